This design comes from an exercise in tuning for small area and a short achievable clock period on the open sky130 flow, not from production work. At most, simulation tests tie the RTL to the original design; equivalence was not proved. Runs are listed by start time; runs that overlapped did not see each other's results, and the first one shown may already differ from the original design. Not every run is shown, and edits may drop behaviour that the tests do not exercise. The RTL of runs 2 to 8 was laid out without a check of its function. Power is estimated from default activity; no workload was simulated.

==> flow/design.v <==
`timescale 1 ns / 1 ps
`default_nettype none
module sync_fifo
    #(
    parameter DATA_WIDTH = 8,
    parameter ADDR_WIDTH = 8
    )(
    clk,
    rst_n,
    wr_en,
    wr_full,
    wr_data,
    rd_en,
    rd_empty,
    rd_data
    );    
    input wire clk;
    input wire rst_n;
    input wire wr_en;
    output wire wr_full;
    input wire [DATA_WIDTH-1:0] wr_data;
    input wire rd_en;
    output wire rd_empty;
    output reg [DATA_WIDTH-1:0] rd_data;
    reg [DATA_WIDTH-1:0] dbg_wr_data_illegal;
    reg [DATA_WIDTH-1:0] fifo_mem [(1 << ADDR_WIDTH)-1:0];
    reg [ADDR_WIDTH-1:0] wr_ptr;
    reg [ADDR_WIDTH-1:0] rd_ptr;
    reg [ADDR_WIDTH:0] qCount;
    wire enqueue;
    wire dequeue;
    assign wr_full  = (~rst_n) ? 1'b0 : (qCount == (1 << ADDR_WIDTH));
    assign rd_empty = (~rst_n) ? 1'b1 : (qCount == {ADDR_WIDTH{1'b0}});
    assign enqueue = wr_en && (~wr_full);
    assign dequeue = rd_en && (~rd_empty);
    always @(posedge clk) begin
        if (rst_n) begin
            if (enqueue) begin
                fifo_mem[wr_ptr] <= wr_data;
            end
            if (!enqueue && !dequeue) begin
                dbg_wr_data_illegal <= wr_data;
            end
        end
    end
    always @(posedge clk or negedge rst_n) begin
        if (!rst_n) begin
            wr_ptr <= {ADDR_WIDTH{1'b0}};
            rd_ptr <= {ADDR_WIDTH{1'b0}};
            qCount <= {ADDR_WIDTH{1'b0}};
            rd_data <= {DATA_WIDTH{1'b0}};
        end
        else begin
            case ({enqueue,dequeue})
                2'b11: begin  
                    rd_data <= fifo_mem[rd_ptr];
                end
                2'b10: begin  
                    rd_data <= rd_data;
                end
                2'b01: begin  
                    rd_data <= fifo_mem[rd_ptr];
                end
                default: begin  
                    rd_data <= rd_data;
                end
            endcase
            qCount <= qCount + (enqueue - dequeue);
            wr_ptr <= wr_ptr + enqueue;
            rd_ptr <= rd_ptr + dequeue;
        end
    end
endmodule
`resetall
==> flow/run.sh <==
#!/bin/bash
# synth_recipe.tcl (not shown) runs the flow's synth.tcl, then flattens the netlist and writes it again
# the make line also repeats each setting of config.mk as NAME=value (left out here)
make -C /OpenROAD-flow-scripts/flow DESIGN_CONFIG=/design/flow/config.mk WORK_HOME=/design/flow/orfs CLKGATE_MAP_FILE= SYNTH_SCRIPT=/design/flow/synth_recipe.tcl finish
==> flow/config.mk <==
export PLATFORM = sky130hd
export DESIGN_NAME = sync_fifo
export DESIGN_NICKNAME = sync_fifo
export VERILOG_FILES = /design/flow/design.v
export SDC_FILE = /design/flow/constraint.sdc
export NUM_CORES = 8
export LEC_CHECK = 0
export CAP_MARGIN = 20
export CORE_MARGIN = 2
export CORE_UTILIZATION = 40
export SETUP_SLACK_MARGIN = 1.2
export SLEW_MARGIN = 20
==> flow/constraint.sdc <==
create_clock -name core_clock -period 3.6 [get_ports {clk}]
set_input_delay 0.7200 -clock core_clock [delete_from_list [all_inputs] [get_ports {clk}]]
set_output_delay 0.7200 -clock core_clock [all_outputs]
set_load 0.01 [all_outputs]
==> results.py, run 1 <==
metrics = {
    "sta": {
        "maxSlewHeadroom": 0.363,
        "fin_hold_ws_ns": 0.175,
        "hold_viol_final": 0,
        "worst_pin_slew_ns": 0.956,
        "fin_crit_sh": 0.892,
        "fin_crit_ns": 3.21,
        "rsz0062_at_grt": "true",
        "fin_ws_ns": 0.387,
        "skew_ns": 0.0634,
        "max_freq_mhz": 311,
        "drv_slew": 0,
        "finalSetupViolCount": 0,
    },
    "min_path": {
        "hold_class": "in -> async",
    },
    "floorplan": {
        "core_mm2": 0.202,
        "die_h_um": 456,
        "io_pins": 22,
        "initial_core_util": 0.403,
        "dieArea_mm2": 0.207,
        "num_rows": 165,
        "die_w_um": 456,
    },
    "yosys": {
        "synth.distinct_cells": 68,
        "synth_most_common_cell": "edfxtp_1",
        "yosys-top-cells-count": "edfxtp_1, mux4_2, nor2_1, mux2i_1, nand2_1",
        "syn_area_per_cell_um2": 20.4,
        "syn_inst": 3998,
        "yosys-top-cells-area": "edfxtp_1, mux4_2, mux2i_1",
        "ys_seq_elements": 2081,
        "synth_flop_cell": "edfxtp_1",
        "ys_warn_count": 1,
        "ys_seq_area_frac": 0.764,
        "synth_edf_count": 2048,
        "synth_top_area_frac": 0.754,
        "synth-async-reset-ratio": 0.0159,
        "syn_area_mm2": 0.0815,
        "syn_nets": 4024,
        "yosysTopAreaCell": "edfxtp_1",
    },
    "clock_network": {
        "clock_sinks": 2081,
        "cts_tree": "built",
        "clk_latency_ns": 0.88,
        "clk_path_buf_depth": 3,
        "cts-htree-levels": 4,
        "holdBufCountCts": 0,
        "clkTransAtPathRegs_ns": 0.06,
        "cts_buffers": 207,
        "root_buffer": "clkbuf_16",
    },
    "placement": {
        "hpwl_mm": 144,
        "io_buffers": 21,
        "gp_congestion": 0.852,
        "dp.cells": 7043,
        "place_ws_ns": -0.0421,
    },
    "finish": {
        "area_growth_pct": 23.0,
        "layout.nets": 4794,
        "fill_cells": 16100,
        "finalNonFillerCells": 7619,
        "drive_gt1_frac": 0.359,
        "fin_util": 0.496,
    },
    "global_routing": {
        "antenna_found_initial": 5,
        "grt_pass1_wl_mm": 329,
        "grt_pass1_vias": 43500,
        "track_usage": 0.220,
        "grt_max_degree": 109,
        "grt-ovfl-total": 0,
    },
    "power_and_ir_drop": {
        "ir_drop_mv": 0.471,
        "finalPower_mw": 75.2,
        "p_per_area_mw_per_mm2": 749,
        "p_leak_nw": 33.3,
    },
    "detailed_routing": {
        "ant_nets": 0,
        "drtIter0Drc": 6149,
        "post-route-drc-count": 0,
        "drt-total-wl_mm": 236,
        "drt-pass1-iter-count": 5,
        "vias": 44400,
        "wl_per_cell_um": 30.9,
        "viasPerCell": 5.83,
    },
    "worst_setup_path": {
        "path_max_fanout": 7,
        "startpoint_type": "register",
        "criticalPathCategory": "reg -> reg",
        "startpoint": "rd_ptr[0]$_DFF_PN0_",
        "end_kind": "register",
        "r2r_start": "rd_ptr[0]$_DFF_PN0_",
        "required_ns": 4.36,
        "arrival_ns": 3.97,
    },
    "outcome": {
        "status": "finished clean",
    },
    "job": {
        "maxCapViolations": 0,
    },
}
==> cells in the final DEF, fill, tap and decap left out, drive strengths merged, types with 7 or more instances in the layout <==
cell,instances
a31oi,14
nand2,126
a22oi,39
inv,24
dfrtp,33
a21oi,48
mux2i,241
o22ai,24
edfxtp,2048
mux2,10
nor2,307
a22o,15
nand2b,7
o221ai,9
nand3,42
and2,9
clkbuf,283
and3,11
or4,8
a211oi,28
a221o,28
a221oi,59
bufbuf,7
mux4,416
nor2b,14
o311ai,7
ha,13
bufinv,16
clkinv,95
o21ai,46
nor3,32
buf,770
dlymetal6s2s,7
a2111oi,13
xnor2,14
==> sequential cells by signal (all words and copies together) (netlist names) <==
name	cells
rd_data	8
qCount	9
fifo_mem	2048
rd_ptr	8
wr_ptr	8
==> metrics by stage <==
| stage | instance area (um^2) | TNS [ns] |
|---|---|---|
| after global routing | 100000 | 0 |
| after global placement | 88900 | -0.317 |
| after detailed placement | 88900 | -0.0421 |
| after floorplan | 81600 | 0 |
| after CTS | 97600 | 0 |
| final | 100000 | 0 |
==> worst max-delay path: stages (launching register included) <==
cell and delay [ns]:
dfrtp_4 0.50, buf_12 0.15, buf_12 0.14, buf_12 0.14
buf_16 0.14, buf_16 0.14, buf_12 0.13, buf_6 0.11
mux4_2 0.45, mux4_2 0.59, o21ai_2 0.20, o21ai_1 0.09
a32o_1 0.29
==> routing by layer <==
metal | share of wire | GRT usage
met4 | 0.033 | 0.0797
met2 | 0.48 | 0.349
met1 | 0.40 | 0.308
met5 | 0 | 0
met3 | 0.090 | 0.0380
==> final timing paths <==
kind                       depth (start not counted)                          to  slack (ns)
max                                               12      rd_data[4]$_DFFE_PN0P_        0.39
min in group core_clock                            1  fifo_mem[169][7]$_DFFE_PP_        0.28
min reg2reg                                        1         wr_ptr[3]$_DFF_PN0_        0.54
max in group asynchronous                          3         rd_ptr[0]$_DFF_PN0_        2.98
min                                                3         qCount[1]$_DFF_PN0_        0.18
max reg2reg                                       12      rd_data[4]$_DFFE_PN0P_        0.39
==> power by group <==
group / leakage [nW] / total (mW) / internal, mW / switching (mW)
Combinational: 11.2 / 26.5 / 11.7 / 14.9
Clock: 3.25 / 21.2 / 11.8 / 9.39
Sequential: 18.8 / 27.4 / 26.9 / 0.478
==> layout make-up <==
class                   count  area, um^2  area share
clock buffers             262        5390      0.0537
well taps                2672        3340      0.0333
clock inverters           120        1300      0.0129
diodes                      6        15.0    0.000150
repair buffers            807        8810      0.0878
multi-input cells        1653       19000       0.190
inverters                  18        75.1    0.000748
flip-flops and latches   2081       62400       0.622
==> kinds of logic (layout without fill, tap and decap cells) <==
family / after synthesis / count (layout) / share of synthesized area
AND/OR/NAND/NOR: 571 / 572 / 0.0296
flip-flops: 2081 / 2081 / 0.764
AO/OA/AOI/OAI: 380 / 380 / 0.0351
buffers and inverters: 265 / 1207 / 0.0207
other: 0 / 6 / 0
adder cells (fa/ha/maj): 14 / 14 / 0.00224
XOR/XNOR: 20 / 20 / 0.00215
multiplexers: 667 / 667 / 0.146
==> what timing repair did <==
item	in CTS	in global routing
setup buffers	76	83
pin swaps	40	53
resized for setup	200	425
setup endpoints to repair	2071	2077
cloned	14	15
==> run 2: changes to the inputs <==
==> flow/design.v (replaced) <==
`timescale 1 ns / 1 ps
`default_nettype none
module sync_fifo
    #(
    parameter DATA_WIDTH = 8,
    parameter ADDR_WIDTH = 8
    )(
    clk,
    rst_n,
    wr_en,
    wr_full,
    wr_data,
    rd_en,
    rd_empty,
    rd_data
    );
    input wire clk;
    input wire rst_n;
    input wire wr_en;
    output wire wr_full;
    input wire [DATA_WIDTH-1:0] wr_data;
    input wire rd_en;
    output wire rd_empty;
    output reg [DATA_WIDTH-1:0] rd_data;
    localparam DEPTH = 1 << ADDR_WIDTH;
    reg [DATA_WIDTH-1:0] mem [0:DEPTH-1];
    reg [DATA_WIDTH-1:0] head;       
    reg [ADDR_WIDTH-1:0] wr_ptr;
    reg [ADDR_WIDTH-1:0] nxt;        
    reg [ADDR_WIDTH:0]   cnt;        
    reg full_r;                      
    reg empty_r;                     
    reg one_r;                       
    wire enq = wr_en & ~full_r;
    wire deq = rd_en & ~empty_r;
    assign wr_full  = full_r;
    assign rd_empty = empty_r;
    wire cnt_is2   = (cnt == 2);
    wire cnt_is255 = (cnt == DEPTH - 1);
    always @(posedge clk) begin
        if (enq)
            mem[wr_ptr] <= wr_data;
    end
    always @(posedge clk) begin
        if (empty_r | (deq & one_r))
            head <= wr_data;
        else if (deq)
            head <= mem[nxt];
        rd_data <= head;
    end
    always @(posedge clk or negedge rst_n) begin
        if (!rst_n) begin
            wr_ptr  <= {ADDR_WIDTH{1'b0}};
            nxt     <= {{(ADDR_WIDTH-1){1'b0}}, 1'b1};
            cnt     <= {(ADDR_WIDTH+1){1'b0}};
            full_r  <= 1'b0;
            empty_r <= 1'b1;
            one_r   <= 1'b0;
        end else begin
            wr_ptr <= wr_ptr + enq;
            nxt    <= nxt + deq;
            case ({enq, deq})
                2'b10: begin
                    cnt     <= cnt + 1'b1;
                    full_r  <= cnt_is255;
                    empty_r <= 1'b0;
                    one_r   <= empty_r;
                end
                2'b01: begin
                    cnt     <= cnt - 1'b1;
                    full_r  <= 1'b0;
                    empty_r <= one_r;
                    one_r   <= cnt_is2;
                end
                default: ;
            endcase
        end
    end
endmodule
`resetall
==> run 2 against run 1 <==
Effect of this change:
- still clean on timing, DRC and antenna
- area after synthesis is 0.69% higher
- worst hold slack better by 0.20 ns
- critical path depth is the same
==> results.py, run 2 <==
metrics = {
    "sta": {
        "fin_hold_ws_ns": 0.372,
        "drv_slew": 0,
        "finalSetupViolCount": 0,
        "rsz0062_at_grt": "true",
        "tns_ns": 0,
        "fin_crit_ns": 3.45,
        "fin_ws_ns": 0.153,
        "fin_crit_sh": 0.958,
        "hold_viol_final": 0,
        "maxSlewHeadroom": 0.238,
        "skew_ns": 0.0335,
        "max_freq_mhz": 290,
        "worst_pin_slew_ns": 1.14,
    },
    "floorplan": {
        "die_h_um": 457,
        "die_w_um": 457,
        "io_pins": 22,
        "core_mm2": 0.204,
        "dieArea_mm2": 0.209,
        "num_rows": 166,
        "initial_core_util": 0.402,
    },
    "global_routing": {
        "antenna_found_initial": 3,
        "track_usage": 0.215,
        "grt_pass1_vias": 42800,
        "grt_max_degree": 209,
        "grt_use_met2": 0.345,
        "grt-ovfl-total": 0,
        "grtUsageMet1": 0.300,
        "met3_usage": 0.0375,
        "grt_pass1_wl_mm": 322,
        "grt-busiest-layer": "met2",
    },
    "finish": {
        "layout.nets": 4580,
        "design_area_mm2": 0.0975,
        "top_register": "mem",
        "final_cell_mix": "edfxtp_1, buf_4, mux4_2, mux2i_1, clkbuf_16",
        "drive_gt1_frac": 0.328,
        "area_growth_pct": 18.7,
        "largest_reg_flops": 2048,
        "mostFrequentLayoutCell": "edfxtp_1",
        "top_regs": "mem x2048, cnt x9",
        "fill_cells": 16800,
        "finalNonFillerCells": 7426,
        "fin_util": 0.477,
    },
    "yosys": {
        "yosys-top-cells-count": "edfxtp_1, mux4_2, nor2_1, mux2i_1, nand2_1",
        "synth_top_area_frac": 0.752,
        "syn_nets": 4065,
        "synth-async-reset-ratio": 0.0134,
        "syn_inst": 4048,
        "yosys-top-cells-area": "edfxtp_1, mux4_2, mux2i_1",
        "ys_seq_elements": 2092,
        "ys_warn_count": 1,
        "syn_area_per_cell_um2": 20.3,
        "synth_flop_cell": "edfxtp_1",
        "syn_area_mm2": 0.0821,
        "synth_edf_count": 2056,
        "synth_most_common_cell": "edfxtp_1",
        "ys_seq_area_frac": 0.762,
        "synth.distinct_cells": 66,
        "yosysTopAreaCell": "edfxtp_1",
    },
    "worst_setup_path": {
        "end_kind": "register",
        "reg2reg_slack_ns": 0.15,
        "startpoint_type": "register",
        "crit_chain": "buf_12 > buf_12 > buf_4 > buf_12 > mux4_2 > a221oi_4 > buf_4 > o22ai_4 > o41ai_4 > a31oi_4 > buf_6 > a211o_1",
        "slowest_stage": "dfstp_4",
        "path_max_fanout": 7,
        "arrival_ns": 4.04,
        "crit_path_frequent_cell": "buf_12",
        "required_ns": 4.19,
        "max_stage_delay_ns": 0.64,
        "criticalPathCategory": "reg -> reg",
    },
    "outcome": {
        "status": "finished clean",
    },
    "clock_network": {
        "cts_tree": "built",
        "root_buffer": "clkbuf_16",
        "cts-htree-levels": 4,
        "clkTransAtPathRegs_ns": 0.06,
        "cts_buffers": 204,
        "clk_latency_ns": 0.85,
        "clock_sinks": 2092,
        "clk_path_buf_depth": 3,
    },
    "power_and_ir_drop": {
        "finalPower_mw": 74.8,
        "p_leak_nw": 31.4,
        "ir_drop_mv": 0.729,
        "p_per_area_mw_per_mm2": 767,
    },
    "detailed_routing": {
        "ant_nets": 0,
        "wl_per_cell_um": 30.4,
        "drtIter0Drc": 4913,
        "drt-total-wl_mm": 226,
        "vias": 42900,
        "post-route-drc-count": 0,
        "viasPerCell": 5.78,
        "drt-pass1-iter-count": 5,
    },
    "placement": {
        "hpwl_mm": 138,
        "io_buffers": 21,
        "dp.cells": 6956,
        "post_dp_cell_area_mm2": 0.0891,
        "gp_congestion": 0.843,
        "place_ws_ns": -0.645,
    },
    "job": {
        "maxCapViolations": 0,
    },
    "min_path": {
        "hold_class": "reg -> reg",
    },
}
==> run 2: cell count changes in the layout (fill, tap and decap cells not counted), moves of 15 or more <==
cell / before / now
a21oi_1: 38 / 72
buf_6: 203 / 17
mux2i_1: 226 / 246
nor2_1: 263 / 192
nor2_2: 28 / 43
nor2_4: 16 / 78
o21ai_0: 16 / 37
==> run 2: power breakdown <==
part	internal [mW]	leakage (nW)	total, mW	switching, mW
sequential	27.3	18.9	27.9	0.628
combinational	11.2	9.30	25.8	14.6
clock	11.9	3.21	21.1	9.18
==> run 2: final cells by class <==
| type | count | area (um^2) | share of cell area |
|---|---|---|---|
| multi-input cells | 1691 | 19300 | 0.198 |
| clock inverters | 117 | 1100 | 0.0113 |
| inverters | 8 | 37.5 | 0.000385 |
| well taps | 2688 | 3360 | 0.0345 |
| clock buffers | 261 | 5460 | 0.0560 |
| flip-flops and latches | 2092 | 62600 | 0.642 |
| diodes | 3 | 7.51 | 0.0000770 |
| repair buffers | 566 | 5580 | 0.0572 |
==> run 2: routing by layer <==
layer | routed length (um) | share of wire
met5 | 18 | 0.000080
met1 | 92600 | 0.41
met4 | 7210 | 0.032
met2 | 108000 | 0.48
met3 | 17600 | 0.078
==> run 2: timing repair <==
action | CTS | global route
setup endpoints to repair | 659 | 404
buffers inserted | 50 | 28
gates cloned | 8 | 2
hold endpoints to repair | 0 | 14
pin swaps | 21 | 25
resized for setup | 154 | 70
hold buffers | 0 | 1
==> run 2: cells by family (layout without fill, tap and decap cells) <==
logic type               count (synthesis)  after routing  share of synthesized area
AO/OA/AOI/OAI                          388            388                     0.0331
XOR/XNOR                                25             25                    0.00267
adder cells (fa/ha/maj)                  5              5                   0.000762
buffers and inverters                  265            952                     0.0199
flip-flops                            2092           2092                      0.762
multiplexers                           700            700                      0.151
other                                    0              3                          0
AND/OR/NAND/NOR                        573            573                     0.0298
==> run 2: worst paths after layout <==
kind	startpoint	to	depth (start not counted)
max	nxt[0]$_DFF_PN1_	head[3]$_DFFE_PP_	12
min	head[7]$_DFFE_PP_	rd_data[7]$_DFF_P_	0
max reg2reg	nxt[0]$_DFF_PN1_	head[3]$_DFFE_PP_	12
min reg2reg	head[7]$_DFFE_PP_	rd_data[7]$_DFF_P_	0
max in group asynchronous	rst_n	empty_r$_DFFE_PN1P_	3
min in group asynchronous	rst_n	cnt[8]$_DFFE_PN0P_	2
==> run 2: worst max-delay path, delay by kind of cell, from the launching register on <==
family                 cells  cell delay, ns
flip-flops                 1            0.64
AO/OA/AOI/OAI              5            1.09
multiplexers               1            0.57
buffers and inverters      6            0.85
==> run 3: changes to the inputs <==
==> flow/design.v (replaced) <==
`timescale 1 ns / 1 ps
`default_nettype none
module sf_aoi222(input wire a0, input wire b0, input wire a1, input wire b1,
                 input wire a2, input wire b2, output wire y);
    assign y = ~((a0 & b0) | (a1 & b1) | (a2 & b2));
endmodule
module sf_nand2(input wire a, input wire b, output wire y);
    assign y = ~(a & b);
endmodule
module sf_nand4(input wire a, input wire b, input wire c, input wire d, output wire y);
    assign y = ~(a & b & c & d);
endmodule
module sf_oai21(input wire a1, input wire a2, input wire b1, output wire y);
    assign y = ~((a1 | a2) & b1);
endmodule
module sf_nor2(input wire a, input wire b, output wire y);
    assign y = ~(a | b);
endmodule
module sf_row16(input wire [15:0] m, input wire [15:0] csel, input wire rsel,
                output wire y);
    wire [5:0] p;
    wire x1, x2;
    sf_aoi222 u0(.a0(m[0]),  .b0(csel[0]),  .a1(m[1]),  .b1(csel[1]),  .a2(m[2]),  .b2(csel[2]),  .y(p[0]));
    sf_aoi222 u1(.a0(m[3]),  .b0(csel[3]),  .a1(m[4]),  .b1(csel[4]),  .a2(m[5]),  .b2(csel[5]),  .y(p[1]));
    sf_aoi222 u2(.a0(m[6]),  .b0(csel[6]),  .a1(m[7]),  .b1(csel[7]),  .a2(m[8]),  .b2(csel[8]),  .y(p[2]));
    sf_aoi222 u3(.a0(m[9]),  .b0(csel[9]),  .a1(m[10]), .b1(csel[10]), .a2(m[11]), .b2(csel[11]), .y(p[3]));
    sf_aoi222 u4(.a0(m[12]), .b0(csel[12]), .a1(m[13]), .b1(csel[13]), .a2(m[14]), .b2(csel[14]), .y(p[4]));
    sf_nand2  u5(.a(m[15]), .b(csel[15]), .y(p[5]));
    sf_nand4  u6(.a(p[0]), .b(p[1]), .c(p[2]), .d(p[3]), .y(x1));
    sf_nand2  u7(.a(p[4]), .b(p[5]), .y(x2));
    sf_oai21  u8(.a1(x1), .a2(x2), .b1(rsel), .y(y));
endmodule
module sync_fifo
    #(
    parameter DATA_WIDTH = 8,
    parameter ADDR_WIDTH = 8
    )(
    clk,
    rst_n,
    wr_en,
    wr_full,
    wr_data,
    rd_en,
    rd_empty,
    rd_data
    );
    input wire clk;
    input wire rst_n;
    input wire wr_en;
    output wire wr_full;
    input wire [DATA_WIDTH-1:0] wr_data;
    input wire rd_en;
    output wire rd_empty;
    output reg [DATA_WIDTH-1:0] rd_data;
    wire [2047:0] memv;     
    reg [7:0] head;         
    reg [7:0] wr_ptr;
    reg [15:0] rc;          
    reg [15:0] rr;          
    reg [8:0] cnt;          
    reg full_r;             
    reg nempty_r;           
    reg one_r;              
    wire empty = ~nempty_r;
    wire enq = wr_en & ~full_r;
    wire deq = rd_en & nempty_r;
    assign wr_full  = full_r;
    assign rd_empty = ~nempty_r;
    wire [15:0] wrow_n, wcol_n;
    genvar i, r, c, b;
    generate
        for (i = 0; i < 16; i = i + 1) begin : g_wdec
            assign wrow_n[i] = ~(enq & (wr_ptr[7:4] == i));
            assign wcol_n[i] = ~(wr_ptr[3:0] == i);
        end
        for (r = 0; r < 16; r = r + 1) begin : g_wr
            for (c = 0; c < 16; c = c + 1) begin : g_wc
                wire we;
                reg [7:0] q;
                sf_nor2 u_we(.a(wrow_n[r]), .b(wcol_n[c]), .y(we));
                always @(posedge clk)
                    if (we) q <= wr_data;
                assign memv[(r*16+c)*8 +: 8] = q;
            end
        end
    endgenerate
    wire [15:0] ry [0:7];
    generate
        for (b = 0; b < 8; b = b + 1) begin : g_bit
            for (r = 0; r < 16; r = r + 1) begin : g_row
                wire [15:0] m;
                for (c = 0; c < 16; c = c + 1) begin : g_m
                    assign m[c] = memv[(r*16+c)*8 + b];
                end
                sf_row16 u_row(.m(m), .csel(rc), .rsel(rr[r]), .y(ry[b][r]));
            end
        end
    endgenerate
    wire [7:0] mem_nxt;
    generate
        for (b = 0; b < 8; b = b + 1) begin : g_or
            assign mem_nxt[b] = ~&ry[b];
        end
    endgenerate
    always @(posedge clk) begin
        if (empty | (deq & one_r))
            head <= wr_data;
        else if (deq)
            head <= mem_nxt;
        rd_data <= head;
    end
    wire [3:0] wc1 = wr_ptr[3:0] + 1'b1;
    wire [3:0] wr1 = wr_ptr[7:4] + (&wr_ptr[3:0]);
    always @(posedge clk) begin
        wr_ptr <= wr_ptr + enq;
        if (empty) begin
            rc <= 16'b1 << wc1;
            rr <= 16'b1 << wr1;
        end else if (deq) begin
            rc <= {rc[14:0], rc[15]};
            if (rc[15])
                rr <= {rr[14:0], rr[15]};
        end
    end
    wire cnt_is2   = (cnt == 9'd2);
    wire cnt_is255 = (cnt == 9'd255);
    always @(posedge clk or negedge rst_n) begin
        if (!rst_n) begin
            cnt      <= 9'd0;
            full_r   <= 1'b0;
            nempty_r <= 1'b0;
            one_r    <= 1'b0;
        end else begin
            case ({enq, deq})
                2'b10: begin
                    cnt      <= cnt + 1'b1;
                    full_r   <= cnt_is255;
                    nempty_r <= 1'b1;
                    one_r    <= empty;
                end
                2'b01: begin
                    cnt      <= cnt - 1'b1;
                    full_r   <= 1'b0;
                    nempty_r <= ~one_r;
                    one_r    <= cnt_is2;
                end
                default: ;
            endcase
        end
    end
endmodule
`resetall
--- a/flow/config.mk
+++ b/flow/config.mk
@@ -8,5 +8,8 @@
 export CAP_MARGIN = 20
 export CORE_MARGIN = 2
 export CORE_UTILIZATION = 40
+export CTS_CLUSTER_DIAMETER = 100
+export CTS_CLUSTER_SIZE = 30
 export SETUP_SLACK_MARGIN = 1.2
 export SLEW_MARGIN = 20
+export SYNTH_HIERARCHICAL = 1
==> run 3 against run 2 <==
Effect of this change:
- critical path type unchanged
- clock power fell by 45%
- synthesized cell count fell by 5.0%
- cell count fell by 9.0%
- wire length fell by 4.9%
- design area fell by 13%
==> results.py, run 3 <==
metrics = {
    "floorplan": {
        "io_pins": 22,
        "num_rows": 158,
        "dieArea_mm2": 0.191,
        "die_w_um": 437,
        "initial_core_util": 0.403,
        "core_mm2": 0.186,
        "die_h_um": 437,
    },
    "sta": {
        "worst_pin_slew_ns": 1.11,
        "fin_crit_ns": 3.20,
        "drv_slew": 0,
        "hold_viol_final": 0,
        "max_freq_mhz": 312,
        "finalSetupViolCount": 0,
        "tns_ns": 0,
        "rsz0062_at_grt": "true",
        "fin_ws_ns": 0.396,
        "skew_ns": 0.0473,
        "fin_hold_ws_ns": 0.362,
        "fin_crit_sh": 0.890,
        "maxSlewHeadroom": 0.262,
    },
    "power_and_ir_drop": {
        "p_per_area_mw_per_mm2": 511,
        "p_leak_nw": 25.4,
        "ir_drop_mv": 0.459,
        "finalPower_mw": 43.4,
    },
    "worst_setup_path": {
        "required_ns": 4.09,
        "path_max_fanout": 48,
        "startpoint_type": "register",
        "rr_worst_depth": 7,
        "crit_path_frequent_cell": "nand4_1",
        "criticalPathCategory": "reg -> reg",
        "end_kind": "register",
        "path_buf_inv": 1,
        "path_delay_family": "simple AND/OR/NAND/NOR gates",
        "arrival_ns": 3.70,
        "max_stage_delay_ns": 0.60,
        "crit_cells": 7,
        "crit_chain": "buf_12 > a222oi_1 > nand4_1 > o21ai_2 > nand4_1 > nor4_2 > a21oi_1",
        "slowest_stage": "nand4_1",
    },
    "yosys": {
        "yosys-top-cells-area": "edfxtp_1, a222oi_1, nand2_1",
        "synth_edf_count": 2088,
        "ys_warn_count": 7,
        "syn_area_mm2": 0.0750,
        "synth.distinct_cells": 55,
        "ys_seq_elements": 2116,
        "yosys-top-cells-count": "edfxtp_1, a222oi_1, nand2_1, nor2_1, nand4_1",
        "synth-async-reset-ratio": 0.00567,
        "ys_seq_area_frac": 0.845,
        "syn_area_per_cell_um2": 19.5,
        "yosysTopAreaCell": "edfxtp_1",
        "syn_nets": 3863,
        "synth_flop_cell": "edfxtp_1",
        "synth_top_area_frac": 0.837,
        "syn_inst": 3846,
        "synth_most_common_cell": "edfxtp_1",
    },
    "detailed_routing": {
        "post-route-drc-count": 0,
        "drtIter0Drc": 8383,
        "wl_per_cell_um": 31.8,
        "drt-total-wl_mm": 215,
        "vias": 42600,
        "viasPerCell": 6.30,
        "drt-pass1-iter-count": 14,
        "ant_nets": 0,
    },
    "global_routing": {
        "grt_max_degree": 99,
        "grt_pass1_wl_mm": 300,
        "grt_pass1_vias": 40200,
        "grt-ovfl-total": 0,
        "track_usage": 0.216,
        "antenna_found_initial": 9,
    },
    "finish": {
        "top_register": "g_wr.g_wc.q",
        "fill_cells": 15700,
        "fin_util": 0.457,
        "top_regs": "g_wr.g_wc.q x2048, rc x16, rr x16",
        "drive_gt1_frac": 0.147,
        "layout.nets": 4248,
        "largest_reg_flops": 2048,
        "final_cell_mix": "edfxtp_1, a222oi_1, nand2_1, buf_4, nand4_1",
        "mostFrequentLayoutCell": "edfxtp_1",
        "area_growth_pct": 13.2,
    },
    "min_path": {
        "hold_class": "in -> async",
    },
    "clock_network": {
        "clock_sinks": 2116,
        "cts_tree": "built",
        "clk_latency_ns": 0.75,
        "root_buffer": "clkbuf_16",
        "clkTransAtPathRegs_ns": 0.12,
        "cts_buffers": 81,
        "holdBufCountCts": 0,
        "cts-htree-levels": 3,
        "clk_path_buf_depth": 3,
    },
    "placement": {
        "io_buffers": 21,
        "hpwl_mm": 124,
        "gp_congestion": 0.836,
        "place_ws_ns": 0.327,
    },
    "outcome": {
        "status": "finished clean",
    },
    "job": {
        "maxCapViolations": 0,
    },
}
[run 3: what timing repair did]
item,CTS,global route
setup buffers,15,11
cloned,7,8
setup endpoints to repair,795,260
resized for setup,89,78
pin swaps,59,61
[run 3: stage by stage]
stage	instance area [um^2]	std cells
6_report	84800	6760
3_5_place_dp	81200	6587
5_1_grt	84800	6757
3_3_place_gp	81200	6587
4_1_cts	84200	6738
2_1_floorplan	75600	3846
[run 3: where the power goes]
| part | switching (mW) | total [mW] | internal, mW |
|---|---|---|---|
| sequential | 0.367 | 27.7 | 27.4 |
| combinational | 3.13 | 4.13 | 1.00 |
| clock | 7.10 | 11.5 | 4.44 |
[run 3: per-layer routing]
metal | vias up | track usage | wire [um]
met5 | - | 0 | 52
met4 | 8 | 0.0603 | 6280
met3 | 273 | 0.0329 | 22300
met2 | 2482 | 0.340 | 101000
met1 | 22100 | 0.313 | 84800
li1 | 17700 | - | -
[run 3: worst paths after layout]
path                                                    to  slack, ns               start
max                                      head[2]$_DFFE_PP_       0.40     rc[0]$_DFFE_PP_
min                                     cnt[2]$_DFFE_PN0P_       0.36               rst_n
max reg2reg                              head[2]$_DFFE_PP_       0.40     rc[0]$_DFFE_PP_
min reg2reg                             cnt[8]$_DFFE_PN0P_       0.49  cnt[8]$_DFFE_PN0P_
max in group asynchronous             nempty_r$_DFFE_PN0P_       2.80               rst_n
min in group core_clock    g_wr[10].g_wc[3].q[2]$_DFFE_PP_       0.43          wr_data[2]
[run 3: layout make-up]
class                   count  area (um^2)  area share
repair buffers            326         3420      0.0404
clock inverters             6         77.6    0.000914
inverters                   7         37.5    0.000442
well taps                2480         3100      0.0366
multi-input cells        1699        12600       0.149
clock buffers             123         2260      0.0266
diodes                      3         7.51   0.0000885
flip-flops and latches   2116        63300       0.746
[run 3: per-module statistics from Yosys (local to each module, per instance), a selection]
module / cells / times used / cell area [um^2] / flip-flops and latches
sync_fifo: 2438 / 1 / 65200 / 2116
sf_oai21: 1 / 128 / 5.00 / 0
sf_nand4: 1 / 128 / 6.26 / 0
sf_aoi222: 1 / 640 / 10.0 / 0
sf_nor2: 1 / 256 / 3.75 / 0
sf_nand2: 1 / 256 / 3.75 / 0
[run 3: cells by family after synthesis]
kind of cell | share of synthesized area
adder cells (fa/ha/maj) | 0.000835
AO/OA/AOI/OAI | 0.101
XOR/XNOR | 0.00234
buffers and inverters | 0.00180
multiplexers | 0.000634
flip-flops | 0.845
AND/OR/NAND/NOR | 0.0491
==> run 4: changes to the inputs <==
--- a/flow/config.mk
+++ b/flow/config.mk
@@ -7,9 +7,9 @@
 export LEC_CHECK = 0
 export CAP_MARGIN = 20
 export CORE_MARGIN = 2
-export CORE_UTILIZATION = 40
+export CORE_UTILIZATION = 60
 export CTS_CLUSTER_DIAMETER = 100
 export CTS_CLUSTER_SIZE = 30
-export SETUP_SLACK_MARGIN = 1.2
+export SETUP_SLACK_MARGIN = 1.6
 export SLEW_MARGIN = 20
 export SYNTH_HIERARCHICAL = 1
==> run 4 against run 3 <==
Effect of this change:
- critical path depth grew 1
- worst hold slack improved by 0.030 ns
- synthesized cell count unchanged
- fmax grew 1.6%
- sequential share of layout area is 2.0 points lower
==> results.py, run 4 <==
metrics = {
    "power_and_ir_drop": {
        "p_leak_nw": 26.0,
        "p_per_area_mw_per_mm2": 517,
        "power_frac_comb": 0.131,
        "finalPower_mw": 45.1,
        "ir_drop_mv": 0.416,
        "swShare": 0.253,
        "clock_power_share": 0.253,
        "seq_power_share": 0.616,
        "intPower_mw": 33.6,
        "switching_power_mw": 11.4,
    },
    "sta": {
        "fin_crit_sh": 0.876,
        "skew_ns": 0.0278,
        "rsz0062_at_grt": "true",
        "hold_viol_final": 0,
        "fin_crit_ns": 3.15,
        "tns_ns": 0,
        "max_freq_mhz": 317,
        "fin_hold_ws_ns": 0.393,
        "drv_slew": 0,
        "maxSlewHeadroom": 0.399,
        "finalSetupViolCount": 0,
        "worst_pin_slew_ns": 0.901,
    },
    "global_routing": {
        "antenna_found_initial": 8,
        "grt_max_degree": 131,
        "grt_pass1_wl_mm": 305,
        "grt-ovfl-total": 0,
        "track_usage": 0.338,
        "grt_pass1_vias": 41600,
    },
    "finish": {
        "top_regs": "g_wr.g_wc.q x2048, rc x16, rr x16",
        "mostFrequentLayoutCell": "edfxtp_1",
        "layout.nets": 4283,
        "drive_gt1_frac": 0.195,
        "top_register": "g_wr.g_wc.q",
        "final_cell_mix": "edfxtp_1, a222oi_1, nand2_1, nor2_4, nand4_1",
        "area_growth_pct": 16.3,
        "largest_reg_flops": 2048,
        "finalNonFillerCells": 5944,
    },
    "worst_setup_path": {
        "required_ns": 4.08,
        "path_max_fanout": 73,
        "criticalPathCategory": "reg -> reg",
        "startpoint_type": "register",
        "end_kind": "register",
        "arrival_ns": 3.63,
    },
    "placement": {
        "io_buffers": 21,
        "hpwl_mm": 122,
        "dp.cells": 5603,
        "gp_congestion": 0.883,
    },
    "yosys": {
        "syn_area_per_cell_um2": 19.5,
        "synth.distinct_cells": 55,
        "synth_edf_count": 2088,
        "synth_top_area_frac": 0.837,
        "synth_flop_cell": "edfxtp_1",
        "ys_warn_count": 7,
        "syn_nets": 3863,
        "yosysTopAreaCell": "edfxtp_1",
        "yosys-top-cells-area": "edfxtp_1, a222oi_1, nand2_1",
        "synth_most_common_cell": "edfxtp_1",
        "syn_inst": 3846,
        "ys_seq_area_frac": 0.845,
        "synth-async-reset-ratio": 0.00567,
        "ys_seq_elements": 2116,
        "yosys-top-cells-count": "edfxtp_1, a222oi_1, nand2_1, nor2_1, nand4_1",
        "syn_area_mm2": 0.0750,
    },
    "detailed_routing": {
        "viasPerCell": 7.36,
        "vias": 43700,
        "drt-total-wl_mm": 220,
        "post-route-drc-count": 0,
        "wl_per_cell_um": 37.1,
        "drtIter0Drc": 9957,
        "drt-pass1-iter-count": 15,
        "ant_nets": 0,
    },
    "clock_network": {
        "clk_path_buf_depth": 3,
        "cts_buffers": 80,
        "cts_tree": "built",
        "clk_latency_ns": 0.72,
        "clock_sinks": 2116,
        "clkTransAtPathRegs_ns": 0.11,
        "cts-htree-levels": 3,
        "root_buffer": "clkbuf_16",
        "holdBufCountCts": 0,
    },
    "floorplan": {
        "core_mm2": 0.124,
        "initial_core_util": 0.605,
        "die_h_um": 357,
        "num_rows": 129,
        "io_pins": 22,
        "dieArea_mm2": 0.128,
        "die_w_um": 357,
    },
    "job": {
        "maxCapViolations": 0,
    },
    "outcome": {
        "status": "finished clean",
    },
    "min_path": {
        "hold_class": "in -> async",
    },
}
-- run 4: path summary, 6_finish.rpt --
kind                              startpoint                              to  slack, ns  cells past startpoint
min reg2reg                head[1]$_DFFE_PP_              rd_data[1]$_DFF_P_       0.43                      0
max                          rc[6]$_DFFE_PP_               head[0]$_DFFE_PP_       0.45                      8
max in group asynchronous              rst_n            nempty_r$_DFFE_PN0P_       2.75                      1
min                                    rst_n              cnt[2]$_DFFE_PN0P_       0.39                      1
max reg2reg                  rc[6]$_DFFE_PP_               head[0]$_DFFE_PP_       0.45                      8
min in group core_clock           wr_data[5]  g_wr[6].g_wc[4].q[5]$_DFFE_PP_       0.42                      1
-- run 4: stage by stage --
| stage | cell area, um^2 | setup WS, ns | utilization |
|---|---|---|---|
| 6_report | 87200 | 0.446 | 0.704 |
| 5_1_grt | 87200 | 0.452 | 0.704 |
| 4_1_cts | 86200 | 0.559 | 0.697 |
| 3_5_place_dp | 80900 | 0.369 | 0.653 |
| 3_3_place_gp | 80900 | 0.222 | 0.653 |
| 2_1_floorplan | 77400 | 0.471 | - |
-- run 4: per-module statistics from Yosys (local to each module, per instance), a selection --
module	copies in the design	flops+latches
sf_aoi222	640	0
sf_nand2	256	0
sf_nand4	128	0
sf_nor2	256	0
sf_oai21	128	0
sync_fifo	1	2116
-- run 4: area by class of cell --
cell class                      count  area (um^2)
Tap cell                         1637         2050
Inverter                            7         37.5
Antenna cell                        4         10.0
Multi-Input combinational cell   1705        14500
Fill cell                        7446        36600
Sequential cell                  2116        63400
Timing Repair Buffer              356         4950
Clock buffer                      114         2240
Clock inverter                      5         61.3
-- run 4: metal layers --
layer / part of all wire / track usage
met5: 0.00024 / 0
met4: 0.035 / 0.108
met3: 0.12 / 0.0673
met2: 0.47 / 0.526
met1: 0.37 / 0.488
-- run 4: power by group through the flow --
stage               sequential [mW]  combinational [mW]  clock, mW
finish                         27.7                5.90       11.4
global route                   27.8                6.03       12.3
CTS                            27.7                5.40       11.5
detailed placement             28.3                4.38          0
global placement               28.3                4.32          0
floorplan                      28.3                2.19          0
-- run 4: kinds of logic after synthesis --
kind of cell    synth area share
flops                      0.845
fa+ha+maj               0.000835
mux                     0.000634
simple gates              0.0491
compound gates             0.101
xor+xnor                 0.00234
buf+inv                  0.00180
-- run 4: critical path, stage by stage (launching register included) --
cell and delay (ns):
edfxtp_1 0.50, buf_12 0.27, a222oi_1 0.58, nand4_1 0.25, o21ai_1 0.36, nand4_1 0.34, nor4_1 0.26, buf_4 0.15
a21oi_1 0.05
-- run 4: what timing repair did --
action / in CTS / in global routing
endpoints found under the setup margin: 2103 / 2082
gates resized for setup: 241 / 79
buffers inserted: 145 / 38
cloned: 24 / 11
pin swaps: 161 / 132
==> run 5: changes to the inputs <==
--- a/flow/design.v
+++ b/flow/design.v
@@ -54,75 +54,113 @@
     output reg [DATA_WIDTH-1:0] rd_data;
     wire [2047:0] memv;     
     reg [7:0] head;         
+    reg [7:0] wlast;        
+    reg lastw;              
     reg [7:0] wr_ptr;
-    reg [15:0] rc;          
-    reg [15:0] rr;          
+    reg nb;                 
+    reg [15:0] cb0, cb1;    
+    reg [2:0] rb0, rb1;     
     reg [8:0] cnt;          
-    reg full_r;             
-    reg nempty_r;           
-    reg one_r;              
+    reg full_r, nempty_r, one_r, two_r;
+    reg full_o, empty_o;    
     wire empty = ~nempty_r;
     wire enq = wr_en & ~full_r;
     wire deq = rd_en & nempty_r;
-    assign wr_full  = full_r;
-    assign rd_empty = ~nempty_r;
+    assign wr_full  = full_o;
+    assign rd_empty = empty_o;
+    genvar i, r, c, b, k;
     wire [15:0] wrow_n, wcol_n;
-    genvar i, r, c, b;
     generate
         for (i = 0; i < 16; i = i + 1) begin : g_wdec
-            assign wrow_n[i] = ~(enq & (wr_ptr[7:4] == i));
-            assign wcol_n[i] = ~(wr_ptr[3:0] == i);
+            assign wrow_n[i] = ~(enq & (wr_ptr[0] == i[3]) & (wr_ptr[7:5] == i[2:0]));
+            assign wcol_n[i] = ~(wr_ptr[4:1] == i);
         end
-        for (r = 0; r < 16; r = r + 1) begin : g_wr
-            for (c = 0; c < 16; c = c + 1) begin : g_wc
-                wire we;
-                reg [7:0] q;
-                sf_nor2 u_we(.a(wrow_n[r]), .b(wcol_n[c]), .y(we));
-                always @(posedge clk)
-                    if (we) q <= wr_data;
-                assign memv[(r*16+c)*8 +: 8] = q;
+        for (k = 0; k < 2; k = k + 1) begin : g_wb
+            for (r = 0; r < 8; r = r + 1) begin : g_wr
+                for (c = 0; c < 16; c = c + 1) begin : g_wc
+                    wire we;
+                    reg [7:0] q;
+                    sf_nor2 u_we(.a(wrow_n[k*8+r]), .b(wcol_n[c]), .y(we));
+                    always @(posedge clk)
+                        if (we) q <= wr_data;
+                    assign memv[((r*16+c)*2+k)*8 +: 8] = q;
+                end
             end
         end
     endgenerate
-    wire [15:0] ry [0:7];
+    wire [7:0] rs0 = 8'b1 << rb0;
+    wire [7:0] rs1 = 8'b1 << rb1;
+    wire [1:0] sd0 [0:7];
+    wire [1:0] sd1 [0:7];
+    reg  [1:0] s0 [0:7];
+    reg  [1:0] s1 [0:7];
     generate
-        for (b = 0; b < 8; b = b + 1) begin : g_bit
-            for (r = 0; r < 16; r = r + 1) begin : g_row
-                wire [15:0] m;
-                for (c = 0; c < 16; c = c + 1) begin : g_m
-                    assign m[c] = memv[(r*16+c)*8 + b];
+        for (k = 0; k < 2; k = k + 1) begin : g_rb
+            for (b = 0; b < 8; b = b + 1) begin : g_bit
+                wire [7:0] ry;
+                for (r = 0; r < 8; r = r + 1) begin : g_row
+                    wire [15:0] m;
+                    for (c = 0; c < 16; c = c + 1) begin : g_m
+                        assign m[c] = memv[((r*16+c)*2+k)*8 + b];
+                    end
+                    sf_row16 u_row(.m(m), .csel(k ? cb1 : cb0),
+                                   .rsel(k ? rs1[r] : rs0[r]), .y(ry[r]));
                 end
-                sf_row16 u_row(.m(m), .csel(rc), .rsel(rr[r]), .y(ry[b][r]));
+                wire h0, h1;
+                sf_nand4 u_h0(.a(ry[0]), .b(ry[1]), .c(ry[2]), .d(ry[3]), .y(h0));
+                sf_nand4 u_h1(.a(ry[4]), .b(ry[5]), .c(ry[6]), .d(ry[7]), .y(h1));
+                if (k == 0) begin : g_k0
+                    assign sd0[b] = {h1, h0};
+                end else begin : g_k1
+                    assign sd1[b] = {h1, h0};
+                end
+            end
+        end
+        for (b = 0; b < 8; b = b + 1) begin : g_s
+            always @(posedge clk) begin
+                s0[b] <= sd0[b];
+                s1[b] <= sd1[b];
             end
         end
     endgenerate
-    wire [7:0] mem_nxt;
+    wire [7:0] v0, v1;
     generate
-        for (b = 0; b < 8; b = b + 1) begin : g_or
-            assign mem_nxt[b] = ~&ry[b];
+        for (b = 0; b < 8; b = b + 1) begin : g_v
+            assign v0[b] = |s0[b];
+            assign v1[b] = |s1[b];
         end
     endgenerate
     always @(posedge clk) begin
         if (empty | (deq & one_r))
             head <= wr_data;
         else if (deq)
-            head <= mem_nxt;
+            head <= (two_r & lastw) ? wlast : (nb ? v1 : v0);
         rd_data <= head;
+        wlast <= wr_data;
+        lastw <= enq;
     end
-    wire [3:0] wc1 = wr_ptr[3:0] + 1'b1;
-    wire [3:0] wr1 = wr_ptr[7:4] + (&wr_ptr[3:0]);
+    wire [6:0] l0 = wr_ptr[7:1] + 1'b1;        
+    wire [6:0] l1 = wr_ptr[7:1] + wr_ptr[0];   
     always @(posedge clk) begin
         wr_ptr <= wr_ptr + enq;
         if (empty) begin
-            rc <= 16'b1 << wc1;
-            rr <= 16'b1 << wr1;
+            nb  <= ~wr_ptr[0];
+            cb0 <= 16'b1 << l0[3:0];
+            rb0 <= l0[6:4];
+            cb1 <= 16'b1 << l1[3:0];
+            rb1 <= l1[6:4];
         end else if (deq) begin
-            rc <= {rc[14:0], rc[15]};
-            if (rc[15])
-                rr <= {rr[14:0], rr[15]};
+            nb <= ~nb;
+            if (nb) begin
+                cb1 <= {cb1[14:0], cb1[15]};
+                if (cb1[15]) rb1 <= rb1 + 1'b1;
+            end else begin
+                cb0 <= {cb0[14:0], cb0[15]};
+                if (cb0[15]) rb0 <= rb0 + 1'b1;
+            end
         end
     end
-    wire cnt_is2   = (cnt == 9'd2);
+    wire cnt_is3   = (cnt == 9'd3);
     wire cnt_is255 = (cnt == 9'd255);
     always @(posedge clk or negedge rst_n) begin
         if (!rst_n) begin
@@ -130,19 +168,28 @@
             full_r   <= 1'b0;
             nempty_r <= 1'b0;
             one_r    <= 1'b0;
+            two_r    <= 1'b0;
+            full_o   <= 1'b0;
+            empty_o  <= 1'b1;
         end else begin
             case ({enq, deq})
                 2'b10: begin
                     cnt      <= cnt + 1'b1;
                     full_r   <= cnt_is255;
+                    full_o   <= cnt_is255;
                     nempty_r <= 1'b1;
+                    empty_o  <= 1'b0;
                     one_r    <= empty;
+                    two_r    <= one_r;
                 end
                 2'b01: begin
                     cnt      <= cnt - 1'b1;
                     full_r   <= 1'b0;
+                    full_o   <= 1'b0;
                     nempty_r <= ~one_r;
-                    one_r    <= cnt_is2;
+                    empty_o  <= one_r;
+                    one_r    <= two_r;
+                    two_r    <= cnt_is3;
                 end
                 default: ;
             endcase
--- a/flow/config.mk
+++ b/flow/config.mk
@@ -7,7 +7,7 @@
 export LEC_CHECK = 0
 export CAP_MARGIN = 20
 export CORE_MARGIN = 2
-export CORE_UTILIZATION = 60
+export CORE_UTILIZATION = 40
 export CTS_CLUSTER_DIAMETER = 100
 export CTS_CLUSTER_SIZE = 30
 export SETUP_SLACK_MARGIN = 1.6
==> run 5 against run 4 <==
Effect of this change:
- still clean on timing, DRC and antenna
- global-route usage is 11 points lower
- non-clock buffer count decreased by 34
- worst hold slack got worse by 0.075 ns
- worst setup slack improved by 0.79 ns
- register-to-register slack gained 0.79 ns
- combinational power grew 61%
- area after synthesis rose by 2.3%
- first-iteration DRC count fell by 5.5%
- sequential share of layout area fell by 0.76 points
- core utilization decreased by 23 points
- sequential power increased by 4%
- clock skew rose by 0.022 ns
==> results.py, run 5 <==
metrics = {
    "sta": {
        "hold_viol_final": 0,
        "tns_ns": 0,
        "worst_pin_slew_ns": 1.02,
        "fin_crit_ns": 2.36,
        "finalSetupViolCount": 0,
        "maxSlewHeadroom": 0.319,
        "rsz0062_at_grt": "true",
        "fin_crit_sh": 0.656,
        "drv_slew": 0,
        "max_freq_mhz": 423,
        "skew_ns": 0.0496,
    },
    "floorplan": {
        "die_h_um": 442,
        "die_w_um": 442,
        "num_rows": 160,
        "initial_core_util": 0.403,
        "core_mm2": 0.190,
        "io_pins": 22,
        "dieArea_mm2": 0.195,
    },
    "finish": {
        "top_register": "g_wb.g_wr.g_wc.q",
        "drive_gt1_frac": 0.189,
        "largest_reg_flops": 2048,
        "final_cell_mix": "edfxtp_1, a222oi_1, nand2_1, nor2_4, nand4_1",
        "fin_util": 0.471,
        "layout.nets": 4412,
        "mostFrequentLayoutCell": "edfxtp_1",
        "area_growth_pct": 16.8,
        "finalNonFillerCells": 6945,
        "fill_cells": 15500,
    },
    "placement": {
        "gp_congestion": 0.869,
        "dp.cells": 6629,
        "hpwl_mm": 128,
        "io_buffers": 21,
    },
    "worst_setup_path": {
        "criticalPathCategory": "reg -> reg",
        "required_ns": 4.17,
        "startpoint_type": "register",
        "path_max_fanout": 6,
        "end_kind": "register",
        "arrival_ns": 2.93,
    },
    "detailed_routing": {
        "drt-pass1-iter-count": 17,
        "post-route-drc-count": 0,
        "viasPerCell": 6.43,
        "drt-total-wl_mm": 231,
        "drtIter0Drc": 9410,
        "wl_per_cell_um": 33.3,
        "vias": 44700,
        "ant_nets": 0,
    },
    "clock_network": {
        "cts_buffers": 83,
        "clock_sinks": 2166,
        "holdBufCountCts": 0,
        "cts_tree": "built",
        "clk_latency_ns": 0.76,
        "cts-htree-levels": 3,
        "clkTransAtPathRegs_ns": 0.12,
        "clk_path_buf_depth": 3,
        "root_buffer": "clkbuf_16",
    },
    "global_routing": {
        "grt_max_degree": 88,
        "track_usage": 0.228,
        "grt_pass1_wl_mm": 319,
        "antenna_found_initial": 4,
        "grt-ovfl-total": 0,
        "grt_pass1_vias": 42000,
    },
    "yosys": {
        "synth_top_area_frac": 0.820,
        "yosys-top-cells-count": "edfxtp_1, a222oi_1, nand2_1, nor2_1, nand4_1",
        "synth_compound_area_frac": 0.101,
        "synth-async-reset-ratio": 0.00646,
        "synth-xor-area-share": 0.00274,
        "synthMuxAreaShare": 0.000571,
        "syn_area_mm2": 0.0767,
        "ys_seq_elements": 2166,
        "ys_seq_area_frac": 0.840,
        "ys_warn_count": 9,
        "synth_flop_cell": "edfxtp_1",
        "synth.distinct_cells": 57,
        "synthAdderAreaFrac": 0.00343,
        "syn_nets": 4034,
        "synthSimpleGateAreaFrac": 0.0502,
        "synth_top_family_by_area": "compound AO/OA/AOI/OAI gates",
        "synth_edf_count": 2095,
        "syn_inst": 4001,
        "syn_area_per_cell_um2": 19.2,
        "yosys-top-cells-area": "edfxtp_1, a222oi_1, nand2_1",
        "yosysTopAreaCell": "edfxtp_1",
        "synth_most_common_cell": "edfxtp_1",
    },
    "min_path": {
        "hold_class": "in -> reg",
    },
    "power_and_ir_drop": {
        "p_per_area_mw_per_mm2": 559,
        "p_leak_nw": 26.6,
        "ir_drop_mv": 0.450,
        "finalPower_mw": 50.1,
    },
    "outcome": {
        "status": "finished clean",
    },
    "job": {
        "maxCapViolations": 0,
    },
}
==> run 5: cell count changes in the layout (fill, tap and decap cells not counted), sizes merged, moves of 8 or more <==
cell,before,now
and2,1,12
dfxtp,16,57
o21ai,156,148
a21oi,14,29
a211oi,0,10
nor2,281,294
buf,331,313
a22o,8,16
nor4,10,1
nand2,326,337
inv,7,23
ha,5,21
==> run 5: timing repair <==
item                        CTS  global route
pin swaps                   203           106
buffers inserted            118            22
hold endpoints to repair      0             0
setup endpoints to repair  2141          1634
gates resized for setup     255            39
gates cloned                 32             4
==> run 5: cell type report <==
type	instances	area [um^2]	share of cell area
tap	2511	3140	0.0351
inverter	18	81.3	0.000908
sequential	2166	64400	0.719
multi-input combinational	1788	15100	0.169
clock inverter	7	103	0.00115
timing repair buffer	322	4390	0.0490
clock buffer	132	2300	0.0257
antenna	1	2.50	0.0000279
==> run 5: Yosys stat by module (local to each module, per instance), a selection <==
module / flip-flops and latches / area, um^2 / copies in the design / cells inside
sf_aoi222: 0 / 10.0 / 640 / 1
sf_nand2: 0 / 3.75 / 256 / 1
sf_nand4: 0 / 6.26 / 160 / 1
sf_nor2: 0 / 3.75 / 256 / 1
sf_oai21: 0 / 5.00 / 128 / 1
sync_fifo: 2166 / 66700 / 1 / 2561
==> run 5: logic make-up after synthesis <==
logic type	count (synthesis)
multiplexers	4
adder cells (fa/ha/maj)	21
flip-flops	2166
AND/OR/NAND/NOR	864
buffers and inverters	53
XOR/XNOR	24
AO/OA/AOI/OAI	869
==> run 5: routing by layer <==
layer / GRT usage / wire length (um) / vias up
li1: - / - / 18300
met1: 0.326 / 89700 / 22800
met2: 0.349 / 105000 / 3183
met3: 0.0398 / 27700 / 363
met4: 0.0863 / 8840 / 0
met5: 0 / 0 / -
==> run 5: where the power goes <==
group / switching [mW] / internal (mW) / leakage (nW)
combinational: 6.50 / 3.01 / 5.97
sequential: 0.482 / 28.2 / 19.5
clock: 7.29 / 4.59 / 1.15
==> run 5: through the flow <==
step | setup slack, ns | hold WS (ns) | area (um^2)
finish | 1.24 | 0.318 | 89600
global route | 1.29 | 0.300 | 89600
CTS | 1.35 | 0.266 | 89100
detailed placement | 0.422 | 0.363 | 83700
global placement | 0.448 | 0.396 | 83700
floorplan | 1.05 | 0.323 | 79100
==> run 5: worst paths after layout <==
check / start / end / slack (ns) / cells past startpoint
min: wr_data[2] / wlast[2]$_DFF_P_ / 0.32 / 1
max: cb0[0]$_DFFE_PP_ / s0[2][0]$_DFF_P_ / 1.24 / 7
min in group asynchronous: rst_n / one_r$_DFFE_PN0P_ / 0.37 / 1
min reg2reg: head[5]$_DFFE_PP_ / rd_data[5]$_DFF_P_ / 0.38 / 0
max reg2reg: cb0[0]$_DFFE_PP_ / s0[2][0]$_DFF_P_ / 1.24 / 7
max in group asynchronous: rst_n / nempty_r$_DFFE_PN0P_ / 2.76 / 1
==> run 5: critical path: stages, from the launching register on <==
cell,delay (ns)
edfxtp_1,0.47
buf_12,0.19
buf_6,0.12
buf_12,0.13
a222oi_1,0.48
nand4_1,0.29
o21ai_2,0.25
nand4_1,0.22
==> run 6: changes to the inputs <==
--- a/flow/config.mk
+++ b/flow/config.mk
@@ -7,9 +7,9 @@
 export LEC_CHECK = 0
 export CAP_MARGIN = 20
 export CORE_MARGIN = 2
-export CORE_UTILIZATION = 40
+export CORE_UTILIZATION = 55
 export CTS_CLUSTER_DIAMETER = 100
 export CTS_CLUSTER_SIZE = 30
-export SETUP_SLACK_MARGIN = 1.6
+export SETUP_SLACK_MARGIN = 1.3
 export SLEW_MARGIN = 20
 export SYNTH_HIERARCHICAL = 1
==> run 6 against run 5 <==
Effect of this change:
- combinational power decreased by 28%
- count of clock-buffer cells in the layout grew 14
- power down 5.2%
- non-clock buffer count up 83
- fmax fell by 1.2%
- critical path type unchanged
- largest cell class unchanged
==> results.py, run 6 <==
metrics = {
    "yosys": {
        "yosys-top-cells-area": "edfxtp_1, a222oi_1, nand2_1",
        "ys_warn_count": 9,
        "syn_area_per_cell_um2": 19.2,
        "ys_seq_area_frac": 0.840,
        "synth_top_area_frac": 0.820,
        "syn_area_mm2": 0.0767,
        "yosys-top-cells-count": "edfxtp_1, a222oi_1, nand2_1, nor2_1, nand4_1",
        "synth-async-reset-ratio": 0.00646,
        "synth_most_common_cell": "edfxtp_1",
        "syn_inst": 4001,
        "syn_nets": 4034,
        "yosysTopAreaCell": "edfxtp_1",
        "synth.distinct_cells": 57,
        "synth_flop_cell": "edfxtp_1",
        "synth_edf_count": 2095,
        "ys_seq_elements": 2166,
    },
    "global_routing": {
        "track_usage": 0.291,
        "grt-ovfl-total": 0,
        "antenna_found_initial": 4,
        "grt_pass1_vias": 40700,
        "grt_pass1_wl_mm": 296,
        "grt_max_degree": 101,
    },
    "sta": {
        "skew_ns": 0.0358,
        "fin_crit_ns": 2.39,
        "max_freq_mhz": 418,
        "fin_hold_ws_ns": 0.355,
        "maxSlewHeadroom": 0.289,
        "rsz0062_at_grt": "true",
        "fin_crit_sh": 0.664,
        "finalSetupViolCount": 0,
        "drv_slew": 0,
        "worst_pin_slew_ns": 1.06,
        "hold_viol_final": 0,
        "tns_ns": 0,
    },
    "worst_setup_path": {
        "crit_chain": "inv_1 > nor2_2 > nand2_4 > buf_4 > nor2_1 > buf_4",
        "required_ns": 4.05,
        "crit_path_frequent_cell": "buf_4",
        "max_stage_delay_ns": 0.52,
        "path_buf_inv": 3,
        "startpoint_type": "register",
        "slowest_stage": "dfxtp_2",
        "criticalPathCategory": "reg -> reg",
        "path_max_fanout": 13,
        "path_delay_family": "simple AND/OR/NAND/NOR gates",
        "arrival_ns": 2.84,
        "end_kind": "register",
    },
    "power_and_ir_drop": {
        "swShare": 0.268,
        "p_leak_nw": 26.6,
        "clock_power_share": 0.250,
        "seq_power_share": 0.605,
        "power_frac_comb": 0.145,
        "ir_drop_mv": 0.397,
        "intPower_mw": 34.8,
        "switching_power_mw": 12.7,
        "p_per_area_mw_per_mm2": 552,
    },
    "clock_network": {
        "clkTransAtPathRegs_ns": 0.12,
        "root_buffer": "clkbuf_16",
        "clock_sinks": 2166,
        "clk_path_buf_depth": 3,
        "cts_buffers": 82,
        "cts_tree": "built",
        "cts-htree-levels": 3,
        "clk_latency_ns": 0.75,
    },
    "detailed_routing": {
        "viasPerCell": 6.78,
        "wl_per_cell_um": 32.9,
        "ant_nets": 0,
        "drt-pass1-iter-count": 14,
        "post-route-drc-count": 0,
        "drtIter0Drc": 8054,
        "vias": 43400,
        "drt-total-wl_mm": 211,
    },
    "finish": {
        "largest_reg_flops": 2048,
        "final_cell_mix": "edfxtp_1, a222oi_1, buf_4, nand2_1, nor2_1",
        "top_register": "g_wb.g_wr.g_wc.q",
        "fin_util": 0.619,
        "layout.nets": 4490,
        "area_growth_pct": 12.2,
        "fill_cells": 9818,
        "mostFrequentLayoutCell": "edfxtp_1",
        "design_area_mm2": 0.0861,
        "drive_gt1_frac": 0.145,
    },
    "placement": {
        "io_buffers": 21,
        "gp_congestion": 0.857,
        "post_dp_cell_area_mm2": 0.0828,
        "hpwl_mm": 128,
    },
    "floorplan": {
        "initial_core_util": 0.552,
        "io_pins": 22,
        "num_rows": 137,
        "die_w_um": 377,
        "dieArea_mm2": 0.142,
        "core_mm2": 0.139,
        "die_h_um": 377,
    },
    "outcome": {
        "status": "finished clean",
    },
    "min_path": {
        "hold_class": "in -> reg",
    },
    "job": {
        "maxCapViolations": 0,
    },
}
[run 6: kinds of logic after synthesis]
family / count (synthesis) / synth area share
AO/OA/AOI/OAI: 869 / 0.101
XOR/XNOR: 24 / 0.00274
adder cells (fa/ha/maj): 21 / 0.00343
buffers and inverters: 53 / 0.00276
flip-flops: 2166 / 0.840
multiplexers: 4 / 0.000571
AND/OR/NAND/NOR: 864 / 0.0502
[run 6: per-module statistics from Yosys (local to each module, per instance), excerpt]
module	times used	cells	flip-flops and latches
sf_nand4	160	1	0
sf_nand2	256	1	0
sync_fifo	1	2561	2166
sf_aoi222	640	1	0
sf_nor2	256	1	0
sf_oai21	128	1	0
[run 6: layer usage]
layer | share of wire | vias to the layer above | track usage
li1 | - | 18400 | -
met1 | 0.41 | 22200 | 0.449
met2 | 0.46 | 2532 | 0.444
met3 | 0.10 | 223 | 0.0442
met4 | 0.022 | 0 | 0.0638
met5 | 0 | - | 0
[run 6: power by group through the flow]
stage          Combinational [mW]  Clock, mW  Sequential (mW)
2_1_floorplan                2.53          0             29.5
3_3_place_gp                 6.32          0             29.4
3_5_place_dp                 6.33          0             29.4
4_1_cts                      6.63       12.0             28.7
5_1_grt                      7.17       12.8             28.8
6_report                     6.88       11.9             28.8
[run 6: worst paths after layout]
| check | startpoint | endpoint | slack [ns] | cells past startpoint |
|---|---|---|---|---|
| hold reg to reg | head[3]$_DFFE_PP_ | rd_data[3]$_DFF_P_ | 0.36 | 0 |
| setup / recovery | wr_ptr[3]$_DFF_P_ | g_wb[0].g_wr[6].g_wc[4].q[5]$_DFFE_PP_ | 1.21 | 6 |
| setup reg to reg | wr_ptr[3]$_DFF_P_ | g_wb[0].g_wr[6].g_wc[4].q[5]$_DFFE_PP_ | 1.21 | 6 |
| min in group asynchronous | rst_n | cnt[6]$_DFFE_PN0P_ | 0.38 | 1 |
| max in group asynchronous | rst_n | nempty_r$_DFFE_PN0P_ | 2.77 | 1 |
| hold / removal | wr_data[1] | wlast[1]$_DFF_P_ | 0.35 | 1 |
[run 6: stage by stage]
| step | power, mW | setup WS (ns) | instances |
|---|---|---|---|
| global route | 48.8 | 1.17 | 6401 |
| floorplan | 32.1 | 0.941 | 4001 |
| global placement | 35.7 | 0.299 | 6210 |
| detailed placement | 35.7 | 0.268 | 6210 |
| finish | 47.5 | 1.21 | 6403 |
| CTS | 47.4 | 1.22 | 6388 |
[run 6: timing repair]
action / 4_1_cts / 5_1_grt
setup endpoints to repair: 1902 / 1212
cloned: 0 / 5
pin swaps: 18 / 32
setup buffers: 26 / 7
hold buffers: 0 / 0
gates resized for setup: 87 / 44
[run 6: layout make-up]
class                   instances  area [um^2]  share of cell area
flip-flops and latches       2166        64400               0.748
multi-input cells            1784        13100               0.152
repair buffers                405         3710              0.0431
clock buffers                 146         2400              0.0279
well taps                    1876         2350              0.0273
inverters                      18         76.3            0.000887
clock inverters                 6         68.8            0.000799
diodes                          2         5.00           0.0000581
==> run 7: changes to the inputs <==
--- a/flow/design.v
+++ b/flow/design.v
@@ -15,6 +15,10 @@
 endmodule
 module sf_nor2(input wire a, input wire b, output wire y);
     assign y = ~(a | b);
+endmodule
+module sf_cbnext(input wire [15:0] cur, input wire [15:0] init, input wire ld,
+                 input wire adv, output wire [15:0] nxt);
+    assign nxt = ld ? init : adv ? {cur[14:0], cur[15]} : cur;
 endmodule
 module sf_row16(input wire [15:0] m, input wire [15:0] csel, input wire rsel,
                 output wire y);
@@ -55,25 +59,26 @@
     wire [2047:0] memv;     
     reg [7:0] head;         
     reg [7:0] wlast;        
-    reg lastw;              
-    reg [7:0] wr_ptr;
+    reg [7:0] wlast2;       
+    reg lastw, lastw2;      
+    reg [7:0] wp;           
     reg nb;                 
-    reg [15:0] cb0, cb1;    
+    reg [15:0] cb0a, cb0b, cb1a, cb1b;  
     reg [2:0] rb0, rb1;     
     reg [8:0] cnt;          
-    reg full_r, nempty_r, one_r, two_r;
-    reg full_o, empty_o;    
+    reg full_r, nempty_r, one_r, two_r, three_r;
+    reg full_o, nempty_o;   
     wire empty = ~nempty_r;
     wire enq = wr_en & ~full_r;
     wire deq = rd_en & nempty_r;
     assign wr_full  = full_o;
-    assign rd_empty = empty_o;
+    assign rd_empty = ~nempty_o;
     genvar i, r, c, b, k;
     wire [15:0] wrow_n, wcol_n;
     generate
         for (i = 0; i < 16; i = i + 1) begin : g_wdec
-            assign wrow_n[i] = ~(enq & (wr_ptr[0] == i[3]) & (wr_ptr[7:5] == i[2:0]));
-            assign wcol_n[i] = ~(wr_ptr[4:1] == i);
+            assign wrow_n[i] = ~(lastw & (wp[0] == i[3]) & (wp[7:5] == i[2:0]));
+            assign wcol_n[i] = ~(wp[4:1] == i);
         end
         for (k = 0; k < 2; k = k + 1) begin : g_wb
             for (r = 0; r < 8; r = r + 1) begin : g_wr
@@ -82,7 +87,7 @@
                     reg [7:0] q;
                     sf_nor2 u_we(.a(wrow_n[k*8+r]), .b(wcol_n[c]), .y(we));
                     always @(posedge clk)
-                        if (we) q <= wr_data;
+                        if (we) q <= wlast;
                     assign memv[((r*16+c)*2+k)*8 +: 8] = q;
                 end
             end
@@ -97,14 +102,15 @@
     generate
         for (k = 0; k < 2; k = k + 1) begin : g_rb
             for (b = 0; b < 8; b = b + 1) begin : g_bit
+                wire [15:0] cs = k ? (b < 4 ? cb1a : cb1b) : (b < 4 ? cb0a : cb0b);
+                wire [7:0] rs = k ? rs1 : rs0;
                 wire [7:0] ry;
                 for (r = 0; r < 8; r = r + 1) begin : g_row
                     wire [15:0] m;
                     for (c = 0; c < 16; c = c + 1) begin : g_m
                         assign m[c] = memv[((r*16+c)*2+k)*8 + b];
                     end
-                    sf_row16 u_row(.m(m), .csel(k ? cb1 : cb0),
-                                   .rsel(k ? rs1[r] : rs0[r]), .y(ry[r]));
+                    sf_row16 u_row(.m(m), .csel(cs), .rsel(rs[r]), .y(ry[r]));
                 end
                 wire h0, h1;
                 sf_nand4 u_h0(.a(ry[0]), .b(ry[1]), .c(ry[2]), .d(ry[3]), .y(h0));
@@ -130,37 +136,51 @@
             assign v1[b] = |s1[b];
         end
     endgenerate
+    wire by1 = two_r & lastw;
+    wire by2 = lastw2 & ((two_r & ~lastw) | (three_r & lastw));
     always @(posedge clk) begin
         if (empty | (deq & one_r))
             head <= wr_data;
         else if (deq)
-            head <= (two_r & lastw) ? wlast : (nb ? v1 : v0);
+            head <= by1 ? wlast : by2 ? wlast2 : (nb ? v1 : v0);
         rd_data <= head;
-        wlast <= wr_data;
-        lastw <= enq;
+        wlast  <= wr_data;
+        wlast2 <= wlast;
+        lastw  <= enq;
+        lastw2 <= lastw;
     end
-    wire [6:0] l0 = wr_ptr[7:1] + 1'b1;        
-    wire [6:0] l1 = wr_ptr[7:1] + wr_ptr[0];   
+    wire [7:0] w  = wp + 1'b1;
+    wire [6:0] l0 = w[7:1] + 1'b1;
+    wire [6:0] l1 = w[7:1] + w[0];
+    wire [15:0] i0 = 16'b1 << l0[3:0];
+    wire [15:0] i1 = 16'b1 << l1[3:0];
+    wire adv0 = deq & ~nb;
+    wire adv1 = deq & nb;
+    wire [15:0] n0a, n0b, n1a, n1b;
+    sf_cbnext u_n0a(.cur(cb0a), .init(i0), .ld(empty), .adv(adv0), .nxt(n0a));
+    sf_cbnext u_n0b(.cur(cb0b), .init(i0), .ld(empty), .adv(adv0), .nxt(n0b));
+    sf_cbnext u_n1a(.cur(cb1a), .init(i1), .ld(empty), .adv(adv1), .nxt(n1a));
+    sf_cbnext u_n1b(.cur(cb1b), .init(i1), .ld(empty), .adv(adv1), .nxt(n1b));
     always @(posedge clk) begin
-        wr_ptr <= wr_ptr + enq;
+        wp <= wp + enq;
+        cb0a <= n0a;
+        cb0b <= n0b;
+        cb1a <= n1a;
+        cb1b <= n1b;
         if (empty) begin
-            nb  <= ~wr_ptr[0];
-            cb0 <= 16'b1 << l0[3:0];
+            nb  <= wp[0];
             rb0 <= l0[6:4];
-            cb1 <= 16'b1 << l1[3:0];
             rb1 <= l1[6:4];
         end else if (deq) begin
             nb <= ~nb;
             if (nb) begin
-                cb1 <= {cb1[14:0], cb1[15]};
-                if (cb1[15]) rb1 <= rb1 + 1'b1;
+                if (cb1a[15]) rb1 <= rb1 + 1'b1;
             end else begin
-                cb0 <= {cb0[14:0], cb0[15]};
-                if (cb0[15]) rb0 <= rb0 + 1'b1;
+                if (cb0a[15]) rb0 <= rb0 + 1'b1;
             end
         end
     end
-    wire cnt_is3   = (cnt == 9'd3);
+    wire cnt_is4   = (cnt == 9'd4);
     wire cnt_is255 = (cnt == 9'd255);
     always @(posedge clk or negedge rst_n) begin
         if (!rst_n) begin
@@ -169,8 +189,9 @@
             nempty_r <= 1'b0;
             one_r    <= 1'b0;
             two_r    <= 1'b0;
+            three_r  <= 1'b0;
             full_o   <= 1'b0;
-            empty_o  <= 1'b1;
+            nempty_o <= 1'b0;
         end else begin
             case ({enq, deq})
                 2'b10: begin
@@ -178,18 +199,20 @@
                     full_r   <= cnt_is255;
                     full_o   <= cnt_is255;
                     nempty_r <= 1'b1;
-                    empty_o  <= 1'b0;
+                    nempty_o <= 1'b1;
                     one_r    <= empty;
                     two_r    <= one_r;
+                    three_r  <= two_r;
                 end
                 2'b01: begin
                     cnt      <= cnt - 1'b1;
                     full_r   <= 1'b0;
                     full_o   <= 1'b0;
                     nempty_r <= ~one_r;
-                    empty_o  <= one_r;
+                    nempty_o <= ~one_r;
                     one_r    <= two_r;
-                    two_r    <= cnt_is3;
+                    two_r    <= three_r;
+                    three_r  <= cnt_is4;
                 end
                 default: ;
             endcase
--- a/flow/config.mk
+++ b/flow/config.mk
@@ -7,9 +7,9 @@
 export LEC_CHECK = 0
 export CAP_MARGIN = 20
 export CORE_MARGIN = 2
-export CORE_UTILIZATION = 55
+export CORE_UTILIZATION = 40
 export CTS_CLUSTER_DIAMETER = 100
 export CTS_CLUSTER_SIZE = 30
-export SETUP_SLACK_MARGIN = 1.3
+export SETUP_SLACK_MARGIN = 2.0
 export SLEW_MARGIN = 20
 export SYNTH_HIERARCHICAL = 1
==> run 7 against run 6 <==
Effect of this change:
- wire length up 18%
- critical path type unchanged
- largest cell class unchanged
- power up 44%
- clock skew down 0.011 ns
- still clean
- synthesized cell count up 7.3%
- clock power about the same
==> results.py, run 7 <==
metrics = {
    "worst_setup_path": {
        "reg2reg_slack_ns": 1.33,
        "path_max_fanout": 5,
        "criticalPathCategory": "reg -> reg",
        "r2r_start": "wp[0]$_DFF_P_",
        "startpoint": "wp[0]$_DFF_P_",
        "arrival_ns": 2.85,
        "required_ns": 4.18,
        "r2r_end": "rb1[1]$_DFFE_PP_",
        "startpoint_type": "register",
        "end_kind": "register",
        "rr_worst_depth": 8,
    },
    "detailed_routing": {
        "ant_nets": 0,
        "drt-total-wl_mm": 248,
        "post-route-drc-count": 0,
        "wl_per_cell_um": 31.8,
        "vias": 48700,
        "viasPerCell": 6.24,
        "drt-pass1-iter-count": 12,
        "drtIter0Drc": 9199,
    },
    "sta": {
        "skew_ns": 0.0252,
        "fin_hold_ws_ns": 0.354,
        "finalSetupViolCount": 0,
        "worst_pin_slew_ns": 1.06,
        "rsz0062_at_grt": "true",
        "drv_slew": 0,
        "max_freq_mhz": 441,
        "fin_crit_sh": 0.630,
        "maxSlewHeadroom": 0.293,
        "fin_ws_ns": 1.33,
        "tns_ns": 0,
        "fin_crit_ns": 2.27,
        "hold_viol_final": 0,
    },
    "finish": {
        "top_register": "g_wb.g_wr.g_wc.q",
        "mostFrequentLayoutCell": "edfxtp_1",
        "fill_cells": 15500,
        "layout.nets": 5141,
        "num_antenna_cells": 0,
        "largest_reg_flops": 2048,
        "final_cell_mix": "edfxtp_1, a222oi_1, nand2_1, buf_6, nor2_4",
        "area_growth_pct": 24.9,
        "drive_gt1_frac": 0.277,
        "fin_util": 0.504,
    },
    "min_path": {
        "worstHoldEndpoint": "rd_data[3]$_DFF_P_",
        "min_path_cells": 0,
        "hold_start": "head[3]$_DFFE_PP_",
        "hold_class": "reg -> reg",
    },
    "floorplan": {
        "initial_core_util": 0.403,
        "core_mm2": 0.195,
        "io_pins": 22,
        "num_rows": 162,
        "dieArea_mm2": 0.201,
        "die_h_um": 448,
        "die_w_um": 448,
    },
    "clock_network": {
        "clk_path_buf_depth": 3,
        "cts_buffers": 83,
        "cts_tree": "built",
        "root_buffer": "clkbuf_16",
        "clk_latency_ns": 0.77,
        "cts-htree-levels": 3,
        "clock_sinks": 2207,
        "clkTransAtPathRegs_ns": 0.12,
    },
    "power_and_ir_drop": {
        "ir_drop_mv": 0.575,
        "p_per_area_mw_per_mm2": 695,
        "finalPower_mw": 68.4,
        "p_leak_nw": 30.9,
    },
    "yosys": {
        "yosys-top-cells-area": "edfxtp_1, a222oi_1, dfxtp_1",
        "ys_seq_area_frac": 0.823,
        "yosys-top-cells-count": "edfxtp_1, a222oi_1, nand2_1, nor2_1, o21ai_1",
        "synth_top_area_frac": 0.786,
        "ys_warn_count": 9,
        "ys_seq_elements": 2207,
        "syn_area_per_cell_um2": 18.4,
        "yosysTopAreaCell": "edfxtp_1",
        "synth_flop_cell": "edfxtp_1",
        "syn_nets": 4325,
        "syn_area_mm2": 0.0788,
        "synth_edf_count": 2063,
        "syn_inst": 4295,
        "synth.distinct_cells": 74,
        "synth_most_common_cell": "edfxtp_1",
        "synth-async-reset-ratio": 0.00634,
    },
    "global_routing": {
        "grt_max_degree": 150,
        "antenna_found_initial": 5,
        "grt_pass1_vias": 45800,
        "grt_pass1_wl_mm": 336,
        "track_usage": 0.233,
        "grt-ovfl-total": 0,
    },
    "placement": {
        "hpwl_mm": 138,
        "io_buffers": 21,
        "place_ws_ns": 0.503,
        "gp_congestion": 0.910,
    },
    "job": {
        "maxCapViolations": 0,
    },
    "outcome": {
        "status": "finished clean",
    },
}
-- run 7: changes by cell type after synthesis, sizes merged, moves of 4 or more --
cell | previous run | this run
o41ai | 5 | 1
nand2 | 331 | 384
nor2 | 294 | 317
edfxtp | 2095 | 2063
a22o | 16 | 0
mux2i | 1 | 74
and3 | 1 | 5
a211oi | 10 | 4
dfxtp | 57 | 130
buf | 14 | 32
o21ai | 148 | 213
o31ai | 8 | 2
nor3 | 12 | 24
a21oi | 29 | 42
-- run 7: cell type report --
type                       count  area [um^2]  area share
multi-input combinational   2025        17200       0.175
clock inverter                 4         27.5    0.000280
clock buffer                 140         2380      0.0241
tap                         2624         3280      0.0333
inverter                      17          113     0.00114
timing repair buffer         777        10300       0.105
sequential                  2207        65100       0.661
-- run 7: Yosys stat by module (local to each module, per instance), a selection --
module	cells	area [um^2]	flip-flops and latches
sf_nand4	1	6.26	0
sf_nand2	1	3.75	0
sf_aoi222	1	10.0	0
sf_cbnext	53	345	0
sf_oai21	1	5.00	0
sf_nor2	1	3.75	0
sync_fifo	2643	67500	2207
-- run 7: logic make-up after synthesis --
group / count (synthesis) / share of synthesized area
buf+inv: 67 / 0.00517
fa+ha+maj: 18 / 0.00286
flops: 2207 / 0.823
compound gates: 925 / 0.101
mux: 76 / 0.00968
simple gates: 976 / 0.0554
xor+xnor: 26 / 0.00298
-- run 7: routing by layer --
layer	vias to the layer above	share of wire	GRT usage
li1	20100	-	-
met1	25000	0.38	0.321
met2	3054	0.47	0.369
met3	488	0.11	0.0484
met4	2	0.042	0.0761
met5	-	0.000044	0
-- run 7: per-stage QoR --
| step | cell area (um^2) | cells |
|---|---|---|
| 2_1_floorplan | 78900 | 4295 |
| 3_3_place_gp | 84100 | 7127 |
| 3_5_place_dp | 84200 | 7128 |
| 4_1_cts | 96000 | 7667 |
| 5_1_grt | 98500 | 7794 |
| 6_report | 98500 | 7794 |
-- run 7: worst max-delay path, stage by stage, from the launching register on --
cell,delay (ns)
dfxtp_4,0.44
buf_12,0.16
ha_4,0.18
buf_6,0.14
xor2_4,0.21
nand4_1,0.26
buf_4,0.22
o21a_1,0.21
o31ai_2,0.26
-- run 7: how the worst max path moves through the flow --
stage | cells past startpoint | endpoint
2_1_floorplan | 12 | cnt[8]$_DFFE_PN0P_
3_3_place_gp | 10 | cnt[8]$_DFFE_PN0P_
3_5_place_dp | 10 | cnt[8]$_DFFE_PN0P_
4_1_cts | 3 | rd_empty
5_1_grt | 10 | cnt[8]$_DFFE_PN0P_
6_report | 8 | rb1[1]$_DFFE_PP_
-- run 7: power breakdown --
group	internal (mW)	total, mW	leakage, nW	switching, mW
Combinational	9.42	25.5	9.95	16.1
Clock	4.61	12.0	1.15	7.44
Sequential	29.1	30.9	19.8	1.83
-- run 7: what timing repair did --
item	CTS	global route
hold buffers	0	0
pin swaps	372	305
setup buffers	375	119
gates resized for setup	1301	323
gates cloned	20	8
setup endpoints to repair	3189	2339
==> run 8: changes to the inputs <==
--- a/flow/config.mk
+++ b/flow/config.mk
@@ -10,6 +10,6 @@
 export CORE_UTILIZATION = 40
 export CTS_CLUSTER_DIAMETER = 100
 export CTS_CLUSTER_SIZE = 30
-export SETUP_SLACK_MARGIN = 2.0
+export SETUP_SLACK_MARGIN = 1.6
 export SLEW_MARGIN = 20
 export SYNTH_HIERARCHICAL = 1
==> run 8 against run 7 <==
Effect of this change:
- largest cell class unchanged
- still clean on timing, DRC and antenna
- global-route usage shrank 1.3 points
- register-to-register slack gained 0.13 ns
- clock power is essentially flat
- first-iteration DRC count shrank 3.0%
- design area shrank 7.7%
- die area is the same
- non-clock buffer count shrank 302
- largest power group unchanged
- combinational power shrank 21%
==> results.py, run 8 <==
metrics = {
    "yosys": {
        "syn_nets": 4325,
        "syn_inst": 4295,
        "yosys-top-cells-area": "edfxtp_1, a222oi_1, dfxtp_1",
        "synth_edf_count": 2063,
        "ys_warn_count": 9,
        "synth_top_area_frac": 0.786,
        "yosysTopAreaCell": "edfxtp_1",
        "synth-async-reset-ratio": 0.00634,
        "ys_seq_area_frac": 0.823,
        "yosys-top-cells-count": "edfxtp_1, a222oi_1, nand2_1, nor2_1, o21ai_1",
        "synth_flop_cell": "edfxtp_1",
        "ys_seq_elements": 2207,
        "syn_area_mm2": 0.0788,
        "syn_area_per_cell_um2": 18.4,
        "synth.distinct_cells": 74,
        "synth_most_common_cell": "edfxtp_1",
    },
    "finish": {
        "fin_util": 0.465,
        "layout.nets": 4836,
        "area_growth_pct": 15.3,
        "largest_reg_flops": 2048,
        "drive_gt1_frac": 0.189,
        "final_cell_mix": "edfxtp_1, a222oi_1, nand2_1, buf_4, nand4_1",
        "top_register": "g_wb.g_wr.g_wc.q",
        "mostFrequentLayoutCell": "edfxtp_1",
    },
    "sta": {
        "max_freq_mhz": 458,
        "fin_crit_ns": 2.18,
        "skew_ns": 0.0349,
        "maxSlewHeadroom": 0.329,
        "hold_viol_final": 0,
        "fin_crit_sh": 0.607,
        "worst_pin_slew_ns": 1.01,
        "rsz0062_at_grt": "true",
        "finalSetupViolCount": 0,
        "drv_slew": 0,
        "tns_ns": 0,
        "fin_ws_ns": 1.42,
    },
    "global_routing": {
        "track_usage": 0.219,
        "grt_pass1_vias": 43100,
        "grt_pass1_wl_mm": 317,
        "antenna_found_initial": 4,
        "grt_max_degree": 140,
        "grt-ovfl-total": 0,
    },
    "floorplan": {
        "dieArea_mm2": 0.201,
        "initial_core_util": 0.403,
        "die_w_um": 448,
        "core_mm2": 0.195,
        "num_rows": 162,
        "die_h_um": 448,
        "io_pins": 22,
    },
    "clock_network": {
        "root_buffer": "clkbuf_16",
        "clk_path_buf_depth": 3,
        "clkTransAtPathRegs_ns": 0.11,
        "holdBufCountCts": 0,
        "clk_latency_ns": 0.78,
        "cts_tree": "built",
        "clock_sinks": 2207,
        "cts_buffers": 84,
        "cts-htree-levels": 3,
    },
    "placement": {
        "io_buffers": 21,
        "place_ws_ns": 0.621,
        "hpwl_mm": 139,
        "gp_congestion": 0.899,
    },
    "power_and_ir_drop": {
        "finalPower_mw": 62.9,
        "ir_drop_mv": 0.428,
        "p_leak_nw": 28.2,
        "p_per_area_mw_per_mm2": 693,
    },
    "worst_setup_path": {
        "required_ns": 2.88,
        "arrival_ns": 1.46,
        "path_delay_family": "flip-flops",
        "path_buf_inv": 3,
        "startpoint_type": "register",
        "rr_worst_depth": 10,
        "slowest_stage": "dfrtp_1",
        "reg2reg_slack_ns": 1.46,
        "r2r_start": "nempty_r$_DFFE_PN0P_",
        "crit_chain": "buf_12 > clkinv_8 > buf_6",
        "path_max_fanout": 2,
        "r2r_end": "cnt[8]$_DFFE_PN0P_",
        "criticalPathCategory": "reg -> out",
        "max_stage_delay_ns": 0.42,
        "end_kind": "output port",
        "crit_cells": 3,
    },
    "min_path": {
        "hold_class": "reg -> reg",
        "worstHoldEndpoint": "rd_data[7]$_DFF_P_",
        "min_path_cells": 0,
        "hold_start": "head[7]$_DFFE_PP_",
    },
    "detailed_routing": {
        "drt-total-wl_mm": 227,
        "ant_nets": 0,
        "post-route-drc-count": 0,
        "wl_per_cell_um": 30.4,
        "drtIter0Drc": 8919,
        "viasPerCell": 6.13,
        "drt-pass1-iter-count": 13,
        "vias": 45900,
    },
    "job": {
        "maxCapViolations": 0,
    },
    "outcome": {
        "status": "finished clean",
    },
}
## run 8: cell counts after synthesis
No cell type changed its count.
## run 8: cell families after synthesis
kind of cell,share of synthesized area
and+or+nand+nor,0.0554
AOI/OAI and AO/OA,0.101
xor gates and xnor gates,0.00298
buffers and inverters,0.00517
muxes,0.00968
DFF,0.823
adders and majority gates,0.00286
## run 8: metrics by stage
stage	hold WS (ns)	std cells	instance area (um^2)
2_1_floorplan	0.323	4295	78900
5_1_grt	0.364	7486	90900
3_3_place_gp	0.326	7228	84900
6_report	0.352	7487	90900
4_1_cts	0.340	7448	89700
3_5_place_dp	0.329	7228	84900
## run 8: how the worst max path moves through the flow
| stage | start | to |
|---|---|---|
| floorplan | rd_en | cnt[8]$_DFFE_PN0P_ |
| global placement | rd_en | cnt[8]$_DFFE_PN0P_ |
| detailed placement | rd_en | cnt[8]$_DFFE_PN0P_ |
| CTS | nempty_r$_DFFE_PN0P_ | rd_empty |
| global route | nempty_r$_DFFE_PN0P_ | rd_empty |
| finish | nempty_r$_DFFE_PN0P_ | rd_empty |
## run 8: power breakdown
| group | internal (mW) | total [mW] | switching, mW |
|---|---|---|---|
| registers | 29.0 | 30.6 | 1.57 |
| logic | 6.63 | 20.2 | 13.6 |
| clock network | 4.62 | 12.1 | 7.51 |
## run 8: repair_timing
item                        CTS  global route
setup endpoints to repair  2001           862
gates cloned                  5             5
gates resized for setup     514           198
pin swaps                    94           115
buffers inserted             73            33
hold endpoints to repair      0             0
## run 8: area by class of cell
type                       count  area [um^2]
antenna                        1         2.50
sequential                  2207        65100
timing repair buffer         475         4710
tap                         2624         3280
clock inverter                 8          101
multi-input combinational   2021        15200
inverter                      17         85.1
fill                       16500       105000
clock buffer                 134         2350
## run 8: per-module statistics from Yosys (local to each module, per instance), excerpt
| module | cell area [um^2] | cells inside | times used | flops+latches |
|---|---|---|---|---|
| sync_fifo | 67500 | 2643 | 1 | 2207 |
| sf_cbnext | 345 | 53 | 4 | 0 |
| sf_aoi222 | 10.0 | 1 | 640 | 0 |
| sf_nand4 | 6.26 | 1 | 160 | 0 |
| sf_oai21 | 5.00 | 1 | 128 | 0 |
| sf_nand2 | 3.75 | 1 | 256 | 0 |
| sf_nor2 | 3.75 | 1 | 256 | 0 |
## run 8: layer usage
layer	vias up	share of wire	GRT usage
met4	2	0.032	0.0627
met1	23500	0.40	0.318
li1	19500	-	-
met3	300	0.10	0.0325
met2	2602	0.46	0.346
met5	-	0.000035	0

==> re-timing with driven ports <==
How much do the figures lean on ideal ports? The routed layouts below were timed once more, with nothing changed but the port constraints. Step 1, drivers: a clkbuf_16 drives clk and a buf_2 each remaining input, both assumed. Step 2 also shifts input and output timing later by t, the mid clock arrival at the registers, as if the neighbouring blocks saw the same clock. Slacks: no drivers / after step 1 / after step 2; pairs: no drivers / after step 1.
run | shift t [ns] | setup slack, ns | worst register clock-pin slew, ns | worst slew at a driven data input, ns
run 1 | 0.942 | 0.387 / 0.387 / 0.302 | 0.07 / 0.07 | 0.08
run 2 | 0.921 | 0.153 / 0.153 / -0.030 | 0.07 / 0.07 | 0.14
run 3 | 0.810 | 0.396 / 0.396 / 0.396 | 0.12 / 0.12 | 0.08
run 4 | 0.786 | 0.446 / 0.446 / 0.446 | 0.12 / 0.12 | 0.07
run 5 | 0.822 | 1.238 / 1.238 / 0.727 | 0.12 / 0.12 | 0.06
run 6 | 0.816 | 1.210 / 1.210 / 0.610 | 0.12 / 0.12 | 0.06
run 7 | 0.834 | 1.333 / 1.298 / 0.579 | 0.12 / 0.12 | 0.04
run 8 | 0.851 | 1.415 / 1.331 / 0.668 | 0.12 / 0.12 | 0.04
Met with ideal ports but missed after step 2: setup timing in run 2. For run 7, which loses most, drivers alone change the setup slack by -0.035 ns; drivers and shift together by -0.754 ns.
